What follows belongs to an exercise in optimizing a design on an open flow for small area; a production flow would make more cautious choices. At most, simulation tests tie the RTL to the original design; equivalence was not proved. Order is by start time. A run may have started before the one above it ended, and the first run may already hold edits. Some runs may be left out. An edit can pass the tests and still lose a function that they never use. The RTL of run 2 was laid out without a check of its function. Power and IR drop assume default switching activity.

$ cat design/flow/design.v
module pong(clock, reset, h_sync, v_sync, DAC_clock, vga_R, vga_G, vga_B, left_key, right_key, blank_n, left_key1, right_key1);
input clock, reset;
output reg [7:0] vga_R, vga_G, vga_B;
wire VGA_clock;
output h_sync, v_sync, DAC_clock;
input left_key, right_key, left_key1, right_key1;
output blank_n;
wire R,G,B;
wire displayArea;
wire [9:0] CounterX;
wire [9:0] CounterY_full;
wire [8:0] CounterY = CounterY_full[8:0];
reg colour;
wire pix_en;
clock_divide red(clock, reset, VGA_clock, pix_en);
VGA_gen gen1(clock, reset, pix_en, CounterX, CounterY_full, displayArea, h_sync, v_sync, blank_n);
assign DAC_clock = VGA_clock;
reg [8:0] bar;
reg [8:0] bar1;
reg [2:0] left_keyr, right_keyr;
reg [2:0] left_keyr1, right_keyr1;
always @(posedge clock)
	if(reset) left_keyr <= 3'b000;
	else if(pix_en) left_keyr <= {left_keyr[1:0], left_key};
always @(posedge clock)
	if(reset) right_keyr <= 3'b000;
	else if(pix_en) right_keyr <= {right_keyr[1:0], right_key};
always @(posedge clock)
	if(reset) left_keyr1 <= 3'b000;
	else if(pix_en) left_keyr1 <= {left_keyr1[1:0], left_key1};
always @(posedge clock)
	if(reset) right_keyr1 <= 3'b000;
	else if(pix_en) right_keyr1 <= {right_keyr1[1:0], right_key1};
always @(posedge clock)
if(reset)
	bar<=0;
else if(pix_en && (left_keyr[2] ^ left_keyr[1] ^ right_keyr[2] ^ right_keyr[1]))
begin
	if(left_keyr[0] > right_keyr[0])
	begin
		if(~&bar)         
			bar <= bar + 6'b111000;	 
	end
	else if(left_keyr[0] < right_keyr[0])
	begin
		if(|bar)         
			bar <= bar - 6'b111000;
	end
	else
		bar <= bar;
end
always @(posedge clock)
if(reset)
	bar1<=0;
else if(pix_en && (left_keyr1[2] ^ left_keyr1[1] ^ right_keyr1[2] ^ right_keyr1[1]))
begin
	if(left_keyr1[0] > right_keyr1[0])
	begin
		if(~&bar1)         
			bar1 <= bar1 + 6'b111000;	 
	end
	else if(left_keyr1[0] < right_keyr1[0])
	begin
		if(|(bar1-192))         
			bar1 <= bar1 - 6'b111000;
	end
	else
		bar1 <= bar1;
end
reg [9:0] ballX;
reg [9:0] ballY;
reg ball_inX, ball_inY;
always @(posedge clock)
if(reset)
	ball_inX <= 0;
else if(pix_en)
begin
	if(ball_inX==0)
		ball_inX <= (CounterX==ballX) & ball_inY;
	else
		ball_inX <= !(CounterX==(ballX+16));
end
always @(posedge clock)
if(reset)
	ball_inY <= 0;
else if(pix_en)
begin
	if(ball_inY==0)
		ball_inY <= ((CounterY)==(ballY));
	else
		ball_inY <= !(CounterY==(ballY+16));
end
wire ball = ball_inX & ball_inY;
wire paddle = (CounterX>=(bar+8)) && (CounterX<=(bar+120)) && (CounterY[8:4]==27);
wire paddle1 = (CounterX>=(bar1+8)) && (CounterX<=(bar1+120)) && (CounterY[8:4]==3);
wire border = (CounterX[9:3]==0) || (CounterX[9:3]==79) || (CounterY[8:3]==0) || (CounterY[8:3]==59);
wire bouncing_ball = border | paddle | paddle1;  
wire end_touch = border;
wire paddle_touch = paddle |paddle1;
reg reset_collision;
always @(posedge clock)
if(reset)
	reset_collision <= 0;
else if(pix_en)
	reset_collision <= (CounterY==500) & (CounterX==0);
reg collision_X1, collision_X2, collision_Y1, collision_Y2, top,bottom;
always @(posedge clock)
	if(reset)
		collision_X1<=0;
	else if(pix_en)
	begin
	if(reset_collision)
		collision_X1<=0;
	else if(bouncing_ball & (CounterX==ballX) & (CounterY==(ballY+8)))
		collision_X1<=1;
	end
always @(posedge clock)
	if(reset)
		collision_X2<=0;
	else if(pix_en)
	begin
	if(reset_collision)
		collision_X2<=0;
	else if(bouncing_ball & (CounterX==(ballX+16)) & (CounterY==(ballY+8)))
		collision_X2<=1;
	end
always @(posedge clock)
	if(reset)
		collision_Y1<=0;
	else if(pix_en)
	begin
	if(reset_collision)
		collision_Y1<=0;
	else if(paddle_touch & (CounterX==(ballX+8)) & (CounterY==ballY))
		collision_Y1<=1;
	end
always @(posedge clock)
	if(reset)
		collision_Y2<=0;
	else if(pix_en)
	begin
	if(reset_collision)
		collision_Y2<=0;
	else if(paddle_touch & (CounterX==(ballX+8)) & (CounterY==(ballY+16)))
		collision_Y2<=1;
	end
always @(posedge clock)
	if(reset)
		top<=0;
	else if(pix_en)
	begin
	if(reset_collision)
		top<=0;
	else if(end_touch & (CounterX==(ballX+8)) & (CounterY==ballY))
		top<=1;
	end
always @(posedge clock)
	if(reset)
		bottom<=0;
	else if(pix_en)
	begin
	if(reset_collision)
		bottom<=0;
	else if(end_touch & (CounterX==(ballX+8)) & (CounterY==(ballY+16)))
		bottom<=1;
	end
wire new_ball_position = reset_collision;   
reg ball_dirX;
reg ball_dirY;
always @(posedge clock)
if(reset)
begin
	ballX <= 50;
	ballY <= 50;
	ball_dirX <= 0;
	ball_dirY <= 0;
	colour <= 0;
end
else if(pix_en && new_ball_position)
begin
	if(~(collision_X1 & collision_X2))
	begin
		ballX <= ballX + (ball_dirX ? -3'b100 : 3'b100);
		if(collision_X2)
				ball_dirX <= 1;
		else if(collision_X1)
				ball_dirX <= 0;
	end
	if(~(collision_Y1 & collision_Y2))
	begin
	if(bottom || top)
		 ballY<=ballY;
	else
	begin
		ballY <= ballY + (ball_dirY ? -3'b100: 3'b100);
		if(collision_Y2)
				begin
				ball_dirY <= 1;
				colour <= ~colour;
				end
		else if(collision_Y1)
			begin
			ball_dirY <= 0;
			colour <= ~colour;
			end
		end
	end
end
assign R = bouncing_ball | ball;
assign G = bouncing_ball| (CounterX[1] ^ CounterY[1]) | ball;
assign B = bouncing_ball | (CounterX[1] ^ CounterY[1]) | ball;
always @(posedge clock)
if(reset)
begin
	vga_R <= 0;
	vga_G <= 0;
	vga_B <= 0;
end
else if(pix_en)
begin
 if(((CounterX==ballX) & ball_inY) && (CounterY==ballY))
	begin
		vga_R <= {7{R}};
		vga_G <= {4{G}};
		vga_B <= {8{B}};
	end
	if(((CounterX>=(bar+8)) && (CounterX<=(bar+120)) && (CounterY[8:4]==27)) || ((CounterX>=(bar1+8)) && (CounterX<=(bar1+120)) && (CounterY[8:4]==3)))
	begin
		vga_R <= {2{R}};
		vga_G <= {8{G}};
		vga_B <= {7{B}};
	end
	else if(CounterX[9:3]==0)
	begin
		vga_R <= {7{R}};
		vga_G <= 8'd0;
		vga_B <= {1{B}};
	end
	else if(CounterX[9:3]==79)
	begin
		vga_R <= {7{R}};
		vga_G <= 8'd0;
		vga_B <= {1{B}};
	end
	else if(CounterY[8:3]==0)
	begin
		vga_R <= {7{R}};
		vga_G <= {8{G}};
		vga_B <= 8'd0;
	end
	else if(CounterY[8:3]==59)
	begin
		vga_R <= 8'd0;
		vga_G <= {8{G}};
		vga_B <= {7{B}};
	end
	else if(colour)
	begin
		vga_R <= {8{R}};
		vga_G <= {10{G}};
		vga_B <= {2{B}};
	end
else
	begin
		vga_R <= {8{R}};
		vga_G <= {8{G}};
		vga_B <= {8{B}};
	end
end
endmodule
module clock_divide(clock, reset, VGA_clock, pix_en);
	input clock; 			 
	input reset;
	output reg VGA_clock;  
	output pix_en;         
	reg q;
	always@(posedge clock)
	begin
		if(reset)
		begin
			q <= 1'b0;
			VGA_clock <= 1'b0;
		end
		else
		begin
			q <= ~q;
			VGA_clock <= q;
		end
	end
	assign pix_en = q;
endmodule
module VGA_gen(clock, reset, pix_en, CounterX, CounterY, displayArea, h_sync, v_sync, blank_n);
	input clock, reset, pix_en;
	output reg [9:0]CounterX, CounterY;
	output reg displayArea;
	output v_sync, h_sync, blank_n;
	reg p_hSync, p_vSync;
	localparam porchHF = 640; 	 
	localparam syncH = 655;	 
	localparam porchHB = 747; 	 
	localparam maxH = 793; 	 
	localparam porchVF = 480; 	 
	localparam syncV = 490; 	 
	localparam porchVB = 492; 	 
	localparam maxV = 525; 	 
	always@(posedge clock)
	begin
		if(reset)
			CounterX <= 0;
		else if(pix_en)
		begin
		if(CounterX == maxH)
			CounterX <= 0;
		else
			CounterX <= CounterX + 1'b1;
		end
	end
	always@(posedge clock)
	begin
		if(reset)
			CounterY <= 0;
		else if(pix_en)
		begin
		if(CounterX == maxH)
		begin
			if(CounterY == maxV)
				CounterY <= 0;
			else
			CounterY <= CounterY + 1'b1;
		end
		end
	end
	always@(posedge clock)
	begin
		if(reset)
			displayArea <= 0;
		else if(pix_en)
			displayArea <= ((CounterX < porchHF) && (CounterY < porchVF));
	end
	always@(posedge clock)
	begin
		if(reset)
		begin
			p_hSync <= 0;
			p_vSync <= 0;
		end
		else if(pix_en)
		begin
			p_hSync <= ((CounterX >= syncH) && (CounterX < porchHB));
			p_vSync <= ((CounterY >= syncV) && (CounterY < porchVB));
		end
	end
	assign v_sync = ~p_vSync;
	assign  h_sync= ~p_hSync;
	assign blank_n = displayArea;
endmodule
$ cat design/flow/run.sh
#!/bin/bash
# synth_recipe.tcl (not shown) runs the flow's synth.tcl, then flattens the netlist and writes it again
# the make line also repeats each setting of config.mk as NAME=value (left out here)
make -C /OpenROAD-flow-scripts/flow DESIGN_CONFIG=/design/flow/config.mk WORK_HOME=/design/flow/orfs CLKGATE_MAP_FILE= SYNTH_SCRIPT=/design/flow/synth_recipe.tcl finish
$ cat design/flow/config.mk
export PLATFORM = sky130hd
export DESIGN_NAME = pong
export DESIGN_NICKNAME = pong
export VERILOG_FILES = /design/flow/design.v
export SDC_FILE = /design/flow/constraint.sdc
export NUM_CORES = 4
export LEC_CHECK = 0
export CAP_MARGIN = 20
export CORE_MARGIN = 2
export CORE_UTILIZATION = 40
export PLACE_DENSITY = 0.6
export SLEW_MARGIN = 20
$ cat design/flow/constraint.sdc
create_clock -name core_clock -period 20.0 [get_ports {clock}]
set_input_delay 4.0000 -clock core_clock [delete_from_list [all_inputs] [get_ports {clock}]]
set_output_delay 4.0000 -clock core_clock [all_outputs]
set_load 0.01 [all_outputs]
==> results.toml, run 1 <==
[sta]
drv_slew = 0
fin_skew_ps = 9.86
min_period_over_period_pct = 29.1
relSlewSlack_pct = 40.4
period_needed_ps = 5830
setup_viol = 0
finalSetupTns_ps = 0
rsz0062_at_grt = "no"
whs_ps = 484
hold_violations = 0
worst_pin_slew_ps = 892
max_freq_mhz = 172

[final_layout]
nNetsFinal = 845
area_growth_pct = 8.88
mostFrequentLayoutCells = "dfxtp_1, nor2_1, ha_1"
stdcell_count = 987
multi_input_area_mm2 = 0.00436
drive_above_1_share_pct = 5.84
final_common_cell = "dfxtp_1"
nFillCells = 1610
n_antenna_cell = 0
final-seq-area_mm2 = 0.00170

[die]
die_w_um = 132
die_area_mm2 = 0.0175
rows = 46
start_util_pct = 41.2
io-pin-count = 34
core_area_mm2 = 0.0160
die_h_um = 132

[global_routing]
grt_pass1_wl_mm = 25.0
gr-max-usage-layer = "met2"
use_met1_pct = 23.0
grt_usage_pct = 17.3
gr-usage-met2_pct = 28.7
grt_pass1_vias = 5110
overflow = 0
grt_max_degree = 62
met3_usage_pct = 2.87
antenna_found_initial = 0

[logic_synthesis]
synth_flop_cell = "dfxtp_1"
synth_edf_count = 0
yosysUniqueCellTypes = 79
syn-instance-count = 773
yosys_warnings = 3
syn_nets = 852
async_flop_share_pct = 0
synth.avg_cell_area_um2 = 8.54
synth-seq-cells = 85
yosysSeqAreaShare_pct = 25.8
synthesis.area_mm2 = 0.00660

[route]
drt_iter0_drc = 309
postRouteAntennaNets = 0
wl_per_cell_um = 15.0
drc = 0
num_vias = 5402
drt-total-wl_mm = 14.9
vias_per_cell = 5.47
dr.pass1.iters = 5

[setup_path]
crit_end = "collision_X2"
regToRegSetupSlack_ps = 16910
cp-start-kind = "primary input"
cp.depth = 7
cp.required_ps = 20270
max_stage_delay_ps = 650
path_buf_inv = 2
cp-end-kind = "register"
worstRegToRegCells = 12
path_class = "in2reg"
cp_top_family = "compound AO/OA/AOI/OAI gates"
path_cells = "buf_2 > buf_4 > a21oi_1 > nand4_1 > a2111oi_0 > nand2_1 > o31ai_2"
crit_arrival_ps = 6100
r2r-start = "bar1[3]"
regToRegEndpoint = "collision_X2"
cp_max_fo = 61
worst_path_max_delay_cell = "a2111oi_0"
startpoint = "reset"

[cts]
cts-resized-gates = 0
tritoncts = "done"
hold_buffers = 0
cts_root_buf = "clkbuf_16"
cts_sinks = 85
clkTransAtPathRegs_ps = 70
cts_buffers = 9
clock_latency_ps = 350
cts_setup_buffers = 0
cts_htree_levels = 3
clock_tree.buffer_depth = 2

[placement]
dpl.hpwl_mm = 11.0
place_congestion = 0.897
port_buffers = 33
dp.cells = 971

[pwr]
power_density_mw_per_mm2 = 56.1
power_uw = 403
ir_worst_vdd_mv = 0.0461
p_leak_uw = 0.00274

[status]
status = "timing/DRC/antenna clean"

[flow_run]
maxCapViolations = 0

[min_path]
hp-class = "reg2reg"
[tightest hold or removal path: cells and delay by family (launching register included)]
kind,cells,cell delay (ps)
simple gates,1,60
compound gates,1,50
flops,1,330
[synthesized netlist by cell type, drive strengths merged (3+ instances only)]
library cell	number	share of area [%]
nor2b	9	0.85
nand3b	12	1.4
nor3b	4	0.46
a2111oi	5	1.0
o31ai	5	0.64
nand2	46	2.6
nor3	19	1.4
o21a	3	0.34
and3b	4	0.57
nand4	14	1.3
buf	28	3.2
o311ai	4	0.53
mux2i	21	3.2
a211oi	11	1.3
xnor2	47	6.4
and3	12	1.2
nand2b	7	0.66
ha	69	13
nand3	30	2.3
inv	41	2.3
clkbuf	25	2.6
and2	3	0.32
a22o	3	0.40
fa	4	1.2
o21ai	28	2.1
nor4b	4	0.53
nor4	5	0.70
dfxtp	85	26
nand4b	3	0.40
a21boi	3	0.34
a21oi	39	3.0
a211o	4	0.53
xor2	34	4.5
a21o	7	0.80
and4	5	0.66
a32o	3	0.47
nor2	74	4.2
or2	8	0.80
o211ai	4	0.53
or3	13	1.3
[layer usage]
metal	vias to the layer above	part of all wire [%]
met5	-	0
li1	2715	-
met4	0	1.3
met1	2585	49
met3	10	2.9
met2	92	47
[through the flow]
stage	worst slack [ps]	util, %	area [um^2]
after floorplan	14580	-	6600
after global placement	14050	42.6	6820
after detailed placement	13800	42.6	6820
after CTS	14190	44.9	7180
after global routing	13810	44.9	7180
final	14170	44.9	7180
[sequential cells by signal (all words and copies together), names as in the netlist, 3 cells and up]
register       cells
right_keyr         3
ballX              8
gen1.CounterY     10
gen1.CounterX     10
bar1               6
left_keyr          3
right_keyr1        3
vga_R              3
left_keyr1         3
vga_B              4
ballY              8
bar                6
[report_power, final]
group	internal, uW	total (uW)	switching [uW]	leakage [uW]
registers	172	175	3.26	0.000687
logic	12.6	27.5	14.9	0.00188
clock network	129	201	71.5	0.000172
[kinds of logic after synthesis]
logic type	synth area share, %
and+or+nand+nor	22.7
AOI/OAI and AO/OA	14.8
buffers and inverters	8.15
DFF	25.8
xor gates and xnor gates	10.9
adders and majority gates	14.3
muxes	3.36
[cell type report]
type	count	share of cell area, %
Clock buffer	11	3.52
Sequential cell	85	23.7
Multi-Input combinational cell	594	60.7
Clock inverter	5	1.48
Inverter	41	2.14
Timing Repair Buffer	35	4.74
Tap cell	216	3.76
[how the worst min path moves through the flow]
stage	cells past startpoint	slack (ps)	start	endpoint
finish	2	480	collision_X1	collision_X1
detailed placement	2	470	collision_X1	collision_X1
global placement	2	470	gen1.p_hSync	gen1.p_hSync
CTS	2	480	collision_X1	collision_X1
global route	2	500	collision_X1	collision_X1
floorplan	2	430	collision_X1	collision_X1
==> run 2: changes to the inputs <==
==> design/flow/design.v (replaced) <==
module pong(clock, reset, h_sync, v_sync, DAC_clock, vga_R, vga_G, vga_B, left_key, right_key, blank_n, left_key1, right_key1);
input clock, reset;
output [7:0] vga_R, vga_G, vga_B;
output h_sync, v_sync, DAC_clock;
input left_key, right_key, left_key1, right_key1;
output blank_n;
reg q;                   
reg [9:0] xm, ym;        
reg kl, kr, ka, kb;      
reg kl1, kr1, ka1, kb1;  
reg [5:0] b, b1;         
reg [7:0] bx;            
reg [6:0] by;            
reg xs, iny;
reg cx1, cx2, cy1, cy2, ctb;
reg dirx, diry, colour;
reg pp;                  
wire lastx = (xm == 10'd793);
wire [5:0] bs = ym[8] ? b : b1;
wire [7:0] e = {1'b0, xm[9:3]} - {2'b0, bs};
wire rowp = (ym[8:4] == 5'd27) | (ym[8:4] == 5'd3);
wire paddle = rowp & ~e[7] & (e[6:0] <= 7'd14) & ((e[6:0] != 7'd0) | (xm[2:0] == 3'd7));
wire lr = (xm[9:3] == 7'd0) | (xm[9:3] == 7'd79);
wire tp = (ym[8:3] == 6'd0);
wire bt = (ym[8:3] == 6'd59);
wire border = lr | tp | bt;
wire xq = (xm[1:0] == 2'd2);
wire x0 = xq & (xm[9:2] == bx);
wire x8 = xs & xq & (xm[3:2] == bx[1:0] + 2'd2);
wire x16 = xs & xq & (xm[3:2] == bx[1:0]);
wire yq = (ym[1:0] == 2'd2);
wire y0 = yq & (ym[8:2] == by);
wire [2:0] by2 = by[2:0] + 3'd2;
wire [2:0] by4 = by[2:0] + 3'd4;
wire y8 = iny & yq & (ym[4:2] == by2);
wire r16 = iny & (ym[4:2] == by4);
wire y16 = r16 & yq;
wire y17 = r16 & (ym[1:0] == 2'd3);
wire rc = (ym == 10'd500) & (xm == 10'd0);
always @(posedge clock)
if (reset) begin
	q <= 1'b0;
	xm <= 10'd1023; ym <= 10'd0;
	kl <= 1'b0; kr <= 1'b0; ka <= 1'b0; kb <= 1'b0;
	kl1 <= 1'b0; kr1 <= 1'b0; ka1 <= 1'b0; kb1 <= 1'b0;
	b <= 6'd0; b1 <= 6'd0;
	bx <= 8'd12; by <= 7'd12;
	xs <= 1'b0; iny <= 1'b0;
	cx1 <= 1'b0; cx2 <= 1'b0; cy1 <= 1'b0; cy2 <= 1'b0; ctb <= 1'b0;
	dirx <= 1'b0; diry <= 1'b0; colour <= 1'b0;
	pp <= 1'b0;
end else begin
	q <= ~q;
	if (q) begin
		xm <= lastx ? 10'd0 : xm + 10'd1;
		if (lastx) ym <= (ym == 10'd525) ? 10'd0 : ym + 10'd1;
		kl <= left_key; kr <= right_key; ka <= kl ^ kr; kb <= ka;
		kl1 <= left_key1; kr1 <= right_key1; ka1 <= kl1 ^ kr1; kb1 <= ka1;
		if (ka ^ kb) begin
			if (kl & ~kr) b <= b + 6'd7;
			else if (~kl & kr & (b != 6'd0)) b <= b - 6'd7;
		end
		if (ka1 ^ kb1) begin
			if (kl1 & ~kr1) b1 <= b1 + 6'd7;
			else if (~kl1 & kr1 & (b1 != 6'd24)) b1 <= b1 - 6'd7;
		end
		if (x0) xs <= 1'b1;
		else if (x16) xs <= 1'b0;
		if (y0) iny <= 1'b1;
		else if (y17) iny <= 1'b0;
		if (rc) begin
			cx1 <= 1'b0; cx2 <= 1'b0; cy1 <= 1'b0; cy2 <= 1'b0; ctb <= 1'b0;
			if (~(cx1 & cx2)) begin
				bx <= dirx ? bx - 8'd1 : bx + 8'd1;
				if (cx2) dirx <= 1'b1;
				else if (cx1) dirx <= 1'b0;
			end
			if (~(cy1 & cy2) & ~ctb) begin
				by <= diry ? by - 7'd1 : by + 7'd1;
				if (cy2) begin diry <= 1'b1; colour <= ~colour; end
				else if (cy1) begin diry <= 1'b0; colour <= ~colour; end
			end
		end else begin
			if ((border | pp) & x0 & y8) cx1 <= 1'b1;
			if ((border | pp) & x16 & y8) cx2 <= 1'b1;
			if (pp & x8 & y0) cy1 <= 1'b1;
			if (pp & x8 & y16) cy2 <= 1'b1;
			if (border & x8 & (y0 | y16)) ctb <= 1'b1;
		end
		pp <= paddle;
	end
end
assign h_sync = ~((xm >= 10'd655) & (xm < 10'd747));
assign v_sync = ~((ym >= 10'd490) & (ym < 10'd492));
assign blank_n = (xm < 10'd640) & (ym < 10'd480);
assign DAC_clock = ~(q | (xm[9] & xm[8] & xm[7]));
wire ball = xs & iny & ~y16;
wire g = ball | (xm[1] ^ ym[1]);
reg r01, r26, r7, gg, b0, b1o, b26, b7;
always @* begin
	if (pp) begin
		r01 = 1; r26 = 0; r7 = 0; gg = 1; b0 = 1; b1o = 1; b26 = 1; b7 = 0;
	end else if (lr) begin
		r01 = 1; r26 = 1; r7 = 0; gg = 0; b0 = 1; b1o = 0; b26 = 0; b7 = 0;
	end else if (tp) begin
		r01 = 1; r26 = 1; r7 = 0; gg = 1; b0 = 0; b1o = 0; b26 = 0; b7 = 0;
	end else if (bt) begin
		r01 = 0; r26 = 0; r7 = 0; gg = 1; b0 = 1; b1o = 1; b26 = 1; b7 = 0;
	end else begin
		r01 = ball; r26 = ball; r7 = ball; gg = g; b0 = g; b1o = g;
		b26 = g & ~colour; b7 = g & ~colour;
	end
end
assign vga_R = {r7, {5{r26}}, {2{r01}}};
assign vga_G = {8{gg}};
assign vga_B = {b7, {5{b26}}, b1o, b0};
endmodule
==> run 2 against run 1 <==
  * Utilization is 0.61 points higher
  * Worst setup slack worse by 1300 ps
  * Sequential power is 16% lower
  * Via count is 20% lower
  * Die area is 23% lower
  * Largest power group unchanged
  * Register-to-register slack better by 270 ps
  * Non-clock buffer count stayed put
  * Cell area is 21% lower
  * Clock power is 8% lower
  * Synthesized cell count is 22% lower
==> results.toml, run 2 <==
[route]
wl_per_cell_um = 15.1
drt_iter0_drc = 389
vias_per_cell = 5.55
drc = 0
postRouteAntennaNets = 0
drt-total-wl_mm = 11.8
num_vias = 4319
dr.pass1.iters = 5

[logic_synthesis]
synth.avg_cell_area_um2 = 8.40
yosys-top-cells-count = "dfxtp_1, nor2_1, nand2_1"
yosysTopAreaCellShare_pct = 26.5
yosys_warnings = 1
syn_nets = 653
synth-seq-cells = 67
synth_most_common_cell = "dfxtp_1"
yosysSeqAreaShare_pct = 26.5
synth_top_area_cell = "dfxtp_1"
synth_edf_count = 0
synthesis.area_mm2 = 0.00506
syn-instance-count = 603
synth_flop_cell = "dfxtp_1"
yosysUniqueCellTypes = 72
async_flop_share_pct = 0
yosys-top-cells-area = "dfxtp_1, ha_1, xnor2_1"

[die]
die_w_um = 117
start_util_pct = 40.6
die_h_um = 117
die_area_mm2 = 0.0136
io-pin-count = 34
core_area_mm2 = 0.0125
rows = 41

[cts]
clock_latency_ps = 340
cts-resized-gates = 0
cts_htree_levels = 3
clock_tree.buffer_depth = 2
cts_sinks = 67
cts_buffers = 9
clkTransAtPathRegs_ps = 60
hold_buffers = 0
cts_root_buf = "clkbuf_16"
cts_setup_buffers = 0
tritoncts = "done"

[flow_run]
maxCapViolations = 0

[final_layout]
nNetsFinal = 651
final_common_cell = "dfxtp_1"
reg_top3 = "xm: 10 flops, ym: 10 flops, bx: 8 flops"
postLayoutCoreUtil_pct = 45.5
n_antenna_cell = 0
mostFrequentLayoutCells = "dfxtp_1, nor2_1, nand2_1"
stdcell_count = 778
final_area_mm2 = 0.00567
drive_above_1_share_pct = 6.44
area_growth_pct = 12.0

[global_routing]
use_met1_pct = 24.3
antenna_found_initial = 0
grt_max_degree = 52
grt_usage_pct = 18.6
overflow = 0
grt_pass1_vias = 4063
gr-usage-met2_pct = 30.0
gr-max-usage-layer = "met2"
grt_pass1_wl_mm = 19.9
met3_usage_pct = 3.84

[setup_path]
regToRegSetupSlack_ps = 17180
worst_path_max_delay_cell = "dfxtp_1"
path_cells = "nand3_1 > nor3_1 > nor2_1 > a21oi_1 > clkdlybuf4s50_1"
path_class = "reg2out"
crit_arrival_ps = 3090
cp_max_fo = 15
cp-end-kind = "output port"
cp.required_ps = 16000
max_stage_delay_ps = 740
cp-start-kind = "register"

[sta]
relSlewSlack_pct = 41.2
worst_pin_slew_ps = 882
max_freq_mhz = 141
drv_slew = 0
rsz0062_at_grt = "no"
setup_viol = 0
hold_violations = 0
fin_skew_ps = 6.37
finalSetupTns_ps = 0
min_period_over_period_pct = 35.5
period_needed_ps = 7090

[pwr]
power_uw = 374
p_leak_uw = 0.00205
power_density_mw_per_mm2 = 66.0
ir_worst_vdd_mv = 0.0289

[min_path]
hp-class = "reg2reg"

[placement]
dp.cells = 762
dpl_cell_area_mm2 = 0.00533
port_buffers = 33
dpl.hpwl_mm = 8.55
place_congestion = 0.876

[status]
status = "timing/DRC/antenna clean"
==> run 2: cell count changes after synthesis, sizes merged, moves of 13 or more <==
cell and delta:
ha -30, xor2 -25, dfxtp -18, a21oi -16, nand3 -16, clkbuf -14, inv -13, xnor2 -13
==> run 2: cell families after synthesis <==
family / after synthesis / share of synthesized area [%]
DFF: 67 / 26.5
xor gates and xnor gates: 43 / 7.44
adders and majority gates: 44 / 11.6
buffers and inverters: 76 / 7.88
and+or+nand+nor: 216 / 22.8
AOI/OAI and AO/OA: 126 / 17.6
muxes: 31 / 6.20
==> run 2: routing by layer <==
layer,vias to the layer above,wire (um)
li1,2145,-
met1,2060,5710
met2,99,5370
met3,15,477
met4,0,216
met5,-,0
==> run 2: metrics by stage <==
| stage | setup WS (ps) | hold WS, ps |
|---|---|---|
| 6_report | 12910 | 463 |
| 3_5_place_dp | 13280 | 457 |
| 4_1_cts | 12900 | 470 |
| 2_1_floorplan | 14050 | 432 |
| 5_1_grt | 12630 | 513 |
| 3_3_place_gp | 13420 | 445 |
==> run 2: final timing paths <==
| path | start | endpoint | depth (start not counted) |
|---|---|---|---|
| setup / recovery | ym[8] | vga_G[7] | 5 |
| hold / removal | cx1 | cx1 | 2 |
| setup reg to reg | ym[8] | pp | 10 |
| hold reg to reg | cx1 | cx1 | 2 |
==> run 2: critical path, delay by kind of cell, from the launching register on <==
| kind | cells | cell delay [ps] |
|---|---|---|
| flops | 1 | 740 |
| compound gates | 1 | 440 |
| buf+inv | 1 | 640 |
| simple gates | 3 | 930 |
==> run 2: area by class of cell <==
| type | instances | area, um^2 |
|---|---|---|
| Tap cell | 172 | 215 |
| Multi-Input combinational cell | 460 | 3320 |
| Timing Repair Buffer | 35 | 340 |
| Sequential cell | 67 | 1340 |
| Inverter | 28 | 105 |
| Clock inverter | 3 | 67.6 |
| Clock buffer | 13 | 280 |
| Fill cell | 1191 | 6790 |
==> run 2: power breakdown <==
group	switching [uW]	internal, uW	total [uW]
combinational	23.6	19.8	43.4
clock	61.4	123	184
sequential	9.19	137	147
==> run 3: changes to the inputs <==
--- a/design/flow/design.v
+++ b/design/flow/design.v
@@ -12,7 +12,8 @@
 reg [7:0] bx;            
 reg [6:0] by;            
 reg xs, iny;
-reg cx1, cx2, cy1, cy2, ctb;
+reg cx1, cx2, cy1, cy2;
+reg c;                   
 reg dirx, diry, colour;
 reg pp;                  
 wire lastx = (xm == 10'd793);
@@ -36,7 +37,23 @@
 wire r16 = iny & (ym[4:2] == by4);
 wire y16 = r16 & yq;
 wire y17 = r16 & (ym[1:0] == 2'd3);
-wire rc = (ym == 10'd500) & (xm == 10'd0);
+wire up = (ka ^ kb) & kl & ~kr;
+wire dn = (ka ^ kb) & ~kl & kr & (b != 6'd0);
+wire [5:0] bt0 = {updn3(b[5:3], up & (b[2:0] != 3'd0) | dn & (b[2:0] != 3'd7), dn),
+                  updn3(b[2:0], up | dn, up)};
+wire up1 = (ka1 ^ kb1) & kl1 & ~kr1;
+wire dn1 = (ka1 ^ kb1) & ~kl1 & kr1 & (b1 != 6'd24);
+wire [5:0] bt1 = {updn3(b1[5:3], up1 & (b1[2:0] != 3'd0) | dn1 & (b1[2:0] != 3'd7), dn1),
+                  updn3(b1[2:0], up1 | dn1, up1)};
+function [2:0] updn3(input [2:0] v, input en, input d);
+	updn3 = {en & (v[0] ^ d) & (v[1] ^ d), en & (v[0] ^ d), en};
+endfunction
+wire row480 = (ym == 10'd480);
+wire sx = row480 & (xm[9:3] == 7'd0);
+wire sy = row480 & (xm[9:3] == 7'd1) & (xm[2:0] != 3'd7);
+wire fin = row480 & (xm == 10'd16);
+wire htb = (by == 7'd1) | (by == 7'd114);
+wire cin = (xm[2:0] == 3'd0) ? (xm[3] ? ~(cy1 & cy2) & ~htb : ~(cx1 & cx2)) : c;
 always @(posedge clock)
 if (reset) begin
 	q <= 1'b0;
@@ -46,7 +63,7 @@
 	b <= 6'd0; b1 <= 6'd0;
 	bx <= 8'd12; by <= 7'd12;
 	xs <= 1'b0; iny <= 1'b0;
-	cx1 <= 1'b0; cx2 <= 1'b0; cy1 <= 1'b0; cy2 <= 1'b0; ctb <= 1'b0;
+	cx1 <= 1'b0; cx2 <= 1'b0; cy1 <= 1'b0; cy2 <= 1'b0; c <= 1'b0;
 	dirx <= 1'b0; diry <= 1'b0; colour <= 1'b0;
 	pp <= 1'b0;
 end else begin
@@ -56,27 +73,27 @@
 		if (lastx) ym <= (ym == 10'd525) ? 10'd0 : ym + 10'd1;
 		kl <= left_key; kr <= right_key; ka <= kl ^ kr; kb <= ka;
 		kl1 <= left_key1; kr1 <= right_key1; ka1 <= kl1 ^ kr1; kb1 <= ka1;
-		if (ka ^ kb) begin
-			if (kl & ~kr) b <= b + 6'd7;
-			else if (~kl & kr & (b != 6'd0)) b <= b - 6'd7;
-		end
-		if (ka1 ^ kb1) begin
-			if (kl1 & ~kr1) b1 <= b1 + 6'd7;
-			else if (~kl1 & kr1 & (b1 != 6'd24)) b1 <= b1 - 6'd7;
-		end
+		b <= b ^ bt0;
+		b1 <= b1 ^ bt1;
 		if (x0) xs <= 1'b1;
 		else if (x16) xs <= 1'b0;
 		if (y0) iny <= 1'b1;
 		else if (y17) iny <= 1'b0;
-		if (rc) begin
-			cx1 <= 1'b0; cx2 <= 1'b0; cy1 <= 1'b0; cy2 <= 1'b0; ctb <= 1'b0;
+		if (sx) begin
+			bx <= {bx[0] ^ cin, bx[7:1]};
+			c <= (bx[0] ^ dirx) & cin;
+		end
+		if (sy) begin
+			by <= {by[0] ^ cin, by[6:1]};
+			c <= (by[0] ^ diry) & cin;
+		end
+		if (fin) begin
+			cx1 <= 1'b0; cx2 <= 1'b0; cy1 <= 1'b0; cy2 <= 1'b0;
 			if (~(cx1 & cx2)) begin
-				bx <= dirx ? bx - 8'd1 : bx + 8'd1;
 				if (cx2) dirx <= 1'b1;
 				else if (cx1) dirx <= 1'b0;
 			end
-			if (~(cy1 & cy2) & ~ctb) begin
-				by <= diry ? by - 7'd1 : by + 7'd1;
+			if (~(cy1 & cy2)) begin
 				if (cy2) begin diry <= 1'b1; colour <= ~colour; end
 				else if (cy1) begin diry <= 1'b0; colour <= ~colour; end
 			end
@@ -85,7 +102,6 @@
 			if ((border | pp) & x16 & y8) cx2 <= 1'b1;
 			if (pp & x8 & y0) cy1 <= 1'b1;
 			if (pp & x8 & y16) cy2 <= 1'b1;
-			if (border & x8 & (y0 | y16)) ctb <= 1'b1;
 		end
 		pp <= paddle;
 	end
==> design/flow/flow/run.sh (new file) <==
#!/bin/bash
# The standard layout (standard.sh: the standard flow's synthesis and ORFS flow), with
# two changes: ports are buffered with the smallest buffer, and the clock
# tree is built from clkbuf_4 cells without dummy loads.
set -euo pipefail
bash standard.sh \
  "BUFFER_PORTS_ARGS=-buffer_cell sky130_fd_sc_hd__buf_1" \
  "CTS_ARGS=-sink_clustering_enable -repair_clock_nets -buf_list sky130_fd_sc_hd__clkbuf_4 -dont_use_dummy_load" \
  finish > flow_make.log 2>&1
==> design/flow/standard.sh (new file) <==
#!/bin/bash
# synth_recipe.tcl (not shown) runs the flow's synth.tcl, then flattens the netlist and writes it again
# the make line also repeats each setting of config.mk as NAME=value (left out here)
make -C /OpenROAD-flow-scripts/flow DESIGN_CONFIG=/design/flow/config.mk WORK_HOME=/design/flow/orfs CLKGATE_MAP_FILE= SYNTH_SCRIPT=/design/flow/synth_recipe.tcl "${@:-finish}"
removed: design/flow/run.sh
==> run 3 against run 2 <==
  * Still clean
  * Register-to-register slack worse by 130 ps
  * Routed wire length is 17% lower
  * First-iteration DRC count is 53% lower
  * Hold slack worse by 4.2 ps
  * Cell area is 22% lower
  * Clock power is 65% lower
  * Highest routed layer unchanged
  * Utilization is 4.4 points lower
  * Power is 34% lower
  * Clock-buffer cell count is 4 lower
  * Via count is 16% lower
  * Combinational power is 16% lower
  * Die area is 13% lower
==> results.toml, run 3 <==
[status]
status = "timing/DRC/antenna clean"

[final_layout]
nNetsFinal = 541
n_antenna_cell = 0
final_common_cell = "dfxtp_1"
area_growth_pct = 1.12
drive_above_1_share_pct = 5.44
mostFrequentLayoutCells = "dfxtp_1, nor2_1, nand2_1"
nFillCells = 1122
reg_top3 = "xm: 10 flops, ym: 10 flops, bx: 8 flops"
stdcell_count = 655

[setup_path]
cp-start-kind = "register"
crit_end = "vga_B[3]"
worstRegToRegCells = 9
cp-end-kind = "output port"
regToRegSetupSlack_ps = 17050
cp.required_ps = 16000
cp_max_fo = 12
crit_arrival_ps = 2570
r2r-start = "ym[8]"
path_class = "reg2out"
regToRegEndpoint = "pp"
startpoint = "ym[3]"

[global_routing]
grt_usage_pct = 17.9
antenna_found_initial = 0
overflow = 0
grt_pass1_vias = 3399
grt_pass1_wl_mm = 16.6
grt_max_degree = 48

[route]
num_vias = 3632
wl_per_cell_um = 15.0
dr.pass1.iters = 4
drt_iter0_drc = 181
vias_per_cell = 5.55
drt-total-wl_mm = 9.81
drc = 0
postRouteAntennaNets = 0

[cts]
clkTransAtPathRegs_ps = 110
clock_tree.buffer_depth = 2
cts_buffers = 9
cts_setup_buffers = 0
cts_htree_levels = 3
clock_latency_ps = 420
hold_buffers = 0
tritoncts = "done"
cts_sinks = 67
cts-resized-gates = 0
cts_root_buf = "clkbuf_4"

[pwr]
p_leak_uw = 0.00154
power_density_mw_per_mm2 = 55.7
ir_worst_vdd_mv = 0.0367

[logic_synthesis]
syn_nets = 550
yosysUniqueCellTypes = 67
yosysTopAreaCellShare_pct = 30.7
synth-seq-cells = 67
synth_most_common_cell = "dfxtp_1"
syn-instance-count = 526
yosys-top-cells-area = "dfxtp_1, xnor2_1, mux2i_1"
synth_top_area_cell = "dfxtp_1"
synth_flop_cell = "dfxtp_1"
synth.avg_cell_area_um2 = 8.30
yosys-top-cells-count = "dfxtp_1, nor2_1, nand2_1"
synthesis.area_mm2 = 0.00437
synth_edf_count = 0
yosysSeqAreaShare_pct = 30.7
async_flop_share_pct = 0
yosys_warnings = 1

[die]
start_util_pct = 40.6
die_w_um = 108
core_area_mm2 = 0.0107
die_h_um = 108
io-pin-count = 34
die_area_mm2 = 0.0118
rows = 38

[min_path]
hp-class = "reg2reg"

[sta]
drv_slew = 0
setup_viol = 0
max_freq_mhz = 152
min_period_over_period_pct = 32.8
relSlewSlack_pct = 50.1
finalWorstSetupSlack_ps = 13430
fin_skew_ps = 29.3
rsz0062_at_grt = "no"
period_needed_ps = 6570
worst_pin_slew_ps = 742
hold_violations = 0
finalSetupTns_ps = 0

[placement]
place_ws_ps = 13870
place_congestion = 0.814
dpl.hpwl_mm = 7.25
port_buffers = 33
dp.cells = 646

[flow_run]
maxCapViolations = 0
-- run 3: changes by cell type after synthesis, moves of 11 or more --
cell | before | now
o21ai_0 | 26 | 11
inv_1 | 28 | 15
nand3_1 | 13 | 28
a211oi_1 | 13 | 2
xor2_1 | 9 | 21
ha_1 | 39 | 17
-- run 3: kinds of logic after synthesis --
kind of cell             Yosys count  synth area share (%)
AND/OR/NAND/NOR                  222                  27.4
AO/OA/AOI/OAI                     71                  11.1
buffers and inverters             70                  8.94
flip-flops                        67                  30.7
XOR/XNOR                          50                  10.0
multiplexers                      28                  6.50
adder cells (fa/ha/maj)           18                  5.33
-- run 3: worst min-delay path by stage --
stage,start,to,slack [ps],depth (start not counted)
after detailed placement,cx1,cx1,450,2
after global routing,cx1,cx1,490,2
after CTS,cx1,cx1,460,2
final,cx1,cx1,460,2
after global placement,cx1,cx1,440,2
after floorplan,cx1,cx1,420,2
-- run 3: area by class of cell --
cell class                      count  area (um^2)  area share (%)
Tap cell                          140          175            3.97
Inverter                           15         56.3            1.28
Timing Repair Buffer               35          140            3.17
Multi-Input combinational cell    389         2640            59.7
Sequential cell                    67         1340            30.4
Clock buffer                        9         67.6            1.53
-- run 3: worst max-delay path: stages, from the launching register on --
cell      delay (ps)
dfxtp_1          630
xnor2_1          160
nand3_1          150
o211a_1          230
nor2_1           100
o311ai_0         670
buf_1            220
-- run 3: metal layers --
metal  global-route usage (%)  wire [um]
met1                     23.0       4550
met4                     6.32        187
met2                     29.6       4650
met3                     3.98        422
met5                        0          0
-- run 3: power breakdown --
| part | switching (uW) | leakage [uW] | internal (uW) |
|---|---|---|---|
| combinational | 21.3 | 0.000955 | 15.3 |
| sequential | 8.63 | 0.000543 | 137 |
| clock | 43.0 | 0.0000414 | 20.9 |
| total | 72.9 | 0.00154 | 173 |
-- run 3: metrics by stage --
| step | instance area (um^2) | total power [uW] | util, % | hold WS [ps] |
|---|---|---|---|---|
| floorplan | 4370 | 177 | - | 422 |
| global placement | 4350 | 184 | 40.5 | 438 |
| detailed placement | 4350 | 185 | 40.5 | 450 |
| CTS | 4420 | 250 | 41.1 | 463 |
| global route | 4420 | 260 | 41.1 | 494 |
| finish | 4420 | 246 | 41.1 | 459 |
==> run 4: changes to the inputs <==
--- a/design/flow/design.v
+++ b/design/flow/design.v
@@ -11,11 +11,11 @@
 reg [5:0] b, b1;         
 reg [7:0] bx;            
 reg [6:0] by;            
-reg xs, iny;
-reg cx1, cx2, cy1, cy2;
-reg c;                   
+reg iny;
 reg dirx, diry, colour;
+reg xs;                  
 reg pp;                  
+reg cx1, cx2, cy1, cy2;  
 wire lastx = (xm == 10'd793);
 wire [5:0] bs = ym[8] ? b : b1;
 wire [7:0] e = {1'b0, xm[9:3]} - {2'b0, bs};
@@ -37,12 +37,12 @@
 wire r16 = iny & (ym[4:2] == by4);
 wire y16 = r16 & yq;
 wire y17 = r16 & (ym[1:0] == 2'd3);
-wire up = (ka ^ kb) & kl & ~kr;
-wire dn = (ka ^ kb) & ~kl & kr & (b != 6'd0);
+wire up = q & (ka ^ kb) & kl & ~kr;
+wire dn = q & (ka ^ kb) & ~kl & kr & (b != 6'd0);
 wire [5:0] bt0 = {updn3(b[5:3], up & (b[2:0] != 3'd0) | dn & (b[2:0] != 3'd7), dn),
                   updn3(b[2:0], up | dn, up)};
-wire up1 = (ka1 ^ kb1) & kl1 & ~kr1;
-wire dn1 = (ka1 ^ kb1) & ~kl1 & kr1 & (b1 != 6'd24);
+wire up1 = q & (ka1 ^ kb1) & kl1 & ~kr1;
+wire dn1 = q & (ka1 ^ kb1) & ~kl1 & kr1 & (b1 != 6'd24);
 wire [5:0] bt1 = {updn3(b1[5:3], up1 & (b1[2:0] != 3'd0) | dn1 & (b1[2:0] != 3'd7), dn1),
                   updn3(b1[2:0], up1 | dn1, up1)};
 function [2:0] updn3(input [2:0] v, input en, input d);
@@ -51,9 +51,9 @@
 wire row480 = (ym == 10'd480);
 wire sx = row480 & (xm[9:3] == 7'd0);
 wire sy = row480 & (xm[9:3] == 7'd1) & (xm[2:0] != 3'd7);
-wire fin = row480 & (xm == 10'd16);
+wire fin = q & row480 & (xm == 10'd16);
 wire htb = (by == 7'd1) | (by == 7'd114);
-wire cin = (xm[2:0] == 3'd0) ? (xm[3] ? ~(cy1 & cy2) & ~htb : ~(cx1 & cx2)) : c;
+wire cin = (xm[2:0] == 3'd0) ? (xm[3] ? ~(cy1 & cy2) & ~htb : ~(cx1 & cx2)) : xs;
 always @(posedge clock)
 if (reset) begin
 	q <= 1'b0;
@@ -62,49 +62,45 @@
 	kl1 <= 1'b0; kr1 <= 1'b0; ka1 <= 1'b0; kb1 <= 1'b0;
 	b <= 6'd0; b1 <= 6'd0;
 	bx <= 8'd12; by <= 7'd12;
-	xs <= 1'b0; iny <= 1'b0;
-	cx1 <= 1'b0; cx2 <= 1'b0; cy1 <= 1'b0; cy2 <= 1'b0; c <= 1'b0;
+	iny <= 1'b0;
 	dirx <= 1'b0; diry <= 1'b0; colour <= 1'b0;
-	pp <= 1'b0;
 end else begin
 	q <= ~q;
+	xm <= (q & lastx) ? 10'd0 : xm + {9'd0, q};
+	ym <= (q & lastx & (ym == 10'd525)) ? 10'd0 : ym + {9'd0, q & lastx};
+	b <= b ^ bt0;
+	b1 <= b1 ^ bt1;
+	if (y0) iny <= 1'b1;
+	else if (y17) iny <= 1'b0;
 	if (q) begin
-		xm <= lastx ? 10'd0 : xm + 10'd1;
-		if (lastx) ym <= (ym == 10'd525) ? 10'd0 : ym + 10'd1;
 		kl <= left_key; kr <= right_key; ka <= kl ^ kr; kb <= ka;
 		kl1 <= left_key1; kr1 <= right_key1; ka1 <= kl1 ^ kr1; kb1 <= ka1;
-		b <= b ^ bt0;
-		b1 <= b1 ^ bt1;
-		if (x0) xs <= 1'b1;
+		if (sx) bx <= {bx[0] ^ cin, bx[7:1]};
+		if (sy) by <= {by[0] ^ cin, by[6:1]};
+	end
+	if (fin) begin
+		if (~(cx1 & cx2)) begin
+			if (cx2) dirx <= 1'b1;
+			else if (cx1) dirx <= 1'b0;
+		end
+		if (~(cy1 & cy2)) begin
+			if (cy2) begin diry <= 1'b1; colour <= ~colour; end
+			else if (cy1) begin diry <= 1'b0; colour <= ~colour; end
+		end
+	end
+end
+always @(posedge clock) begin
+	if (q) begin
+		pp <= paddle;
+		if (sx) xs <= (bx[0] ^ dirx) & cin;
+		else if (sy) xs <= (by[0] ^ diry) & cin;
+		else if (x0) xs <= 1'b1;
 		else if (x16) xs <= 1'b0;
-		if (y0) iny <= 1'b1;
-		else if (y17) iny <= 1'b0;
-		if (sx) begin
-			bx <= {bx[0] ^ cin, bx[7:1]};
-			c <= (bx[0] ^ dirx) & cin;
-		end
-		if (sy) begin
-			by <= {by[0] ^ cin, by[6:1]};
-			c <= (by[0] ^ diry) & cin;
-		end
-		if (fin) begin
-			cx1 <= 1'b0; cx2 <= 1'b0; cy1 <= 1'b0; cy2 <= 1'b0;
-			if (~(cx1 & cx2)) begin
-				if (cx2) dirx <= 1'b1;
-				else if (cx1) dirx <= 1'b0;
-			end
-			if (~(cy1 & cy2)) begin
-				if (cy2) begin diry <= 1'b1; colour <= ~colour; end
-				else if (cy1) begin diry <= 1'b0; colour <= ~colour; end
-			end
-		end else begin
-			if ((border | pp) & x0 & y8) cx1 <= 1'b1;
-			if ((border | pp) & x16 & y8) cx2 <= 1'b1;
-			if (pp & x8 & y0) cy1 <= 1'b1;
-			if (pp & x8 & y16) cy2 <= 1'b1;
-		end
-		pp <= paddle;
 	end
+	cx1 <= ~tp & (cx1 | (border | pp) & x0 & y8);
+	cx2 <= ~tp & (cx2 | (border | pp) & x16 & y8);
+	cy1 <= ~tp & (cy1 | pp & x8 & y0);
+	cy2 <= ~tp & (cy2 | pp & x8 & y16);
 end
 assign h_sync = ~((xm >= 10'd655) & (xm < 10'd747));
 assign v_sync = ~((ym >= 10'd490) & (ym < 10'd492));
==> design/flow/flow/run.sh (replaced) <==
#!/bin/bash
# Layout flow: the standard synthesis, then the combinational logic of
# its netlist mapped again for area (ABC's amap), keeping every register
# cell and name as the standard synthesis made it; then the standard ORFS
# layout, with ports buffered by the smallest buffer and a clock tree of
# clkbuf_4 cells without dummy loads.
set -euo pipefail
WORK=$PWD
FLOW_DIR=$WORK/flow
R=$WORK/orfs/results/sky130hd/pong/base
LIB=$FLOW_HOME/platforms/sky130hd/lib/sky130_fd_sc_hd__tt_025C_1v80.lib
YOSYS=yosys
if [[ -x $FLOW_HOME/../tools/install/yosys/bin/yosys ]]; then
  YOSYS=$FLOW_HOME/../tools/install/yosys/bin/yosys
fi

# 1. standard synthesis
bash standard.sh synth > log_1_synth.txt 2>&1

# 2. remap the combinational logic
cp $R/1_2_yosys.v $WORK/std_1_2_yosys.v
DONT_USE=$(sed -n '/^export DONT_USE_CELLS/,/^$/p' $FLOW_HOME/platforms/sky130hd/config.mk \
  | grep -o 'sky130_fd_sc_hd__[A-Za-z0-9_]*' | sed 's/^/-dont_use /' | tr '\n' ' ')
cat > $WORK/remap1.ys <<EOY
read_liberty -ignore_miss_func $LIB
blackbox =sky130_fd_sc_hd__*df* =sky130_fd_sc_hd__*dl*
read_verilog $WORK/std_1_2_yosys.v
hierarchy -top pong
flatten
opt_clean -purge
techmap
opt -fast -purge
select pong
write_verilog -noattr -selected $WORK/gates.v
EOY
cat > $WORK/remap2.ys <<EOY
read_liberty -lib $LIB
read_verilog $WORK/gates.v
hierarchy -top pong
techmap
opt -fast
abc -script $FLOW_DIR/area.abc -liberty $LIB $DONT_USE
opt_clean -purge
splitnets
opt_clean -purge
hilomap -singleton -hicell sky130_fd_sc_hd__conb_1 HI -locell sky130_fd_sc_hd__conb_1 LO
insbuf -buf sky130_fd_sc_hd__buf_4 A X
opt_clean -purge
check -assert -mapped
tee -o $WORK/remap_stat.txt stat -liberty $LIB
write_verilog -noattr -nohex -nodec $WORK/remap_1_2_yosys.v
EOY
$YOSYS -s $WORK/remap1.ys > log_2_remap1.txt 2>&1
$YOSYS -s $WORK/remap2.ys > log_2_remap2.txt 2>&1
cp $WORK/remap_1_2_yosys.v $R/1_2_yosys.v
rm -f $R/1_synth.odb $R/1_synth.sdc

# 3. the rest of the standard layout
bash standard.sh \
  "BUFFER_PORTS_ARGS=-buffer_cell sky130_fd_sc_hd__buf_1" \
  "CTS_ARGS=-sink_clustering_enable -repair_clock_nets -buf_list sky130_fd_sc_hd__clkbuf_4 -dont_use_dummy_load" \
  finish > log_3_layout.txt 2>&1
==> design/flow/flow/area.abc (new file) <==
strash
ifraig
scorr
dc2
dch
amap
topo
==> run 4 against run 3 <==
  * Combinational power fell by 13%
  * Hold slack better by 4.1 ps
  * Via count is 4.8% lower
  * Largest cell class unchanged
  * Cell area shrank 15%
  * Critical path type unchanged
  * Utilization up 1.9 points
==> results.toml, run 4 <==
[cts]
cts-resized-gates = 0
clock_tree.buffer_depth = 2
cts_buffers = 9
hold_buffers = 0
tritoncts = "done"
cts_root_buf = "clkbuf_4"
cts_htree_levels = 3
cts_sinks = 66
clkTransAtPathRegs_ps = 110
clock_latency_ps = 400
cts_setup_buffers = 0

[sta]
hold_violations = 0
drv_slew = 0
fin_skew_ps = 25.3
finalWorstSetupSlack_ps = 13110
worst_pin_slew_ps = 884
finalSetupTns_ps = 0
min_period_over_period_pct = 34.4
rsz0062_at_grt = "no"
max_freq_mhz = 145
period_needed_ps = 6890
setup_viol = 0
relSlewSlack_pct = 40.7

[min_path]
hp-class = "reg2reg"

[pwr]
power_density_mw_per_mm2 = 63.2
power_uw = 237
power.clock.fraction_pct = 26.5
seqPwrFrac_pct = 60.0
intPower_uw = 168
switching_share_pct = 29.1
p_leak_uw = 0.00118
p_sw_uw = 68.9
ir_worst_vdd_mv = 0.0229
combPwrFrac_pct = 13.5

[setup_path]
r2r-start = "ym[8]"
worstRegToRegCells = 11
cp.required_ps = 16000
regToRegEndpoint = "by[0]"
crit_end = "vga_B[3]"
cp_max_fo = 8
startpoint = "ym[4]"
cp-end-kind = "output port"
regToRegSetupSlack_ps = 15630
crit_arrival_ps = 2890
cp-start-kind = "register"
path_class = "reg2out"

[placement]
port_buffers = 33
dpl.hpwl_mm = 6.65
place_ws_ps = 13600
place_congestion = 0.899
dpl_cell_area_mm2 = 0.00368

[die]
io-pin-count = 34
die_area_mm2 = 0.00975
die_h_um = 98.8
start_util_pct = 41.2
rows = 34
die_w_um = 98.8
core_area_mm2 = 0.00872

[global_routing]
overflow = 0
grt_usage_pct = 18.9
grt_pass1_wl_mm = 15.1
grt_max_degree = 31
grt_pass1_vias = 3180
antenna_found_initial = 0

[route]
drt_iter0_drc = 226
dr.pass1.iters = 5
postRouteAntennaNets = 0
drt-total-wl_mm = 8.95
drc = 0
wl_per_cell_um = 14.4
num_vias = 3458
vias_per_cell = 5.57

[logic_synthesis]
syn-instance-count = 494
synthesis.area_mm2 = 0.00359
syn_nets = 500
synth.avg_cell_area_um2 = 7.27
yosys_warnings = 1

[final_layout]
n_antenna_cell = 0
drive_above_1_share_pct = 1.95
final_common_cell = "nor2_1"
mostFrequentLayoutCells = "nor2_1, clkinv_1, dfxtp_1"
nNetsFinal = 521
nFillCells = 902
final_area_mm2 = 0.00375
reg_top3 = "xm: 10 flops, ym: 10 flops, bx: 8 flops"
area_growth_pct = 4.28

[status]
status = "timing/DRC/antenna clean"

[flow_run]
maxCapViolations = 0
run 4: per-stage QoR:
| stage | util (%) | hold slack [ps] | std cells |
|---|---|---|---|
| 4_1_cts | 43.0 | 464 | 621 |
| 3_3_place_gp | 42.2 | 448 | 612 |
| 2_1_floorplan | - | 434 | 494 |
| 3_5_place_dp | 42.2 | 453 | 612 |
| 6_report | 43.0 | 463 | 621 |
| 5_1_grt | 43.0 | 494 | 621 |
run 4: worst min-delay path by stage:
stage	end	depth (start not counted)	from
2_1_floorplan	kl	2	kl
3_3_place_gp	kl1	2	kl1
3_5_place_dp	kl1	2	kl1
4_1_cts	kl1	2	kl1
5_1_grt	kl1	2	kl1
6_report	kl1	2	kl1
run 4: layer usage:
layer | vias up | track usage, % | part of all wire (%)
met4 | 0 | 6.11 | 1.5
li1 | 1789 | - | -
met3 | 14 | 4.89 | 5.5
met2 | 100 | 29.2 | 45
met1 | 1555 | 25.9 | 48
met5 | - | 0 | 0
run 4: area by class of cell:
class	instances	area (um^2)	area share [%]
clock buffer	9	67.6	1.80
sequential	66	1340	35.8
timing repair buffer	34	131	3.51
tap	108	135	3.61
inverter	72	270	7.21
multi-input combinational	332	1800	48.1
run 4: worst max-delay path, cell delays in order, from the launching register on:
cell	delay, ps
dfxtp_1	480
clkinv_1	150
o22ai_1	240
clkinv_1	170
nor3_1	280
nor2_1	110
a222oi_1	430
a21oi_1	130
nor2_1	140
nor2_1	80
o21a_1	150
buf_1	140
run 4: power groups by stage:
stage / clock, uW / sequential (uW) / combinational (uW)
floorplan: 0 / 143 / 24.6
global placement: 0 / 145 / 31.2
detailed placement: 0 / 145 / 31.4
CTS: 65.7 / 142 / 31.6
global route: 71.2 / 143 / 36.2
finish: 62.7 / 142 / 32.0
==> run 5: changes to the inputs <==
--- a/design/flow/design.v
+++ b/design/flow/design.v
@@ -64,6 +64,7 @@
 	bx <= 8'd12; by <= 7'd12;
 	iny <= 1'b0;
 	dirx <= 1'b0; diry <= 1'b0; colour <= 1'b0;
+	pp <= 1'b0; xs <= 1'b0;
 end else begin
 	q <= ~q;
 	xm <= (q & lastx) ? 10'd0 : xm + {9'd0, q};
@@ -77,6 +78,11 @@
 		kl1 <= left_key1; kr1 <= right_key1; ka1 <= kl1 ^ kr1; kb1 <= ka1;
 		if (sx) bx <= {bx[0] ^ cin, bx[7:1]};
 		if (sy) by <= {by[0] ^ cin, by[6:1]};
+		pp <= paddle;
+		if (sx) xs <= (bx[0] ^ dirx) & cin;
+		else if (sy) xs <= (by[0] ^ diry) & cin;
+		else if (x0) xs <= 1'b1;
+		else if (x16) xs <= 1'b0;
 	end
 	if (fin) begin
 		if (~(cx1 & cx2)) begin
@@ -90,13 +96,6 @@
 	end
 end
 always @(posedge clock) begin
-	if (q) begin
-		pp <= paddle;
-		if (sx) xs <= (bx[0] ^ dirx) & cin;
-		else if (sy) xs <= (by[0] ^ diry) & cin;
-		else if (x0) xs <= 1'b1;
-		else if (x16) xs <= 1'b0;
-	end
 	cx1 <= ~tp & (cx1 | (border | pp) & x0 & y8);
 	cx2 <= ~tp & (cx2 | (border | pp) & x16 & y8);
 	cy1 <= ~tp & (cy1 | pp & x8 & y0);
==> design/flow/flow/run.sh (replaced) <==
#!/bin/bash
# Layout flow: the standard synthesis; then the combinational logic of
# its netlist mapped again for area with ABC (a few scripts, the smallest
# result kept), keeping every register cell and name as the standard
# synthesis made it; then the standard ORFS layout, with ports buffered by
# the smallest buffer and a clock tree of clkbuf_4 cells without dummy loads.
set -euo pipefail
WORK=$PWD
FLOW_DIR=$WORK/flow
R=$WORK/orfs/results/sky130hd/pong/base
LIB=$FLOW_HOME/platforms/sky130hd/lib/sky130_fd_sc_hd__tt_025C_1v80.lib
YOSYS=yosys
if [[ -x $FLOW_HOME/../tools/install/yosys/bin/yosys ]]; then
  YOSYS=$FLOW_HOME/../tools/install/yosys/bin/yosys
fi

# 1. standard synthesis
bash standard.sh synth > log_1_synth.txt 2>&1

# 2. map the combinational logic again
cp $R/1_2_yosys.v $WORK/std_1_2_yosys.v
DONT_USE=$(sed -n '/^export DONT_USE_CELLS/,/^$/p' $FLOW_HOME/platforms/sky130hd/config.mk \
  | grep -o 'sky130_fd_sc_hd__[A-Za-z0-9_]*' | sed 's/^/-dont_use /' | tr '\n' ' ')
# the netlist as generic gates, with the register cells kept as they are
cat > $WORK/remap_gates.ys <<EOY
read_liberty -ignore_miss_func $LIB
blackbox =sky130_fd_sc_hd__*df* =sky130_fd_sc_hd__*dl*
read_verilog $WORK/std_1_2_yosys.v
hierarchy -top pong
flatten
opt_clean -purge
techmap
opt -fast -purge
select pong
write_verilog -noattr -selected $WORK/gates.v
EOY
$YOSYS -s $WORK/remap_gates.ys > log_2_remap_gates.txt 2>&1
best=""
best_area=""
pids=()
for s in $FLOW_DIR/map*.abc; do
  m=$(basename $s .abc)
  cat > $WORK/remap_$m.ys <<EOY
read_liberty -lib $LIB
read_verilog $WORK/gates.v
hierarchy -top pong
techmap
opt -fast
abc -script $s -liberty $LIB $DONT_USE
opt_clean -purge
splitnets
opt_clean -purge
hilomap -singleton -hicell sky130_fd_sc_hd__conb_1 HI -locell sky130_fd_sc_hd__conb_1 LO
insbuf -buf sky130_fd_sc_hd__buf_4 A X
opt_clean -purge
check -assert -mapped
tee -o $WORK/remap_$m.stat stat -liberty $LIB
write_verilog -noattr -nohex -nodec $WORK/remap_$m.v
EOY
  ( timeout 600 $YOSYS -s $WORK/remap_$m.ys > log_2_remap_$m.txt 2>&1 || true ) &
  pids+=($!)
done
for p in "${pids[@]}"; do wait $p || true; done
for s in $FLOW_DIR/map*.abc; do
  m=$(basename $s .abc)
  [[ -s $WORK/remap_$m.v && -s $WORK/remap_$m.stat ]] || continue
  a=$(grep -m1 "Chip area" $WORK/remap_$m.stat | awk '{print $NF}')
  echo "$m $a" >> log_2_remap_areas.txt
  if [[ -z $best ]] || awk -v a=$a -v b=$best_area 'BEGIN{exit !(a<b)}'; then
    best=$m; best_area=$a
  fi
done
echo "chosen $best $best_area" >> log_2_remap_areas.txt
cp $WORK/remap_$best.v $R/1_2_yosys.v
rm -f $R/1_synth.odb $R/1_synth.sdc

# 3. the rest of the standard layout
bash standard.sh \
  "BUFFER_PORTS_ARGS=-buffer_cell sky130_fd_sc_hd__buf_1" \
  "CTS_ARGS=-sink_clustering_enable -repair_clock_nets -buf_list sky130_fd_sc_hd__clkbuf_4 -dont_use_dummy_load" \
  finish > log_3_layout.txt 2>&1
==> design/flow/flow/map0.abc (new file) <==
strash
ifraig
scorr
dc2
dch
amap
topo
==> design/flow/flow/map1.abc (new file) <==
strash
&get -n
&deepsyn -T 60 -S 1
&put
dch
amap
topo
==> design/flow/flow/map2.abc (new file) <==
strash
&get -n
&deepsyn -T 60 -S 2
&put
dch
amap
topo
==> design/flow/flow/map3.abc (new file) <==
strash
&get -n
&deepsyn -T 60 -S 3
&put
dch
amap
topo
==> design/flow/flow/map4.abc (new file) <==
strash
&get -n
&deepsyn -T 60
&put
dch
amap
topo
removed: design/flow/flow/area.abc
==> run 5 against run 4 <==
  * Still clean
  * Clock power about the same
  * Cell area down 5.2%
  * Sequential share of layout area up 1.4 points
  * Critical path depth down 1
  * First-iteration DRC count down 27%
  * Power up 8.9%
  * Critical endpoint is now vga_G[2]
==> results.toml, run 5 <==
[setup_path]
cp_max_fo = 8
cp.required_ps = 16000
crit_arrival_ps = 2860
worst_path_max_delay_cell = "dfxtp_1"
max_stage_delay_ps = 450
path_class = "reg2out"
cp-end-kind = "output port"
cp-start-kind = "register"
path_cells = "clkinv_1 > nand3_1 > nor3_1 > a31oi_1 > nor2_1 > o41ai_1 > buf_4 > nor2b_1 > o31ai_1 > buf_1"

[global_routing]
overflow = 0
grt_usage_pct = 20.2
antenna_found_initial = 0
grt_pass1_vias = 3090
grt_max_degree = 21
grt_pass1_wl_mm = 14.4

[cts]
cts-resized-gates = 0
cts_sinks = 66
clkTransAtPathRegs_ps = 100
cts_htree_levels = 3
clock_tree.buffer_depth = 2
cts_setup_buffers = 0
hold_buffers = 0
cts_root_buf = "clkbuf_4"
cts_buffers = 9
clock_latency_ps = 410
tritoncts = "done"

[sta]
min_period_over_period_pct = 34.3
worst_pin_slew_ps = 731
setup_viol = 0
drv_slew = 0
rsz0062_at_grt = "no"
whs_ps = 470
max_freq_mhz = 146
hold_violations = 0
relSlewSlack_pct = 50.9
finalSetupTns_ps = 0
period_needed_ps = 6860
fin_skew_ps = 24.1

[route]
postRouteAntennaNets = 0
drt_iter0_drc = 165
drc = 0
wl_per_cell_um = 14.5
dr.pass1.iters = 4
drt-total-wl_mm = 8.61
num_vias = 3319
vias_per_cell = 5.60

[final_layout]
multi_input_area_mm2 = 0.00161
final-seq-area_mm2 = 0.00132
area_growth_pct = 4.65
nNetsFinal = 496
final_common_cell = "nor2_1"
nFillCells = 861
reg_top3 = "xm: 10 flops, ym: 10 flops, bx: 8 flops"
n_antenna_cell = 0
stdcell_count = 593
drive_above_1_share_pct = 2.25
final_area_mm2 = 0.00355
mostFrequentLayoutCells = "nor2_1, clkinv_1, dfxtp_1"

[logic_synthesis]
synth.avg_cell_area_um2 = 7.25
syn-instance-count = 468
syn_nets = 474
yosys_warnings = 1
synthesis.area_mm2 = 0.00339

[placement]
dp.cells = 584
port_buffers = 33
dpl_cell_area_mm2 = 0.00348
place_congestion = 0.927
dpl.hpwl_mm = 6.60

[flow_run]
maxCapViolations = 0

[die]
core_area_mm2 = 0.00822
rows = 33
die_h_um = 96.1
die_area_mm2 = 0.00923
io-pin-count = 34
die_w_um = 96.1
start_util_pct = 41.3

[min_path]
hp-class = "reg2reg"

[status]
status = "timing/DRC/antenna clean"

[pwr]
power_uw = 258
ir_worst_vdd_mv = 0.0330
power_density_mw_per_mm2 = 72.6
p_leak_uw = 0.00109
==> run 5: cell types whose count changed in the layout (fill, tap and decap cells not counted), sizes merged, moves of 4 or more <==
cell and change:
nand3 -4, o22ai +17, nor2 -15, or4 -5, nand2 -4, o221a -6
a21oi -5, nor3 +4
==> run 5: routing by layer <==
| metal | wire length (um) | GRT usage [%] | vias to the layer above |
|---|---|---|---|
| li1 | - | - | 1695 |
| met1 | 4360 | 27.9 | 1541 |
| met2 | 3770 | 30.4 | 74 |
| met3 | 383 | 4.62 | 9 |
| met4 | 94 | 7.98 | 0 |
| met5 | 0 | 0 | - |
==> run 5: worst max-delay path: cells and delay by family, from the launching register on <==
| family | cells | cell delay [ps] |
|---|---|---|
| flip-flops | 1 | 450 |
| AO/OA/AOI/OAI | 3 | 830 |
| AND/OR/NAND/NOR | 4 | 490 |
| buffers and inverters | 3 | 680 |
==> run 5: cell type report <==
| type | instances | share of cell area, % |
|---|---|---|
| Multi-Input combinational cell | 303 | 45.3 |
| Timing Repair Buffer | 35 | 3.91 |
| Clock buffer | 9 | 1.90 |
| Sequential cell | 66 | 37.2 |
| Tap cell | 105 | 3.70 |
| Inverter | 75 | 7.93 |
==> run 5: stage by stage <==
stage                     setup WS (ps)  util (%)
after floorplan                   13890         -
after global placement            13640      42.4
after detailed placement          13630      42.4
after CTS                         13170      43.2
after global routing              12830      43.2
final                             13140      43.2
==> run 5: report_power, final <==
part / internal [uW] / switching, uW / total [uW] / leakage, uW
combinational: 15.0 / 31.5 / 46.4 / 0.000514
sequential: 138 / 10.9 / 148 / 0.000535
clock: 20.9 / 41.9 / 62.9 / 0.0000414
==> run 5: final timing paths <==
kind / startpoint / to / slack (ps) / depth (start not counted)
max reg2reg: xm[3] / ym[9] / 16240 / 14
min: bx[3] / bx[2] / 470 / 2
min reg2reg: bx[3] / bx[2] / 470 / 2
max: xm[4] / vga_G[2] / 13140 / 10
==> run 6: changes to the inputs <==
==> design/flow/flow/map1.abc (replaced) <==
strash
&get -n
&deepsyn -J 200 -T 300 -S 0
&put
dch
amap
topo
==> design/flow/flow/map2.abc (replaced) <==
strash
&get -n
&deepsyn -J 200 -T 300 -S 1
&put
dch
amap
topo
==> design/flow/flow/map3.abc (replaced) <==
strash
&get -n
&deepsyn -J 200 -T 300 -S 2
&put
dch
amap
topo
==> design/flow/flow/map4.abc (replaced) <==
strash
&get -n
&deepsyn -J 200 -T 300 -S 3
&put
dch
amap
topo
==> design/flow/flow/map5.abc (new file) <==
strash
&get -n
&deepsyn -J 200 -T 300 -S 0
&put
dch
amap -F 3 -A 8
topo
==> design/flow/flow/map6.abc (new file) <==
strash
&get -n
&deepsyn -J 200 -T 300 -S 0
&dch
&nf -R 1000 -p -F 8 -A 8
&put
topo
==> run 6 against run 5 <==
  * Clock skew increased by 13 ps
  * Utilization is 0.095 points lower
  * Synthesized cell count fell by 1.3%
  * Power increased by 0.31%
  * Cell area rose by 0.28%
  * Sequential power is essentially flat
  * Via count rose by 2.2%
  * Critical path type unchanged
  * Critical endpoint is now vga_B[6]
  * Largest cell class unchanged
  * Largest power group unchanged
  * Highest routed layer unchanged
==> results.toml, run 6 <==
[status]
status = "timing/DRC/antenna clean"

[cts]
cts_htree_levels = 3
cts_buffers = 9
cts_setup_buffers = 0
tritoncts = "done"
cts-resized-gates = 0
hold_buffers = 0
clkTransAtPathRegs_ps = 110
clock_latency_ps = 420
clock_tree.buffer_depth = 2
cts_sinks = 66
cts_root_buf = "clkbuf_4"

[min_path]
hp-class = "reg2reg"
hold_start = "cx1"
hold_depth = 1
whs_endpoint = "dirx"

[die]
die_w_um = 96.3
die_h_um = 96.3
die_area_mm2 = 0.00928
core_area_mm2 = 0.00826
rows = 33
io-pin-count = 34
start_util_pct = 41.3

[setup_path]
cp-end-kind = "output port"
path_class = "reg2out"
max_stage_delay_ps = 610
worstRegToRegCells = 14
cp.required_ps = 16000
worst_path_max_delay_cell = "dfxtp_1"
path_cells = "clkinv_1 > nand3_1 > nor2_1 > or3_1 > nor2b_1 > clkinv_1 > nor4_1 > nor2_1 > nor2_1 > or2_0 > buf_1"
regToRegEndpoint = "ym[8]"
cp-start-kind = "register"
cp_max_fo = 13
r2r-start = "xm[3]"
crit_arrival_ps = 3390
regToRegSetupSlack_ps = 16840
crit_top_cell = "nor2_1"

[route]
dr.pass1.iters = 5
postRouteAntennaNets = 0
wl_per_cell_um = 15.1
drt-total-wl_mm = 8.84
drt_iter0_drc = 290
vias_per_cell = 5.79
drc = 0
num_vias = 3392

[pwr]
p_sw_uw = 83.6
power.clock.fraction_pct = 24.1
combPwrFrac_pct = 17.7
p_leak_uw = 0.00112
power_density_mw_per_mm2 = 72.6
intPower_uw = 175
seqPwrFrac_pct = 58.3
switching_share_pct = 32.3
power_uw = 259
ir_worst_vdd_mv = 0.0352

[sta]
min_period_over_period_pct = 37.0
period_needed_ps = 7390
hold_violations = 0
finalSetupTns_ps = 0
rsz0062_at_grt = "no"
worst_pin_slew_ps = 678
finalWorstSetupSlack_ps = 12610
max_freq_mhz = 135
relSlewSlack_pct = 54.4
setup_viol = 0
drv_slew = 0
fin_skew_ps = 37.5

[logic_synthesis]
syn-instance-count = 462
yosys_warnings = 1
synth.avg_cell_area_um2 = 7.38
syn_nets = 468
synthesis.area_mm2 = 0.00341

[placement]
place_congestion = 0.929
place_ws_ps = 13110
port_buffers = 33
dpl_cell_area_mm2 = 0.00349
dpl.hpwl_mm = 6.75

[final_layout]
multi_input_area_mm2 = 0.00162
final_area_mm2 = 0.00356
area_growth_pct = 4.40
nFillCells = 855
drive_above_1_share_pct = 2.08
mostFrequentLayoutCells = "clkinv_1, dfxtp_1, nor2_1"
reg_top3 = "xm: 10 flops, ym: 10 flops, bx: 8 flops"
final_common_cell = "clkinv_1"
nNetsFinal = 489
final-seq-area_mm2 = 0.00132
n_antenna_cell = 0

[global_routing]
grt_max_degree = 21
grt_pass1_vias = 2919
antenna_found_initial = 0
grt_pass1_wl_mm = 14.6
overflow = 0
grt_usage_pct = 20.6

[flow_run]
maxCapViolations = 0
run 6: power groups by stage:
stage	clock network, uW	logic, uW	registers, uW
after floorplan	0	34.8	149
after global placement	0	44.8	153
after detailed placement	0	45.1	153
after CTS	64.8	45.2	150
after global routing	71.0	51.7	152
final	62.2	45.7	151
run 6: area by class of cell:
cell class                 count  share of cell area [%]
inverter                      78                    8.22
tap                          105                    3.69
sequential                    66                    37.1
timing repair buffer          34                    3.69
multi-input combinational    294                    45.4
clock buffer                   9                    1.90
run 6: metal layers:
metal	GRT usage, %	part of all wire, %
met5	0	0
met4	8.22	2.2
met2	29.1	42
met1	29.7	49
met3	5.32	7.1
run 6: how the worst max path moves through the flow:
| stage | from | end | slack, ps | cells past startpoint |
|---|---|---|---|---|
| finish | ym[8] | vga_B[6] | 12610 | 11 |
| global route | ym[8] | vga_B[2] | 12260 | 11 |
| CTS | ym[8] | vga_B[6] | 12620 | 11 |
| detailed placement | ym[8] | vga_B[6] | 13110 | 11 |
| global placement | ym[8] | vga_B[4] | 13280 | 11 |
| floorplan | ym[8] | vga_G[0] | 13540 | 10 |
run 6: metrics by stage:
stage | utilization (%) | hold WS (ps) | std cells
2_1_floorplan | - | 434 | 462
3_5_place_dp | 42.3 | 461 | 577
5_1_grt | 43.1 | 504 | 586
4_1_cts | 43.1 | 471 | 586
6_report | 43.1 | 473 | 586
3_3_place_gp | 42.3 | 458 | 577
run 6: critical path, delay by kind of cell (launching register included):
| family | cells | cell delay (ps) |
|---|---|---|
| flip-flops | 1 | 610 |
| buffers and inverters | 3 | 620 |
| AND/OR/NAND/NOR | 8 | 1750 |

-- what the ideal ports hide --
In the flow no input, the clock included, has a driving cell. The finished layouts below were timed again as built, in two steps.
Step 1 sets driving cells, clkbuf_16 on the clock port and buf_2 on the other inputs (assumed; they add their load-dependent delay and slew).
Step 2 adds t to the input delays and takes it off the output delays; t is the mean of the earliest and latest rising clock arrival at the registers after step 1. Input paths then give back, and output paths get back, about the clock's delay inside the block.
Three values: ideal ports, drivers, drivers and shift; two values: the first two.
run	t (ns)	slack for setup (ns)	hold slack, ns	clock arrival spread, ns	worst data-port slew with drivers (ns)
run 1	0.383	14.172 / 14.189 / 13.806	0.484 / 0.484 / 0.484	0.010 / 0.010	0.03
run 2	0.377	12.908 / 12.870 / 13.247	0.463 / 0.463 / 0.463	0.008 / 0.008	0.03
run 3	0.438	13.433 / 13.404 / 13.842	0.459 / 0.459 / 0.459	0.029 / 0.029	0.03
run 4	0.411	13.110 / 13.083 / 13.494	0.463 / 0.463 / 0.463	0.025 / 0.025	0.03
run 5	0.424	13.144 / 13.115 / 13.539	0.470 / 0.470 / 0.470	0.025 / 0.024	0.03
run 6	0.427	12.606 / 12.577 / 13.004	0.473 / 0.473 / 0.473	0.038 / 0.037	0.03
After both steps every run listed still meets setup and hold. The setup slack of run 1, which loses most, moves by +0.017 ns with the drivers and by -0.366 ns with both steps.
